Source: an optimization exercise on an open RTL-to-GDS flow (aim: small area and a short achievable clock period). Production flows keep margins and buffers that such runs may drop. At most, simulation tests tie the RTL to the original design; equivalence was not proved. Order is by start time. A run may have started before the one above it ended, and the first run may already hold edits. Not every run is shown, and edits may drop behaviour that the tests do not exercise. For runs 2 and 3, only the layout was checked, not whether the RTL still works. Power figures rest on the tool's default switching activity, not on a simulated workload.

<file path="design/flow/design.v">
module adder #(parameter N = 64)
					(input logic [N-1:0] a, b,
					output logic [N-1:0] y);
	assign y = a + b;
endmodule
module mux2 #(parameter N = 64)
				(input logic [N-1:0] d0, d1,
				input logic s,
				output logic [N-1:0] y);
	assign y = s ? d1 : d0;
endmodule
module flopr
				#(parameter N = 64)  
				(input logic clk,
				 input logic reset,
				 input logic [N-1:0] d,
				 output logic [N-1:0] q);
always_ff @(posedge clk, posedge reset)
if (reset) q <= 4'b0;
else q <= d;
endmodule
module sl2 #(parameter N = 64)
				(input logic [N-1:0] a,					
				output logic [N-1:0] y);
	assign y[0] = 1'b0;
	assign y[1] = 1'b0;
	assign y[63:2] = a[61:0];
endmodule
module signext (input logic [31:0] a,
					 output logic [63:0] y);
	always_comb
	casez(a[31:21])
		11'b111_1100_0010: y= { {56{a[20]}}, a[19:12]};
		11'b111_1100_0000: y= {{56{a[20]}}, a[19:12]};		
		11'b101_1010_0???: y= {{46{a[23]}}, a[22:5]};		
		default:y = 64'b0;
	endcase
endmodule
module alu (input logic [63:0] a,
				input logic [63:0] b,
				input logic [3:0] ALUControl,
				output logic [63:0] result,
				output logic zero);
	always_comb
		begin
			casez(ALUControl)
				4'b0000: result = a & b;
				4'b0001: result = a | b;
				4'b0010: result = a + b;
				4'b0110: result = a - b;
				4'b0111: result = b;
				4'b1100: result = ~(a | b);
				default: result = 64'b0;
			endcase
			if (result === 64'b0) zero = 1;
			else zero = 0;
		end
endmodule
module aludec (input  logic [10:0] funct,  
					input  logic [1:0]  aluop,  
					output logic [3:0] alucontrol);  				
	always_comb
		if (aluop == 2'b00) alucontrol = 4'b0010;			 
		else if (aluop == 2'b01) alucontrol = 4'b0111; 	 
		else if((aluop == 2'b10)  & (funct == 11'b10001011000)) alucontrol = 4'b0010;	 
		else if((aluop == 2'b10)  & (funct == 11'b11001011000)) alucontrol = 4'b0110;	 
		else if((aluop == 2'b10)  & (funct == 11'b10001010000)) alucontrol = 4'b0000;	 
		else if((aluop == 2'b10)  & (funct == 11'b10101010000)) alucontrol = 4'b0001;	 
		else alucontrol = 4'b0000;
endmodule
module maindec (input logic [10:0] Op,
					 output logic Reg2Loc, ALUSrc, MemtoReg, RegWrite, MemRead, MemWrite, Branch,
					 output logic [1:0] ALUOp);
		always_comb
		begin
			casez(Op)
			11'b100_0101_1000,11'b110_0101_1000,11'b100_0101_0000,11'b101_0101_0000: begin
				{ Reg2Loc, ALUSrc, MemtoReg, RegWrite, MemRead, MemWrite, Branch, ALUOp } = 9'b000100010;
			end
			11'b111_1100_0010 : { Reg2Loc, ALUSrc, MemtoReg, RegWrite, MemRead, MemWrite, Branch, ALUOp } = 9'b011110000;
			11'b111_1100_0000 : { Reg2Loc, ALUSrc, MemtoReg, RegWrite, MemRead, MemWrite, Branch, ALUOp } = 9'b110001000;
			11'b101_1010_0??? : { Reg2Loc, ALUSrc, MemtoReg, RegWrite, MemRead, MemWrite, Branch, ALUOp } = 9'b100000101;
			default: { Reg2Loc, ALUSrc, MemtoReg, RegWrite, MemRead, MemWrite, Branch, ALUOp } = 9'b0;
			endcase
		end
endmodule
module controller(input logic [10:0] instr,
						output logic [3:0] AluControl,						
						output logic reg2loc, regWrite, AluSrc, Branch,
											memtoReg, memRead, memWrite);
	logic [1:0] AluOp_s;
	maindec 	decPpal 	(.Op(instr), 
							.Reg2Loc(reg2loc), 
							.ALUSrc(AluSrc), 
							.MemtoReg(memtoReg), 
							.RegWrite(regWrite), 
							.MemRead(memRead), 
							.MemWrite(memWrite), 
							.Branch(Branch), 
							.ALUOp(AluOp_s));	
	aludec 	decAlu 	(.funct(instr), 
							.aluop(AluOp_s), 
							.alucontrol(AluControl));
endmodule
module regfile (input logic clk, we3,
					 input logic [4:0] ra1, ra2, wa3,
					 input logic [63:0] wd3,
					 output logic [63:0] rd1, rd2);
	logic [63:0] regs [31];
	assign rd1 = (wa3==ra1 && (we3 && wa3 != 31)) ? wd3 : (ra1 == 5'd31) ? 64'b0 : regs[ra1];
	assign rd2 = (wa3==ra2 && (we3 && wa3 != 31)) ? wd3 : (ra2 == 5'd31) ? 64'b0 : regs[ra2];
	always_ff @(posedge clk)
	begin
		if(we3 && (wa3 != 31)) regs[wa3] <= wd3;
	end
endmodule
module fetch #(parameter N = 64)
					(input logic PCSrc_F, clk, reset,
					input logic [N-1:0] PCBranch_F,
					output logic [N-1:0] imem_addr_F);
	logic [63:0] result_adder;
	logic [63:0] pc_final;
	adder Add (.a(imem_addr_F), .b(64'b100), .y(result_adder));
	mux2 MUX (.d0(result_adder), .d1(PCBranch_F), .s(PCSrc_F), .y(pc_final));
	flopr PC (.clk(clk), .reset(reset), .d(pc_final), .q(imem_addr_F));
endmodule
module decode #(parameter N = 64)
					(input logic regWrite_D, reg2loc_D, clk,
					input logic [N-1:0] writeData3_D,
					input logic [31:0] instr_D,
					output logic [N-1:0] signImm_D, readData1_D, readData2_D, 
					input logic [4:0] wa3_D);  
	logic [4:0] ra2;			
	mux2 	#(5) 	ra2mux	(.d0(instr_D[20:16]), .d1(instr_D[4:0]), .s(reg2loc_D), .y(ra2));
	regfile 		registers(.clk(clk), .we3(regWrite_D), .ra1(instr_D[9:5]), .ra2(ra2), .wa3(wa3_D), 
								 .wd3(writeData3_D), .rd1(readData1_D), .rd2(readData2_D));
	signext 		ext		(.a(instr_D), .y(signImm_D));	
endmodule
module execute #(parameter N = 64)    (
													input logic AluSrc,
                                       input logic [3:0] AluControl,
                                       input logic [63:0] PC_E, signImm_E, readData1_E, readData2_E,
                                       output logic [63:0] PCBranch_E, aluResult_E, writeData_E,
                                       output logic zero_E);
    logic [N-1:0] Sl2ToAdd, MuxToALU;             
    mux2     #(N)        MUX            (.d0(readData2_E), .d1(signImm_E), .s(AluSrc), .y(MuxToALU));
    adder #(N)        Add            (.a(Sl2ToAdd), .b(PC_E), .y(PCBranch_E));
    sl2     #(N)        ShiftLeft2    (.a(signImm_E), .y(Sl2ToAdd));
    alu                 ALU            (.a(readData1_E), .b(MuxToALU), .ALUControl(AluControl), .result(aluResult_E), .zero(zero_E));
    assign writeData_E = readData2_E;
endmodule
module memory 	(input logic Branch_M, zero_M,					
					output logic PCSrc_M);
	assign PCSrc_M = Branch_M & zero_M;
endmodule
module writeback #(parameter N = 64)
					(input logic [N-1:0] aluResult_W, DM_readData_W,
					input logic memtoReg,
					output logic [N-1:0] writeData3_W);					
	mux2 #(64) MtoRmux (.d0(aluResult_W), .d1(DM_readData_W), .s(memtoReg), .y(writeData3_W));
endmodule
module datapath #(parameter N = 64)
					(input logic reset, clk,
					input logic reg2loc,									
					input logic AluSrc,
					input logic [3:0] AluControl,
					input logic	Branch,
					input logic memRead,
					input logic memWrite,
					input logic regWrite,	
					input logic memtoReg,									
					input logic [31:0] IM_readData,
					input logic [N-1:0] DM_readData,
					output logic [N-1:0] IM_addr, DM_addr, DM_writeData,
					output logic DM_writeEnable, DM_readEnable );					
	logic PCSrc;
	logic [N-1:0] PCBranch_E, aluResult_E, writeData_E, writeData3; 
	logic [N-1:0] signImm_D, readData1_D, readData2_D;
	logic zero_E;
	logic [95:0] qIF_ID;
	logic [270:0] qID_EX;
	logic [202:0] qEX_MEM;
	logic [134:0] qMEM_WB;
	fetch 	#(64) 	FETCH 	(.PCSrc_F(PCSrc),
										.clk(clk),
										.reset(reset),
										.PCBranch_F(qEX_MEM[197:134]),
										.imem_addr_F(IM_addr));								
	flopr 	#(96)		IF_ID 	(.clk(clk),
										.reset(reset), 
										.d({IM_addr, IM_readData}),
										.q(qIF_ID));
	decode 	#(64) 	DECODE 	(.regWrite_D(qMEM_WB[134]),
										.reg2loc_D(reg2loc), 
										.clk(clk),
										.writeData3_D(writeData3),
										.instr_D(qIF_ID[31:0]), 
										.signImm_D(signImm_D), 
										.readData1_D(readData1_D),
										.readData2_D(readData2_D),
										.wa3_D(qMEM_WB[4:0]));				
	flopr 	#(271)	ID_EX 	(.clk(clk),
										.reset(reset), 
										.d({AluSrc, AluControl, Branch, memRead, memWrite, regWrite, memtoReg,	
											qIF_ID[95:32], signImm_D, readData1_D, readData2_D, qIF_ID[4:0]}),
										.q(qID_EX));	
	execute 	#(64) 	EXECUTE 	(.AluSrc(qID_EX[270]),
										.AluControl(qID_EX[269:266]),
										.PC_E(qID_EX[260:197]), 
										.signImm_E(qID_EX[196:133]), 
										.readData1_E(qID_EX[132:69]), 
										.readData2_E(qID_EX[68:5]), 
										.PCBranch_E(PCBranch_E), 
										.aluResult_E(aluResult_E), 
										.writeData_E(writeData_E), 
										.zero_E(zero_E));											
	flopr 	#(203)	EX_MEM 	(.clk(clk),
										.reset(reset), 
										.d({qID_EX[265:261], PCBranch_E, zero_E, aluResult_E, writeData_E, qID_EX[4:0]}),
										.q(qEX_MEM));	
	memory				MEMORY	(.Branch_M(qEX_MEM[202]), 
										.zero_M(qEX_MEM[133]), 
										.PCSrc_M(PCSrc));
	assign DM_writeData = qEX_MEM[68:5];
	assign DM_addr = qEX_MEM[132:69];
	assign DM_writeEnable = qEX_MEM[200];
	assign DM_readEnable = qEX_MEM[201];
	flopr 	#(135)	MEM_WB 	(.clk(clk),
										.reset(reset), 
										.d({qEX_MEM[199:198], qEX_MEM[132:69],	DM_readData, qEX_MEM[4:0]}),
										.q(qMEM_WB));
	writeback #(64) 	WRITEBACK (.aluResult_W(qMEM_WB[132:69]), 
										.DM_readData_W(qMEM_WB[68:5]), 
										.memtoReg(qMEM_WB[133]), 
										.writeData3_W(writeData3));		
endmodule
module processor_arm #(parameter N = 64)
							(input logic CLOCK_50, reset,
							output logic [N-1:0] IM_addr,
							input logic [31:0] IM_readData,
							output logic [N-1:0] DM_writeData, DM_addr,
							output logic DM_writeEnable, DM_readEnable,
							input logic [N-1:0] DM_readData);
	logic [31:0] q;
	logic [3:0] AluControl;
	logic reg2loc, regWrite, AluSrc, Branch, memtoReg, memRead, memWrite;
	logic [10:0] instr;
	assign q = IM_readData;
	controller 		c 			(.instr(instr),
									.AluControl(AluControl),
									.reg2loc(reg2loc),
									.regWrite(regWrite),
									.AluSrc(AluSrc),
									.Branch(Branch),
									.memtoReg(memtoReg),
									.memRead(memRead),
									.memWrite(memWrite));
	datapath #(64) dp 		(.reset(reset),
									.clk(CLOCK_50),
									.reg2loc(reg2loc),
									.AluSrc(AluSrc),
									.AluControl(AluControl),
									.Branch(Branch),
									.memRead(memRead),
									.memWrite(memWrite),
									.regWrite(regWrite),
									.memtoReg(memtoReg),
									.IM_readData(q),
									.DM_readData(DM_readData),
									.IM_addr(IM_addr),
									.DM_addr(DM_addr),
									.DM_writeData(DM_writeData),
									.DM_writeEnable(DM_writeEnable),
									.DM_readEnable(DM_readEnable));
	flopr #(11)		IF_ID_TOP(.clk(CLOCK_50),
									.reset(reset),
									.d(q[31:21]),
									.q(instr));
endmodule
</file>
<file path="design/flow/run.sh">
#!/bin/bash
# synth_recipe.tcl (not shown) runs the flow's synth.tcl, then flattens the netlist and writes it again
# the make line also repeats each setting of config.mk as NAME=value (left out here)
make -C /OpenROAD-flow-scripts/flow DESIGN_CONFIG=/design/flow/config.mk WORK_HOME=/design/flow/orfs CLKGATE_MAP_FILE= SYNTH_SCRIPT=/design/flow/synth_recipe.tcl finish
</file>
<file path="design/flow/config.mk">
export PLATFORM = sky130hd
export DESIGN_NAME = processor_arm
export DESIGN_NICKNAME = processor_arm
export VERILOG_FILES = /design/flow/design.v
export SDC_FILE = /design/flow/constraint.sdc
export NUM_CORES = 4
export LEC_CHECK = 0
export CAP_MARGIN = 20
export CORE_MARGIN = 2
export CORE_UTILIZATION = 40
export SLEW_MARGIN = 20
</file>
<file path="design/flow/constraint.sdc">
create_clock -name core_clock -period 7.0 [get_ports {CLOCK_50}]
set_input_delay 1.4000 -clock core_clock [delete_from_list [all_inputs] [get_ports {CLOCK_50}]]
set_output_delay 1.4000 -clock core_clock [all_outputs]
set_load 0.01 [all_outputs]
</file>
==> impl_metrics.toml, run 1 <==
[synthesis]
synthCells = 10400
seq_area_frac_synth = 0.603
ys_warn_count = 11
avgSynthCellArea_um2 = 12.4
synth_cell_types = 95
ys_async_sr_fraction = 0.267
mappedNetlistArea_um2 = 129000
synth-seq-cells = 2705
ys.flop_type = "edfxtp_1"
synth_edf_count = 1984

[worst_setup_path]
r2r_start = "dp.ID_EX.q[270]"
rrSetupSlack_ns = 0.24
crit_fanout = 5
cp_slowest_cell = "or4b_4"
cpPeakStageDelay_ns = 0.56
worstPathArrival_ns = 7.54
crit_path_end_kind = "flop"
crit_type = "reg -> reg"
r2r-end = "dp.EX_MEM.q[133]"
crit_required_ns = 7.79
critPathLaunchType = "flop"
reg2reg_depth = 26

[sta]
maxSlewViolCount = 0
min_period_over_period = 0.965
period_needed_ns = 6.76
setup_tns_ns = 0
timing.hold.ws_ns = 0.333
worst_slew_pin_slew_ns = 1.26
hold_viol = 0
clock_skew_ns = 0.0454
maxSlewHeadroom = 0.136
setup_violations = 0
fmax_mhz = 148

[floorplan]
ioPinCount = 292
dieHeight_um = 571
design.core.area_um2 = 321000
die_width_um = 571
start_util = 0.402
dieArea_um2 = 326000
rows = 208

[final_layout]
drive_gt1_frac = 0.148
fin_nets = 10700
area_growth_pct = 14.4
fillers = 28400

[pwr]
p_leak_uw = 0.0538
ir_drop_uv = 223
power_density_nw_per_um2 = 292

[grt]
overflow = 0
grt_max_degree = 158
antenna_found_initial = 43
grt.total_usage = 0.271
grt_pass1_vias = 90800
grt_pass1_wl_um = 646000

[worst_hold_path]
hold_path.startpoint = "dp.EX_MEM.q[3]"
holdPathStages = 0
hold_path_end = "dp.MEM_WB.q[3]"
hp-class = "reg -> reg"

[route]
num_vias = 92600
final_antenna_net_count = 0
finalWirelength_um = 453000
drtIter0Drc = 12000
viasPerCell = 6.17
wl_per_cell_um = 30.2
dr.pass1.iters = 7
drc_errors = 0

[clock_tree]
cts_tree = "yes"
root_buffer = "clkbuf_16"
clock_latency_ns = 0.88
cts_buffers = 288
h-tree-depth = 5
cts_max_path_buffers = 4
clock_sinks = 2705
path_clk_slew_ns = 0.06

[status]
status = "complete, no violations"

[placed_design]
gp_congestion = 0.919
io_buffer_count = 291
dpl.hpwl_um = 272000

[flow_run]
cap_violations = 0
## critical path: cells and delay by family, from the launching register on
family	cells	cell delay, ns
DFF	1	0.43
and+or+nand+nor	14	3.90
buffers and inverters	3	0.44
adders and majority gates	1	0.38
xor gates and xnor gates	1	0.14
AOI/OAI and AO/OA	7	1.38
## Yosys cell counts (13+ instances only)
master | instances | share of area
ha_1 | 128 | 0.012
inv_1 | 139 | 0.0041
clkbuf_1 | 557 | 0.016
xnor2_1 | 138 | 0.0094
nand4_1 | 55 | 0.0027
or3_1 | 31 | 0.0015
nand2_1 | 2235 | 0.065
mux2_2 | 15 | 0.0013
nor3_1 | 65 | 0.0025
o21ai_0 | 252 | 0.0098
mux4_2 | 576 | 0.10
a22o_1 | 16 | 0.0011
a22oi_1 | 73 | 0.0043
o211ai_1 | 33 | 0.0019
a21o_1 | 122 | 0.0071
buf_4 | 131 | 0.0076
a211oi_1 | 13 | 0.00076
nor2b_1 | 19 | 0.00092
buf_1 | 118 | 0.0034
nor2_1 | 292 | 0.0085
a31oi_1 | 143 | 0.0069
and3_1 | 122 | 0.0059
a311oi_1 | 241 | 0.016
a2111oi_0 | 23 | 0.0016
nand2b_1 | 18 | 0.00087
or2_2 | 14 | 0.00068
o21a_1 | 25 | 0.0015
maj3_1 | 53 | 0.0041
xor2_1 | 89 | 0.0061
o31ai_1 | 16 | 0.00093
mux2i_1 | 216 | 0.017
o22ai_1 | 71 | 0.0034
o221ai_1 | 15 | 0.0010
and2_1 | 19 | 0.00092
a21oi_1 | 280 | 0.011
edfxtp_1 | 1984 | 0.46
nor4_1 | 18 | 0.00087
o21bai_1 | 16 | 0.00093
buf_2 | 62 | 0.0024
nand3_1 | 1045 | 0.041
dfrtp_1 | 721 | 0.14
## where the power goes
part	internal (µW)	total, µW	switching (µW)
Clock	8910	15400	6460
Sequential	19600	20100	489
Combinational	2280	7610	5330
## per-layer routing
layer	global-route usage	wire (µm)
met5	0	147
met3	0.0633	52100
met1	0.376	179000
met2	0.416	204000
met4	0.0999	18000
## cell usage in the layout (no fill, tap or decap), drive strengths merged, types with 33 or more instances in the layout
cell           synthesis  layout
nand2               2235    2235
edfxtp              1984    1984
nand3               1045    1045
dfrtp                721     721
mux4                 576     576
buf                  313     390
clkbuf               558     367
nor2                 292     292
clkdlybuf4s50          0     291
a21oi                281     281
o21ai                263     263
a311oi               241     241
mux2i                216     216
inv                  140     147
a31oi                144     144
xnor2                138     138
ha                   128     128
a21o                 122     122
and3                 122     122
clkinv                 0     104
xor2                  89      89
a22oi                 73      73
o22ai                 72      72
nor3                  67      67
maj3                  56      56
nand4                 55      55
o211ai                33      33
## metrics by stage
step / instances / total power (µW) / worst slack, ns / utilization / area, µm²
2_1_floorplan: 10400 / 24200 / -4.28 / - / 129000
3_5_place_dp: 14500 / 27700 / -0.534 / 0.428 / 137000
3_3_place_gp: 14500 / 27600 / -0.592 / 0.428 / 137000
5_1_grt: 15000 / 44400 / -0.0316 / 0.460 / 147000
4_1_cts: 15000 / 42900 / 0.00757 / 0.458 / 147000
6_report: 15000 / 43000 / 0.243 / 0.460 / 147000
## cell type report
cell class	instances	area (µm²)	area share
Clock buffer	367	7860	0.0533
Clock inverter	141	1430	0.00971
Timing Repair Buffer	681	6750	0.0458
Sequential cell	2705	77600	0.527
Tap cell	4305	5390	0.0366
Antenna cell	9	22.5	0.000153
Inverter	140	529	0.00359
Multi-Input combinational cell	6670	47700	0.324
## registers in the layout (all words and copies together), names as in the netlist
name,flops
dp.MEM_WB.q,135
dp.DECODE.registers.regs,1984
dp.FETCH.PC.q,64
IF_ID_TOP.q,10
dp.EX_MEM.q,202
dp.ID_EX.q,224
dp.IF_ID.q,86
## how the worst max path moves through the flow
stage,from,to,slack (ns)
final,dp.ID_EX.q[270],dp.EX_MEM.q[133],0.24
after global routing,dp.ID_EX.q[270],dp.EX_MEM.q[133],-0.03
after detailed placement,dp.ID_EX.q[270],dp.EX_MEM.q[133],-0.53
after CTS,dp.ID_EX.q[270],dp.EX_MEM.q[133],0.008
after floorplan,reset,IF_ID_TOP.q[0],-4.28
after global placement,dp.ID_EX.q[270],dp.EX_MEM.q[133],-0.59
## cells by family after synthesis
kind of cell             count (synthesis)  synth area share
flip-flops                            2705             0.603
AND/OR/NAND/NOR                       4000             0.136
buffers and inverters                 1011            0.0340
XOR/XNOR                               227            0.0154
adder cells (fa/ha/maj)                186            0.0171
AO/OA/AOI/OAI                         1450            0.0761
multiplexers                           807             0.119
## repair_timing
| action | CTS | global route |
|---|---|---|
| endpoints found under the setup margin | 1 | 2 |
| hold buffers | 0 | 0 |
| resized for setup | 11 | 98 |
| pin swaps | 5 | 34 |
| buffers inserted | 10 | 8 |
==> run 2, diff against run 1 <==
==> design/flow/design.v (replaced) <==
module regfile (input  logic        clk, we3,
                input  logic [4:0]  ra1, ra2, wa3,
                input  logic [63:0] wd3,
                output logic [63:0] rd1, rd2);
	logic [63:0] regs [31];
	logic [30:0] s1, s2;
	always_comb begin
		rd1 = 64'b0;
		rd2 = 64'b0;
		for (int i = 0; i < 31; i++) begin
			s1[i] = (ra1 == i[4:0]);
			s2[i] = (ra2 == i[4:0]);
			rd1 = rd1 | ({64{s1[i]}} & regs[i]);
			rd2 = rd2 | ({64{s2[i]}} & regs[i]);
		end
	end
	always_ff @(posedge clk)
		if (we3) regs[wa3] <= wd3;
endmodule
module processor_arm #(parameter N = 64)
	(input  logic CLOCK_50, reset,
	 output logic [N-1:0] IM_addr,
	 input  logic [31:0] IM_readData,
	 output logic [N-1:0] DM_writeData, DM_addr,
	 output logic DM_writeEnable, DM_readEnable,
	 input  logic [N-1:0] DM_readData);
	logic clk;
	assign clk = CLOCK_50;
	logic [63:2] pc;
	logic [31:0] ins;
	logic [10:0] op;
	assign ins = IM_readData;
	assign op  = ins[31:21];
	assign IM_addr = {pc, 2'b00};
	logic dADD, dSUB, dAND, dORR, dLD, dST, dCBZ;
	assign dADD = (op == 11'b10001011000);
	assign dSUB = (op == 11'b11001011000);
	assign dAND = (op == 11'b10001010000);
	assign dORR = (op == 11'b10101010000);
	assign dLD  = (op == 11'b11111000010);
	assign dST  = (op == 11'b11111000000);
	assign dCBZ = (op[10:3] == 8'b10110100);
	logic [63:2] f_pc;
	logic [4:0]  f_ra1, f_ra2, f_rd;
	logic [18:0] f_off;
	logic        f_sub, f_and, f_orr, f_immD;
	logic        f_ld, f_st, f_cbz, f_rw;
	always_ff @(posedge clk) begin
		f_pc  <= pc;
		f_ra1 <= ins[9:5];
		f_ra2 <= ins[28] ? ins[4:0] : ins[20:16];
		f_rd  <= ins[4:0];
		f_off <= ins[23:5];
		f_sub <= dSUB;
		f_and <= dAND;
		f_orr <= dORR;
		f_immD <= dLD | dST;
	end
	always_ff @(posedge clk, posedge reset)
		if (reset) begin
			f_ld <= 1'b0; f_st <= 1'b0; f_cbz <= 1'b0; f_rw <= 1'b0;
		end else begin
			f_ld  <= dLD;
			f_st  <= dST;
			f_cbz <= dCBZ;
			f_rw  <= (dADD | dSUB | dAND | dORR | dLD) & (ins[4:0] != 5'd31);
		end
	logic [63:0] rd1, rd2;
	logic        m_rw, m_ld;
	logic [4:0]  m_rd;
	logic [63:0] m_res, wd;
	regfile registers (.clk(clk), .we3(m_rw), .ra1(f_ra1), .ra2(f_ra2), .wa3(m_rd),
	                   .wd3(wd), .rd1(rd1), .rd2(rd2));
	logic [63:0] e_A, e_B;
	logic [18:0] e_off;
	logic [4:0]  e_rd;
	logic        e_sub, e_and, e_orr, e_immD, e_immB;
	logic        e_ld, e_st, e_cbz, e_rw;
	always_ff @(posedge clk) begin
		e_A    <= f_cbz ? {f_pc, 2'b00} : rd1;
		e_B    <= rd2 ^ {64{f_sub}};
		e_off  <= f_off;
		e_rd   <= f_rd;
		e_sub  <= f_sub;
		e_and  <= f_and;
		e_orr  <= f_orr;
		e_immD <= f_immD;
		e_immB <= f_cbz;
	end
	always_ff @(posedge clk, posedge reset)
		if (reset) begin
			e_ld <= 1'b0; e_st <= 1'b0; e_cbz <= 1'b0; e_rw <= 1'b0;
		end else begin
			e_ld  <= f_ld;
			e_st  <= f_st;
			e_cbz <= f_cbz;
			e_rw  <= f_rw;
		end
	logic [63:0] b, sum, res;
	logic        zero;
	always_comb begin
		if (e_immD)      b = {{55{e_off[15]}}, e_off[15:7]};
		else if (e_immB) b = {{43{e_off[18]}}, e_off, 2'b00};
		else             b = e_B;
	end
	assign sum  = e_A + b + {63'b0, e_sub};
	assign res  = e_and ? (e_A & b) : e_orr ? (e_A | b) : sum;
	assign zero = (e_B == 64'b0);
	logic [63:0] m_sd;
	logic        m_st, m_taken;
	always_ff @(posedge clk) begin
		m_res <= res;
		m_sd  <= e_B;
		m_rd  <= e_rd;
	end
	always_ff @(posedge clk, posedge reset)
		if (reset) begin
			m_ld <= 1'b0; m_st <= 1'b0; m_taken <= 1'b0; m_rw <= 1'b0;
		end else begin
			m_ld    <= e_ld;
			m_st    <= e_st;
			m_taken <= e_cbz & zero;
			m_rw    <= e_rw;
		end
	assign DM_addr        = m_res;
	assign DM_writeData   = m_sd;
	assign DM_writeEnable = m_st;
	assign DM_readEnable  = m_ld;
	assign wd = m_ld ? DM_readData : m_res;
	always_ff @(posedge clk, posedge reset)
		if (reset) pc <= 62'b0;
		else       pc <= m_taken ? m_res[63:2] : pc + 62'd1;
endmodule
==> run 2 against run 1 <==
Net effect:
- still clean
- wire length grew 10%
- combinational power decreased by 12%
- critical path depth down 11
- worst hold slack worse by 0.0084 ns
- clock power is 16% lower
- sequential cell count shrank 262
- first-iteration DRC count is 75% higher
- non-clock buffer count decreased by 153
- cell count decreased by 26%
- die area decreased by 21%
==> impl_metrics.toml, run 2 <==
[synthesis]
synthTopCellsByArea = "edfxtp_1 (58%), dfxtp_1 (7.6%), a221oi_1 (5.4%), a22o_1 (5.3%), a22oi_1 (4.5%)"
synth_edf_count = 1984
ys_async_sr_fraction = 0.0303
synth-seq-cells = 2443
synth.most_common_cell = "edfxtp_1"
ys_warn_count = 2
synthTopCellsByCount = "edfxtp_1 (1984), a221oi_1 (624), a22o_1 (622)"
seq_area_frac_synth = 0.679
synthCells = 7207
ys.flop_type = "edfxtp_1"
yosys.area.top_type = "edfxtp_1"
synth_top_area_share = 0.585
avgSynthCellArea_um2 = 14.1
mappedNetlistArea_um2 = 102000
synth_cell_types = 92

[clock_tree]
path_clk_slew_ns = 0.06
cts_hold_buf = 0
root_buffer = "clkbuf_16"
h-tree-depth = 4
cts_max_path_buffers = 3
cts_setup_buffers = 0
clock_latency_ns = 0.92
cts_resized = 0
clock_sinks = 2443
cts_buffers = 229
cts_tree = "yes"

[sta]
worst_slew_pin_slew_ns = 1.33
rsz0062_at_grt = "no"
hold_viol = 0
maxSlewViolCount = 0
setup_tns_ns = 0
fmax_mhz = 184
min_period_over_period = 0.775
maxSlewHeadroom = 0.105
clock_skew_ns = 0.0395
setup_violations = 0
period_needed_ns = 5.42

[worst_setup_path]
path_buf_inv = 1
reg2reg_depth = 15
crit_type = "reg -> reg"
crit_required_ns = 7.81
rrSetupSlack_ns = 1.58
startpoint = "e_immB"
r2r_start = "e_immB"
crit_path_end_kind = "flop"
cpPeakStageDelay_ns = 0.96
crit_fanout = 44
r2r-end = "m_res[61]"
critPathLaunchType = "flop"
worstPathArrival_ns = 6.23
path_delay_family = "compound AO/OA/AOI/OAI gates"
cp_cell_sequence = "nand2_1 > o21ai_4 > buf_4 > a21oi_1 > ha_1 > nand4_1 > or2_1 > nor3_1 > o21ai_0 > a211o_1 > a211oi_2 > o22ai_1 > o21bai_1 > mux2_2 > a221oi_1"
cp_slowest_cell = "dfxtp_1"

[grt]
grt_pass1_wl_um = 660000
overflow = 0
antenna_found_initial = 24
grt_max_degree = 88
grt_pass1_vias = 76700
grt.total_usage = 0.372

[final_layout]
area_growth_pct = 15.9
final_common_cell = "edfxtp_1"
design_area_um2 = 118000
finish.utilization = 0.466
final_cell_mix = "edfxtp_1 (1984), a221oi_1 (624), a22o_1 (622)"
largest_reg_flops = 1984
fin_nets = 7698
drive_gt1_frac = 0.116
top_register = "registers.regs"

[floorplan]
start_util = 0.402
dieArea_um2 = 259000
rows = 185
dieHeight_um = 509
die_width_um = 509
ioPinCount = 292
design.core.area_um2 = 254000

[flow_run]
cap_violations = 0

[pwr]
ir_drop_uv = 227
p_int_uw = 27000
power_density_nw_per_um2 = 324
sequentialPowerShare = 0.488
combPwrFrac = 0.175
p_sw_uw = 11300
power.share.clock = 0.337
netSwitchingFraction = 0.294
p_leak_uw = 0.0387

[worst_hold_path]
hold_path.startpoint = "f_and"
holdPathStages = 0
hp-class = "reg -> reg"
hold_path_end = "e_and"

[placed_design]
dpl.hpwl_um = 270000
dpl_cell_area_um2 = 110000
io_buffer_count = 289
gp_congestion = 0.968

[route]
wl_per_cell_um = 45.3
viasPerCell = 7.55
dr.pass1.iters = 11
drtIter0Drc = 20900
drc_errors = 0
final_antenna_net_count = 0
finalWirelength_um = 501000
num_vias = 83400

[status]
status = "complete, no violations"
[run 2: cell types whose count changed after synthesis, moves of 539 or more]
cell / previous run / this run
nand2_1: 2235 / 198
mux4_2: 576 / 0
dfrtp_1: 721 / 74
a22o_1: 16 / 622
nand3_1: 1045 / 252
a22oi_1: 73 / 612
a221oi_1: 9 / 624
[run 2: kinds of logic after synthesis]
logic type | synth area share
xor+xnor | 0.0150
simple gates | 0.0558
flops | 0.679
other cells | 0.0000368
buf+inv | 0.0291
fa+ha+maj | 0.0162
compound gates | 0.190
mux | 0.0156
[run 2: cell type report]
cell class / count / area [µm²]
antenna: 10 / 25.0
clock buffer: 283 / 6090
clock inverter: 149 / 1530
fill: 22100 / 136000
inverter: 221 / 832
multi-input combinational: 4046 / 30700
sequential: 2443 / 69200
tap: 3366 / 4210
timing repair buffer: 528 / 5540
[run 2: how the worst max path moves through the flow]
stage / end / slack [ns] / cells past startpoint
2_1_floorplan: registers.regs[12][0] / 2.84 / 3
3_3_place_gp: m_res[61] / 1.43 / 15
3_5_place_dp: m_res[61] / 1.55 / 15
4_1_cts: m_res[61] / 1.50 / 15
5_1_grt: m_res[61] / 1.32 / 15
6_report: m_res[61] / 1.58 / 15
[run 2: power groups by stage]
stage | Clock [µW] | Sequential [µW] | Combinational (µW)
6_report | 12900 | 18700 | 6690
5_1_grt | 13400 | 18700 | 6890
4_1_cts | 12800 | 18700 | 6240
3_5_place_dp | 0 | 19000 | 6240
3_3_place_gp | 0 | 19000 | 6160
2_1_floorplan | 0 | 18700 | 3250
[run 2: stage by stage]
stage / hold WS [ns] / total power [µW] / instances / worst slack (ns)
after floorplan: 0.310 / 21900 / 7208 / 2.84
after global placement: 0.313 / 25100 / 10600 / 1.43
after detailed placement: 0.312 / 25200 / 10600 / 1.55
after CTS: 0.325 / 37800 / 11000 / 1.50
after global routing: 0.333 / 39000 / 11000 / 1.32
final: 0.325 / 38300 / 11000 / 1.58
[run 2: layer usage]
layer	wire length [µm]	vias to the layer above	global-route usage
met3	97800	2668	0.193
li1	-	30200	-
met1	165000	40300	0.458
met5	586	-	0.00537
met4	38100	38	0.209
met2	199000	10100	0.521
[run 2: worst register-to-register path: stages, from the launching register on]
cell	delay, ns
dfxtp_1	0.96
nand2_1	0.22
o21ai_4	0.19
buf_4	0.48
a21oi_1	0.14
ha_1	0.45
nand4_1	0.16
or2_1	0.30
nor3_1	0.16
o21ai_0	0.23
a211o_1	0.45
a211oi_2	0.38
o22ai_1	0.25
o21bai_1	0.33
mux2_2	0.38
a221oi_1	0.25
==> run 3, diff against run 2 <==
--- a/design/flow/design.v
+++ b/design/flow/design.v
@@ -1,3 +1,6 @@
 module regfile (input  logic        clk, we3,
-                input  logic [4:0]  ra1, ra2, wa3,
+                input  logic [31:0] sel1,
+                input  logic [30:0] sel2,
+                input  logic [63:0] ext1,
+                input  logic [4:0]  wa3,
                 input  logic [63:0] wd3,
@@ -5,11 +8,8 @@
 	logic [63:0] regs [31];
-	logic [30:0] s1, s2;
 	always_comb begin
-		rd1 = 64'b0;
+		rd1 = {64{sel1[31]}} & ext1;
 		rd2 = 64'b0;
 		for (int i = 0; i < 31; i++) begin
-			s1[i] = (ra1 == i[4:0]);
-			s2[i] = (ra2 == i[4:0]);
-			rd1 = rd1 | ({64{s1[i]}} & regs[i]);
-			rd2 = rd2 | ({64{s2[i]}} & regs[i]);
+			rd1 = rd1 | ({64{sel1[i]}} & regs[i]);
+			rd2 = rd2 | ({64{sel2[i]}} & regs[i]);
 		end
@@ -34,2 +34,5 @@
 	assign IM_addr = {pc, 2'b00};
+	logic [4:0] ra1, ra2;
+	assign ra1 = ins[9:5];
+	assign ra2 = ins[28] ? ins[4:0] : ins[20:16];
 	logic dADD, dSUB, dAND, dORR, dLD, dST, dCBZ;
@@ -43,3 +46,5 @@
 	logic [63:2] f_pc;
-	logic [4:0]  f_ra1, f_ra2, f_rd;
+	logic [31:0] f_s1;
+	logic [30:0] f_s2;
+	logic [4:0]  f_rd;
 	logic [18:0] f_off;
@@ -49,4 +54,7 @@
 		f_pc  <= pc;
-		f_ra1 <= ins[9:5];
-		f_ra2 <= ins[28] ? ins[4:0] : ins[20:16];
+		for (int i = 0; i < 31; i++) begin
+			f_s1[i] <= ~dCBZ & (ra1 == i[4:0]);
+			f_s2[i] <= (ra2 == i[4:0]);
+		end
+		f_s1[31] <= dCBZ;
 		f_rd  <= ins[4:0];
@@ -71,4 +79,4 @@
 	logic [63:0] m_res, wd;
-	regfile registers (.clk(clk), .we3(m_rw), .ra1(f_ra1), .ra2(f_ra2), .wa3(m_rd),
-	                   .wd3(wd), .rd1(rd1), .rd2(rd2));
+	regfile registers (.clk(clk), .we3(m_rw), .sel1(f_s1), .sel2(f_s2),
+	                   .ext1({f_pc, 2'b00}), .wa3(m_rd), .wd3(wd), .rd1(rd1), .rd2(rd2));
 	logic [63:0] e_A, e_B;
@@ -79,3 +87,3 @@
 	always_ff @(posedge clk) begin
-		e_A    <= f_cbz ? {f_pc, 2'b00} : rd1;
+		e_A    <= rd1;
 		e_B    <= rd2 ^ {64{f_sub}};
--- a/design/flow/config.mk
+++ b/design/flow/config.mk
@@ -7,2 +7,3 @@
 export LEC_CHECK = 0
+export ABC_CLOCK_PERIOD_IN_PS = 2500
 export CAP_MARGIN = 20
@@ -10,2 +11,3 @@
 export CORE_UTILIZATION = 40
+export SETUP_SLACK_MARGIN = 4.2
 export SLEW_MARGIN = 20
==> run 3 against run 2 <==
Net effect:
- still clean
- register-to-register slack improved by 1.5 ns
- die area increased by 0.71%
- global-route usage increased by 2.3 points
- core utilization increased by 1.7 points
- power increased by 4.9%
- maximum frequency increased by 38%
- synthesized cell count increased by 0.85%
- combinational power increased by 6.6%
- synthesized area increased by 0.71%
- setup slack improved by 1.5 ns
- first-iteration DRC count increased by 9.1%
- worst hold slack improved by 0.0011 ns
- critical endpoint is now m_res[60]
- highest routed layer unchanged
==> impl_metrics.toml, run 3 <==
[placed_design]
io_buffer_count = 289
dpl.hpwl_um = 285000
pre_cts_ws_ns = 2.07
gp_congestion = 0.975
dpl_cell_area_um2 = 110000

[synthesis]
avgSynthCellArea_um2 = 14.1
synthTopCellsByCount = "edfxtp_1 (1984), a22oi_1 (1080), dfxtp_1 (443)"
synth_top_family_by_area = "compound AO/OA/AOI/OAI gates"
synthSimpleGateAreaFrac = 0.0614
synthAdderAreaFrac = 0.0161
synth_edf_count = 1984
seq_area_frac_synth = 0.685
muxShareOfSynthArea = 0.0106
mappedNetlistArea_um2 = 103000
synth_cell_types = 104
synth_xor_area_frac = 0.0143
synth.most_common_cell = "edfxtp_1"
ys_async_sr_fraction = 0.0296
synth_top_area_share = 0.581
synthCells = 7268
ys.flop_type = "edfxtp_1"
synthTopCellsByArea = "edfxtp_1 (58%), dfxtp_1 (8.6%), a22oi_1 (7.9%), a221oi_1 (3.6%), a22o_1 (3.6%)"
yosys.area.top_type = "edfxtp_1"
synth_compound_area_frac = 0.186
ys_warn_count = 2
synth-seq-cells = 2501

[worst_setup_path]
rrSetupSlack_ns = 3.07
worstPathArrival_ns = 4.76
critPathLaunchType = "flop"
crit_path_end_kind = "flop"
crit_required_ns = 7.83
crit_type = "reg -> reg"
crit_fanout = 5

[sta]
setup_tns_ns = 0
timing.hold.ws_ns = 0.326
worst_slew_pin_slew_ns = 1.28
maxSlewHeadroom = 0.147
setup_violations = 0
setup_ws_ns = 3.07
rsz0062_at_grt = "yes"
clock_skew_ns = 0.0800
min_period_over_period = 0.561
period_needed_ns = 3.93
fmax_mhz = 255
hold_viol = 0
maxSlewViolCount = 0

[clock_tree]
clock_sinks = 2501
path_clk_slew_ns = 0.06
cts_tree = "yes"
root_buffer = "clkbuf_16"
cts_max_path_buffers = 3
cts_hold_buf = 0
h-tree-depth = 4
clock_latency_ns = 0.96
cts_buffers = 235

[pwr]
p_leak_uw = 0.0410
power_density_nw_per_um2 = 327
finalPower_uw = 40200
ir_drop_uv = 277

[route]
drc_errors = 0
dr.pass1.iters = 14
final_antenna_net_count = 0
finalWirelength_um = 535000
drtIter0Drc = 22800
wl_per_cell_um = 47.2
num_vias = 86700
viasPerCell = 7.66

[worst_hold_path]
hp-class = "reg -> reg"

[grt]
grt_pass1_vias = 79600
antenna_found_initial = 47
grt.total_usage = 0.395
grt_pass1_wl_um = 699000
grt_max_degree = 81
overflow = 0

[final_layout]
fin_nets = 7936
design_area_um2 = 123000
drive_gt1_frac = 0.207
final_cell_mix = "edfxtp_1 (1984), a22oi_1 (1078), a22o_1 (419), a221oi_1 (419), buf_4 (336)"
top_register = "registers.regs"
area_growth_pct = 19.7
largest_reg_flops = 1984
final_common_cell = "edfxtp_1"

[floorplan]
dieArea_um2 = 261000
dieHeight_um = 511
rows = 185
die_width_um = 511
design.core.area_um2 = 255000
ioPinCount = 292
start_util = 0.403

[status]
status = "complete, no violations"

[flow_run]
cap_violations = 0
[run 3: cell types whose count changed in the layout (fill, tap and decap cells not counted), moves of 110 or more]
cell,change
a22oi_1,+466
buf_6,+210
a221oi_1,-205
a22o_1,-203
clkdlybuf4s50_1,-193
a21oi_1,-170
buf_4,+164
dfxtp_4,+128
dfxtp_1,-110
[run 3: report_power, final]
part	switching [µW]	internal, µW
clock network	6030	7650
logic	4830	2300
registers	959	18400
[run 3: layer usage]
layer | up-vias | GRT usage | wire length, µm
met5 | - | 0.0163 | 850
met4 | 49 | 0.263 | 47200
met3 | 3073 | 0.217 | 104000
met2 | 10500 | 0.537 | 208000
met1 | 42300 | 0.476 | 175000
li1 | 30800 | - | -
[run 3: final cells by class]
| cell class | count | area [µm²] |
|---|---|---|
| sequential | 2501 | 70900 |
| multi-input combinational | 4062 | 31400 |
| antenna | 39 | 97.6 |
| fill | 21600 | 132000 |
| clock inverter | 132 | 1670 |
| inverter | 163 | 617 |
| timing repair buffer | 744 | 7370 |
| clock buffer | 314 | 6480 |
| tap | 3366 | 4210 |
[run 3: stage by stage]
step / utilization / std cells
after detailed placement: 0.433 / 10500
after floorplan: - / 7269
final: 0.482 / 11300
after global routing: 0.482 / 11300
after CTS: 0.478 / 11200
after global placement: 0.433 / 10500
[run 3: repair_timing]
item,in CTS,in global routing
endpoints found under the setup margin,963,1606
setup buffers,241,49
gates resized for setup,1404,167
pin swaps,117,83
[run 3: kinds of logic (layout without fill, tap and decap cells)]
kind of cell,Yosys count,in the layout
flip-flops,2501,2501
other,1,41
AND/OR/NAND/NOR,1208,1208
AO/OA/AOI/OAI,2456,2456
XOR/XNOR,167,167
multiplexers,98,98
adder cells (fa/ha/maj),131,131
buffers and inverters,706,1353
[run 3: worst paths after layout]
| kind | startpoint | endpoint | cells past startpoint |
|---|---|---|---|
| worst min-delay path | f_orr | e_orr | 0 |
| worst max register to register | e_immB | m_res[60] | 18 |
| min in group asynchronous | reset | f_rw | 2 |
| worst max-delay path | e_immB | m_res[60] | 18 |
| worst min register to register | f_orr | e_orr | 0 |
| max in group asynchronous | reset | pc[49] | 3 |
[run 3: worst max-delay path, stage by stage, from the launching register on]
cell and delay (ns):
dfxtp_4 0.36, buf_12 0.14, nor2_4 0.12, buf_6 0.12, a22oi_2 0.07, fa_2 0.39
inv_2 0.07, fa_2 0.20, a211o_1 0.15, a21o_4 0.16, o21ai_4 0.09, a2111oi_4 0.46
o311ai_4 0.12, buf_6 0.15, a21oi_4 0.23, a31oi_4 0.17, o41ai_2 0.24, mux2_2 0.38
a311oi_2 0.18
==> run 4, diff against run 3 <==
--- a/design/flow/design.v
+++ b/design/flow/design.v
@@ -1 +1,57 @@
+module adder (input  logic [63:0] g0, p0,
+              output logic [63:0] s);
+	logic [63:0] ng1, np1, g2, p2, ng3, np3, g4, p4, ng5, np5, g6, p6;
+	pfx_inv  #(1)  l1 (.g(g0),  .p(p0),  .ng(ng1), .np(np1));
+	pfx_true #(2)  l2 (.ng(ng1), .np(np1), .g(g2),  .p(p2));
+	pfx_inv  #(4)  l3 (.g(g2),  .p(p2),  .ng(ng3), .np(np3));
+	pfx_true #(8)  l4 (.ng(ng3), .np(np3), .g(g4),  .p(p4));
+	pfx_inv  #(16) l5 (.g(g4),  .p(p4),  .ng(ng5), .np(np5));
+	pfx_true #(32) l6 (.ng(ng5), .np(np5), .g(g6),  .p(p6));
+	assign s = p0 ^ {g6[62:0], 1'b0};
+endmodule
+module pfx_inv #(parameter D = 1)
+	(input  logic [63:0] g, p,
+	 output logic [63:0] ng, np);
+	genvar i;
+	generate
+		for (i = 0; i < 64; i++) begin : b
+			if (i >= D) begin : c
+				assign ng[i] = ~(g[i] | (p[i] & g[i-D]));
+				assign np[i] = ~(p[i] & p[i-D]);
+			end else begin : t
+				assign ng[i] = ~g[i];
+				assign np[i] = ~p[i];
+			end
+		end
+	endgenerate
+endmodule
+module pfx_true #(parameter D = 2)
+	(input  logic [63:0] ng, np,
+	 output logic [63:0] g, p);
+	genvar i;
+	generate
+		for (i = 0; i < 64; i++) begin : b
+			if (i >= D) begin : c
+				assign g[i] = ~(ng[i] & (np[i] | ng[i-D]));
+				assign p[i] = ~(np[i] | np[i-D]);
+			end else begin : t
+				assign g[i] = ~ng[i];
+				assign p[i] = ~np[i];
+			end
+		end
+	endgenerate
+endmodule
+module incr (input  logic [63:2] a,
+             output logic [63:2] y);
+	logic [63:0] z, p0, ng1, np1, g2, p2, ng3, np3, g4, p4, ng5, np5, g6, p6;
+	assign z  = 64'b0;
+	assign p0 = {2'b0, a};
+	pfx_inv  #(1)  l1 (.g(z),   .p(p0),  .ng(ng1), .np(np1));
+	pfx_true #(2)  l2 (.ng(ng1), .np(np1), .g(g2),  .p(p2));
+	pfx_inv  #(4)  l3 (.g(g2),  .p(p2),  .ng(ng3), .np(np3));
+	pfx_true #(8)  l4 (.ng(ng3), .np(np3), .g(g4),  .p(p4));
+	pfx_inv  #(16) l5 (.g(g4),  .p(p4),  .ng(ng5), .np(np5));
+	pfx_true #(32) l6 (.ng(ng5), .np(np5), .g(g6),  .p(p6));
+	assign y = a ^ {p6[60:0], 1'b1};
+endmodule
 module regfile (input  logic        clk, we3,
@@ -81,17 +137,22 @@
 	                   .ext1({f_pc, 2'b00}), .wa3(m_rd), .wd3(wd), .rd1(rd1), .rd2(rd2));
-	logic [63:0] e_A, e_B;
-	logic [18:0] e_off;
+	logic [63:0] bop;
+	always_comb begin
+		if (f_immD)     bop = {{55{f_off[15]}}, f_off[15:7]};
+		else if (f_cbz) bop = {{43{f_off[18]}}, f_off, 2'b00};
+		else            bop = rd2 ^ {64{f_sub}};
+	end
+	logic [63:0] ga, pa;
+	assign ga = rd1 & bop;
+	assign pa = rd1 ^ bop;
+	logic [63:0] e_g, e_p, e_sd;
 	logic [4:0]  e_rd;
-	logic        e_sub, e_and, e_orr, e_immD, e_immB;
+	logic        e_and, e_orr;
 	logic        e_ld, e_st, e_cbz, e_rw;
 	always_ff @(posedge clk) begin
-		e_A    <= rd1;
-		e_B    <= rd2 ^ {64{f_sub}};
-		e_off  <= f_off;
+		e_g    <= {ga[63:1], ga[0] | (pa[0] & f_sub)};
+		e_p    <= {pa[63:1], pa[0] ^ f_sub};
+		e_sd   <= rd2;
 		e_rd   <= f_rd;
-		e_sub  <= f_sub;
 		e_and  <= f_and;
 		e_orr  <= f_orr;
-		e_immD <= f_immD;
-		e_immB <= f_cbz;
 	end
@@ -106,17 +167,13 @@
 		end
-	logic [63:0] b, sum, res;
+	logic [63:0] sum, res;
 	logic        zero;
-	always_comb begin
-		if (e_immD)      b = {{55{e_off[15]}}, e_off[15:7]};
-		else if (e_immB) b = {{43{e_off[18]}}, e_off, 2'b00};
-		else             b = e_B;
-	end
-	assign sum  = e_A + b + {63'b0, e_sub};
-	assign res  = e_and ? (e_A & b) : e_orr ? (e_A | b) : sum;
-	assign zero = (e_B == 64'b0);
+	adder alu_add (.g0(e_g), .p0(e_p), .s(sum));
+	assign res  = e_and ? e_g : e_orr ? (e_g | e_p) : sum;
+	assign zero = (e_sd == 64'b0);
 	logic [63:0] m_sd;
-	logic        m_st, m_taken;
+	logic        m_st, m_taken, m_ldsel;
 	always_ff @(posedge clk) begin
 		m_res <= res;
-		m_sd  <= e_B;
+		m_ldsel <= e_ld;     
+		m_sd  <= e_sd;
 		m_rd  <= e_rd;
@@ -136,6 +193,8 @@
 	assign DM_readEnable  = m_ld;
-	assign wd = m_ld ? DM_readData : m_res;
+	assign wd = m_ldsel ? DM_readData : m_res;
+	logic [63:2] pc_inc;
+	incr pc_add (.a(pc), .y(pc_inc));
 	always_ff @(posedge clk, posedge reset)
 		if (reset) pc <= 62'b0;
-		else       pc <= m_taken ? m_res[63:2] : pc + 62'd1;
-endmodule
+		else       pc <= m_taken ? m_res[63:2] : pc_inc;
+endmodule
==> design/flow/flow/run.sh (new file) <==
#!/bin/bash
# Layout flow: the standard ORFS flow (standard synthesis unchanged), with
# the I/O port buffers made with buf_4 instead of the default pick and with
# cell sizing not restricted to the same footprint. Each tool's output goes
# to its own log file in this folder (ORFS keeps per-step logs in orfs/logs).
set -euo pipefail
export BUFFER_PORTS_ARGS="-buffer_cell sky130_fd_sc_hd__buf_4"
bash standard.sh synth > synth.log 2>&1
bash standard.sh MATCH_CELL_FOOTPRINT=0 finish > layout.log 2>&1
==> design/flow/standard.sh (new file) <==
#!/bin/bash
# synth_recipe.tcl (not shown) runs the flow's synth.tcl, then flattens the netlist and writes it again
# the make line also repeats each setting of config.mk as NAME=value (left out here)
make -C /OpenROAD-flow-scripts/flow DESIGN_CONFIG=/design/flow/config.mk WORK_HOME=/design/flow/orfs CLKGATE_MAP_FILE= SYNTH_SCRIPT=/design/flow/synth_recipe.tcl "${@:-finish}"
--- a/design/flow/config.mk
+++ b/design/flow/config.mk
@@ -7,3 +7,2 @@
 export LEC_CHECK = 0
-export ABC_CLOCK_PERIOD_IN_PS = 2500
 export CAP_MARGIN = 20
@@ -11,3 +10,6 @@
 export CORE_UTILIZATION = 40
-export SETUP_SLACK_MARGIN = 4.2
+export CTS_CLUSTER_DIAMETER = 150
+export CTS_CLUSTER_SIZE = 25
+export SETUP_SLACK_MARGIN = 4.05
 export SLEW_MARGIN = 20
+export SYNTH_HIERARCHICAL = 1
removed: design/flow/run.sh
==> run 4 against run 3 <==
Net effect:
- count of clock-buffer cells in the layout shrank 112
- wire length grew 2.8%
- still clean on timing, DRC and antenna
- die area grew 0.93%
- worst hold slack gained 0.014 ns
- global-route usage grew 0.40 points
- final area shrank 5.7%
- cell count is essentially flat
- combinational power shrank 18%
- clock power shrank 41%
- critical path type unchanged
- synthesized cell count grew 3.9%
- critical endpoint is now registers.regs[4][1]
==> impl_metrics.toml, run 4 <==
[final_layout]
fin_nets = 7944
top_register = "registers.regs"
final_cell_mix = "edfxtp_1 (1984), a22oi_1 (1788), buf_4 (463)"
area_growth_pct = 11.8
finish.utilization = 0.450
drive_gt1_frac = 0.147
largest_reg_flops = 1984
final_common_cell = "edfxtp_1"

[floorplan]
dieHeight_um = 513
ioPinCount = 292
die_width_um = 513
start_util = 0.403
rows = 186
dieArea_um2 = 263000
design.core.area_um2 = 257000

[placed_design]
dpl.hpwl_um = 323000
gp_congestion = 1.11
io_buffer_count = 289

[sta]
clock_skew_ns = 0.101
fmax_mhz = 322
rsz0062_at_grt = "yes"
timing.hold.ws_ns = 0.340
maxSlewViolCount = 0
worst_slew_pin_slew_ns = 1.29
setup_tns_ns = 0
period_needed_ns = 3.11
min_period_over_period = 0.444
hold_viol = 0
setup_violations = 0
maxSlewHeadroom = 0.140

[flow_run]
cap_violations = 0

[worst_setup_path]
r2r_start = "m_rw"
crit_fanout = 27
crit_path_end_kind = "flop"
worstPathArrival_ns = 3.58
startpoint = "m_rw"
crit_type = "reg -> reg"
critPathLaunchType = "flop"
crit_required_ns = 7.47

[route]
drtIter0Drc = 21500
finalWirelength_um = 550000
viasPerCell = 7.50
dr.pass1.iters = 13
wl_per_cell_um = 48.6
final_antenna_net_count = 0
drc_errors = 0
num_vias = 84800

[clock_tree]
cts_max_path_buffers = 3
cts_buffers = 112
h-tree-depth = 3
path_clk_slew_ns = 0.11
cts_tree = "yes"
root_buffer = "clkbuf_16"
clock_sinks = 2544
clock_latency_ns = 0.91
cts_hold_buf = 0

[pwr]
ir_drop_uv = 261
p_leak_uw = 0.0377
power_density_nw_per_um2 = 294

[synthesis]
ys_warn_count = 8
avgSynthCellArea_um2 = 13.7
synthCells = 7554
mappedNetlistArea_um2 = 104000

[grt]
gr-usage-met1 = 0.481
grt.total_usage = 0.399
grtUsageMet3 = 0.183
grt_pass1_vias = 78900
grt_max_degree = 59
top_usage_layer = "met2"
overflow = 0
antenna_found_initial = 48
use_met2 = 0.554
grt_pass1_wl_um = 706000

[worst_hold_path]
hold_path.startpoint = "f_rd[1]"
hp-class = "reg -> reg"

[status]
status = "complete, no violations"
run 4: changes by cell type in the layout (fill, tap and decap cells not counted), moves of 125 or more:
cell | before | now
a22oi_1 | 1078 | 1788
a221oi_1 | 419 | 3
a22o_1 | 419 | 62
nor2_1 | 139 | 335
a21oi_1 | 109 | 292
nand3_1 | 271 | 135
nand4_1 | 253 | 386
nand2_1 | 203 | 334
buf_4 | 336 | 463
buf_6 | 211 | 86
run 4: final cells by class:
class,count,area (µm²)
sequential,2544,71600
multi-input combinational,4304,29900
tap,3384,4230
timing repair buffer,618,5840
fill,22800,141000
clock buffer,202,3140
antenna,49,123
clock inverter,11,163
inverter,202,762
run 4: through the flow:
stage	worst slack (ns)	std cells	power [µW]	instance area [µm²]
after floorplan	3.05	7557	22100	104000
after global placement	3.55	10900	25500	110000
after detailed placement	3.62	10900	25500	110000
after CTS	3.79	11200	33500	115000
after global routing	3.97	11300	34500	116000
final	3.89	11300	34100	116000
run 4: path summary, 6_finish.rpt:
| path | endpoint | slack [ns] | depth (start not counted) |
|---|---|---|---|
| worst max-delay path | registers.regs[4][1] | 3.89 | 3 |
| worst min-delay path | e_rd[1] | 0.34 | 0 |
| worst max register to register | registers.regs[4][1] | 3.89 | 3 |
| worst min register to register | e_rd[1] | 0.34 | 0 |
| max in group asynchronous | pc[30] | 4.66 | 4 |
| min in group asynchronous | m_ld | 0.55 | 2 |
run 4: layer usage:
layer | part of all wire | vias to the layer above
li1 | - | 31000
met1 | 0.33 | 41500
met2 | 0.40 | 9774
met3 | 0.17 | 2558
met4 | 0.093 | 38
met5 | 0.0013 | -
run 4: where the power goes:
group,internal (µW),switching [µW],leakage (µW),total (µW)
Clock,3100,5000,0.00155,8100
Combinational,1580,4240,0.0132,5820
Sequential,18700,1460,0.0229,20200
Total,23400,10700,0.0377,34100
run 4: timing repair:
| item | in CTS | in global routing |
|---|---|---|
| gates cloned | 2 | 1 |
| endpoints found under the hold margin | 0 | 0 |
| gates resized for setup | 253 | 59 |
| setup buffers | 117 | 46 |
| pin swaps | 6 | 12 |
| setup endpoints to repair | 457 | 122 |
run 4: worst max-delay path, cell delays in order (launching register included):
cell	delay, ns
dfrtp_1	0.41
or3b_2	0.69
nor2_4	0.66
buf_4	0.85
==> run 5, diff against run 4 <==
--- a/design/flow/design.v
+++ b/design/flow/design.v
@@ -56,2 +56,10 @@
 endmodule
+module flopr #(parameter N = 64)
+	(input  logic clk, reset,
+	 input  logic [N-1:0] d,
+	 output logic [N-1:0] q);
+	always_ff @(posedge clk, posedge reset)
+		if (reset) q <= '0;
+		else       q <= d;
+endmodule
 module regfile (input  logic        clk, we3,
@@ -64,12 +72,40 @@
 	logic [63:0] regs [31];
-	always_comb begin
-		rd1 = {64{sel1[31]}} & ext1;
-		rd2 = 64'b0;
-		for (int i = 0; i < 31; i++) begin
-			rd1 = rd1 | ({64{sel1[i]}} & regs[i]);
-			rd2 = rd2 | ({64{sel2[i]}} & regs[i]);
-		end
-	end
+	logic [10:0][63:0] x1, x2;
+	genvar k;
+	generate
+		for (k = 0; k < 10; k++) begin : grp
+			aoi222 p1 (.s0(sel1[3*k]), .s1(sel1[3*k+1]), .s2(sel1[3*k+2]),
+			           .d0(regs[3*k]), .d1(regs[3*k+1]), .d2(regs[3*k+2]), .y(x1[k]));
+			aoi222 p2 (.s0(sel2[3*k]), .s1(sel2[3*k+1]), .s2(sel2[3*k+2]),
+			           .d0(regs[3*k]), .d1(regs[3*k+1]), .d2(regs[3*k+2]), .y(x2[k]));
+		end
+	endgenerate
+	aoi22 p1_last (.s0(sel1[30]), .s1(sel1[31]), .d0(regs[30]), .d1(ext1), .y(x1[10]));
+	nand_sel p2_last (.s0(sel2[30]), .d0(regs[30]), .y(x2[10]));
+	nand11 o1 (.x(x1), .y(rd1));
+	nand11 o2 (.x(x2), .y(rd2));
 	always_ff @(posedge clk)
 		if (we3) regs[wa3] <= wd3;
+endmodule
+module aoi222 (input  logic s0, s1, s2,
+               input  logic [63:0] d0, d1, d2,
+               output logic [63:0] y);
+	assign y = ~(({64{s0}} & d0) | ({64{s1}} & d1) | ({64{s2}} & d2));
+endmodule
+module aoi22 (input  logic s0, s1,
+              input  logic [63:0] d0, d1,
+              output logic [63:0] y);
+	assign y = ~(({64{s0}} & d0) | ({64{s1}} & d1));
+endmodule
+module nand_sel (input  logic s0,
+                 input  logic [63:0] d0,
+                 output logic [63:0] y);
+	assign y = ~({64{s0}} & d0);
+endmodule
+module nand11 (input  logic [10:0][63:0] x,
+               output logic [63:0] y);
+	always_comb begin
+		y = 64'b0;
+		for (int i = 0; i < 11; i++) y = y | ~x[i];
+	end
 endmodule
@@ -89,3 +125,4 @@
 	assign op  = ins[31:21];
-	assign IM_addr = {pc, 2'b00};
+	logic [63:2] pc_o, pc_next;
+	assign IM_addr = {pc_o, 2'b00};
 	logic [4:0] ra1, ra2;
@@ -196,5 +233,7 @@
 	incr pc_add (.a(pc), .y(pc_inc));
+	assign pc_next = m_taken ? m_res[63:2] : pc_inc;
 	always_ff @(posedge clk, posedge reset)
 		if (reset) pc <= 62'b0;
-		else       pc <= m_taken ? m_res[63:2] : pc_inc;
-endmodule
+		else       pc <= pc_next;
+	flopr #(62) pc_out (.clk(clk), .reset(reset), .d(pc_next), .q(pc_o));
+endmodule
==> run 5 against run 4 <==
Net effect:
- clock power rose by 0.7%
- die area rose by 0.89%
- non-clock buffer count fell by 63
- synthesized cell count fell by 8.4%
- sequential power barely moved
- maximum frequency fell by 5.0%
- sequential share of layout area rose by 2.2 points
- cell count fell by 6.2%
- critical endpoint is now registers.regs[6][57]
- largest power group unchanged
==> impl_metrics.toml, run 5 <==
[placed_design]
dpl.hpwl_um = 306000
gp_congestion = 1.06
io_buffer_count = 289
dpl_cell_area_um2 = 109000
dpl.cell_count = 10300

[final_layout]
area_growth_pct = 9.05
final_common_cell = "edfxtp_1"
final_cell_mix = "edfxtp_1 (1984), a222oi_1 (1280), buf_4 (444)"
top_register = "registers.regs"
finish.utilization = 0.439
largest_reg_flops = 1984
fin_cells = 10600
fin_nets = 7254
design_area_um2 = 114000
drive_gt1_frac = 0.131

[floorplan]
rows = 187
dieHeight_um = 515
design.core.area_um2 = 260000
dieArea_um2 = 265000
ioPinCount = 292
start_util = 0.402
die_width_um = 515

[worst_setup_path]
worstPathArrival_ns = 3.77
cpPeakStageDelay_ns = 0.98
cp_cell_sequence = "nand4b_1 > nor2_4 > buf_4"
rrSetupSlack_ns = 3.73
crit_required_ns = 7.50
reg2reg_depth = 3
crit_type = "reg -> reg"
path_buf_inv = 1
crit_fanout = 44
r2r_start = "m_rw"
critPathLaunchType = "flop"
cp_slowest_cell = "nor2_4"
r2r-end = "registers.regs[6][57]"
path_delay_family = "simple AND/OR/NAND/NOR gates"
crit_path_end_kind = "flop"
crit_cells = 3

[grt]
grt.total_usage = 0.336
grt_max_degree = 65
antenna_found_initial = 80
grt_pass1_vias = 70700
grt_pass1_wl_um = 612000
overflow = 0

[sta]
clock_skew_ns = 0.0626
hold_viol = 0
setup_violations = 0
maxSlewHeadroom = 0.0994
worst_slew_pin_slew_ns = 1.34
rsz0062_at_grt = "yes"
min_period_over_period = 0.467
timing.hold.ws_ns = 0.319
period_needed_ns = 3.27
fmax_mhz = 306
setup_tns_ns = 0
maxSlewViolCount = 0

[clock_tree]
clock_sinks = 2606
cts_hold_buf = 0
h-tree-depth = 3
clock_latency_ns = 0.91
cts_buffers = 115
cts_max_path_buffers = 3
path_clk_slew_ns = 0.10
cts_tree = "yes"
root_buffer = "clkbuf_16"

[synthesis]
mappedNetlistArea_um2 = 105000
synthCells = 6921
avgSynthCellArea_um2 = 15.1
ys_warn_count = 10

[route]
num_vias = 77300
drtIter0Drc = 23300
dr.pass1.iters = 14
finalWirelength_um = 472000
final_antenna_net_count = 0
drc_errors = 0
wl_per_cell_um = 44.4
viasPerCell = 7.28

[pwr]
power_density_nw_per_um2 = 307
p_leak_uw = 0.0380
ir_drop_uv = 343

[worst_hold_path]
hold_path.startpoint = "f_orr"
holdPathStages = 0
hold_path_end = "e_orr"
hp-class = "reg -> reg"

[flow_run]
cap_violations = 0

[status]
status = "complete, no violations"
[run 5: repair_timing]
action	in CTS	in global routing
gates resized for setup	148	117
endpoints found under the setup margin	1180	451
cloned	5	7
pin swaps	30	83
setup buffers	22	60
[run 5: power breakdown]
part           switching (µW)  leakage, µW  internal, µW
registers                1360       0.0238         19100
clock network            4950      0.00161          3210
logic                    4830       0.0125          1630
total                   11100       0.0380         23900
[run 5: worst max-delay path by stage]
stage                               start               endpoint  slack (ns)
after global routing                 m_rw  registers.regs[6][49]        3.70
after global placement    IM_readData[28]               f_s2[15]        3.59
after floorplan                   m_rd[3]   registers.regs[1][0]        3.05
after detailed placement  IM_readData[28]               f_s2[15]        3.62
after CTS                            m_rw  registers.regs[3][15]        3.73
final                                m_rw  registers.regs[6][57]        3.73
[run 5: layout make-up]
type	instances	area, µm²
Tap cell	3402	4260
Sequential cell	2606	73000
Clock inverter	10	161
Multi-Input combinational cell	3612	27300
Timing Repair Buffer	555	5180
Fill cell	23300	146000
Clock buffer	209	3250
Inverter	202	764
Antenna cell	19	47.5
[run 5: stage by stage]
step / worst slack [ns] / total power, µW
floorplan: 3.05 / 22600
global placement: 3.59 / 26400
detailed placement: 3.62 / 26500
CTS: 3.73 / 34500
global route: 3.70 / 35600
finish: 3.73 / 35000
[run 5: metal layers]
metal | GRT usage | share of wire
met1 | 0.436 | 0.35
met2 | 0.482 | 0.41
met3 | 0.141 | 0.18
met4 | 0.165 | 0.067
met5 | 0.00365 | 0.0010
==> run 6, diff against run 5 <==
--- a/design/flow/design.v
+++ b/design/flow/design.v
@@ -183,2 +183,5 @@
 	assign pa = rd1 ^ bop;
+	logic g0, p0;
+	assign p0 = f_sub ? (rd1[0] ^ rd2[0]) : pa[0];
+	assign g0 = f_sub ? (rd1[0] | ~rd2[0]) : ga[0];
 	logic [63:0] e_g, e_p, e_sd;
@@ -188,4 +191,4 @@
 	always_ff @(posedge clk) begin
-		e_g    <= {ga[63:1], ga[0] | (pa[0] & f_sub)};
-		e_p    <= {pa[63:1], pa[0] ^ f_sub};
+		e_g    <= {ga[63:1], g0};
+		e_p    <= {pa[63:1], p0};
 		e_sd   <= rd2;
--- a/design/flow/config.mk
+++ b/design/flow/config.mk
@@ -9,6 +9,6 @@
 export CORE_MARGIN = 2
-export CORE_UTILIZATION = 40
+export CORE_UTILIZATION = 50
 export CTS_CLUSTER_DIAMETER = 150
 export CTS_CLUSTER_SIZE = 25
-export SETUP_SLACK_MARGIN = 4.05
+export SETUP_SLACK_MARGIN = 4.2
 export SLEW_MARGIN = 20
==> run 6 against run 5 <==
Net effect:
- still clean on timing, DRC and antenna
- core utilization rose by 11 points
- count of clock-buffer cells in the layout rose by 3
- critical path depth rose by 4
- synthesized cell count barely moved
- cell count fell by 5.4%
- clock power fell by 0.6%
- sequential cell count did not move
- via count rose by 2.0%
- sequential share of layout area fell by 0.056 points
- critical path type unchanged
- largest cell class unchanged
- highest routed layer unchanged
==> impl_metrics.toml, run 6 <==
[worst_hold_path]
hp-class = "reg -> reg"
hold_path.startpoint = "f_orr"
hold_path_end = "e_orr"
holdPathStages = 0

[clock_tree]
clock_sinks = 2606
root_buffer = "clkbuf_16"
cts_tree = "yes"
cts_buffers = 114
cts_hold_buf = 0
cts_max_path_buffers = 3
h-tree-depth = 3
path_clk_slew_ns = 0.11
clock_latency_ns = 0.87

[worst_setup_path]
cp_cell_sequence = "buf_4 > a222oi_1 > nand4_1 > or3_1 > xnor2_1 > a21oi_1 > ha_1"
cp_slowest_cell = "a222oi_1"
cpPeakStageDelay_ns = 0.58
worstPathArrival_ns = 3.81
reg2reg_depth = 7
crit_cells = 7
path_delay_family = "simple AND/OR/NAND/NOR gates"
crit_type = "reg -> reg"
path_buf_inv = 1
rrSetupSlack_ns = 3.93
r2r-end = "e_p[51]"
crit_fanout = 6
r2r_start = "f_s2[15]"
crit_path_end_kind = "flop"
critPathLaunchType = "flop"
crit_required_ns = 7.74

[grt]
grt.total_usage = 0.418
grt_max_degree = 65
grt_pass1_vias = 71900
overflow = 0
grt_pass1_wl_um = 606000
antenna_found_initial = 61

[sta]
fmax_mhz = 326
setup_violations = 0
maxSlewHeadroom = 0.209
setup_tns_ns = 0
worst_slew_pin_slew_ns = 1.19
maxSlewViolCount = 0
clock_skew_ns = 0.0528
min_period_over_period = 0.438
rsz0062_at_grt = "yes"
period_needed_ns = 3.07
hold_viol = 0

[floorplan]
rows = 167
dieHeight_um = 461
die_width_um = 461
ioPinCount = 292
design.core.area_um2 = 207000
dieArea_um2 = 213000
start_util = 0.504

[placed_design]
dpl.hpwl_um = 296000
io_buffer_count = 289
gp_congestion = 1.08
dpl.cell_count = 9627

[final_layout]
final_cell_mix = "edfxtp_1 (1984), a222oi_1 (1280), nand2_1 (395)"
area_growth_pct = 9.34
final_common_cell = "edfxtp_1"
finish.utilization = 0.551
largest_reg_flops = 1984
top_register = "registers.regs"
fin_nets = 7279
fin_cells = 10000
drive_gt1_frac = 0.150
fillers = 16800

[synthesis]
avgSynthCellArea_um2 = 15.1
ys_warn_count = 10
mappedNetlistArea_um2 = 105000
synthCells = 6924

[pwr]
power_density_nw_per_um2 = 303
p_leak_uw = 0.0383
ir_drop_uv = 347

[route]
num_vias = 78900
wl_per_cell_um = 47.3
viasPerCell = 7.85
final_antenna_net_count = 0
drtIter0Drc = 23500
finalWirelength_um = 475000
drc_errors = 0
dr.pass1.iters = 17

[flow_run]
cap_violations = 0

[status]
status = "complete, no violations"
[run 6: changes by cell type in the layout (fill, tap and decap cells not counted), sizes merged, moves of 2 or more]
| cell | change |
|---|---|
| buf | +15 |
| clkbuf | +12 |
| clkinv | -5 |
| diode | +16 |
| ha | +2 |
| inv | -3 |
| mux2i | +2 |
[run 6: stage by stage]
stage          hold slack [ns]  worst slack [ns]  total power (µW)  cell area (µm²)
3_5_place_dp             0.312              3.60             25900           107000
3_3_place_gp             0.312              3.63             25800           107000
2_1_floorplan            0.310              3.17             22600           105000
6_report                 0.331              3.93             34700           114000
4_1_cts                  0.331              3.78             34100           113000
5_1_grt                  0.344              4.09             35300           114000
[run 6: worst max-delay path by stage]
stage | startpoint | end | slack, ns
2_1_floorplan | m_rw | registers.regs[9][0] | 3.17
3_3_place_gp | f_s2[0] | e_p[18] | 3.63
3_5_place_dp | f_s2[0] | e_p[19] | 3.60
4_1_cts | m_rw | registers.regs[5][18] | 3.78
5_1_grt | f_s2[15] | e_p[47] | 4.09
6_report | f_s2[15] | e_p[51] | 3.93
[run 6: metal layers]
metal / share of wire / track usage
met2: 0.41 / 0.601
met3: 0.17 / 0.149
met1: 0.35 / 0.562
met5: 0.00091 / 0.0147
met4: 0.066 / 0.204
[run 6: what timing repair did]
item | 4_1_cts | 5_1_grt
endpoints found under the setup margin | 753 | 471
pin swaps | 34 | 92
gates cloned | 7 | 18
buffers inserted | 77 | 59
resized for setup | 363 | 93
[run 6: final cells by class]
class,instances,area (µm²),share of cell area
clock inverters,4,40.0,0.000350
flip-flops and latches,2606,73200,0.640
repair buffers,579,6190,0.0542
clock buffers,212,3280,0.0287
diodes,35,87.6,0.000766
multi-input cells,3614,27300,0.239
well taps,2788,3490,0.0305
inverters,201,762,0.00667
[run 6: power by group]
group	internal [µW]	leakage, µW	switching [µW]
clock	3200	0.00157	4910
combinational	1740	0.0129	4490
sequential	19100	0.0238	1200
total	24100	0.0383	10600
[run 6: worst reg2reg max path, delay by kind of cell (launching register included)]
| kind | cells | cell delay (ns) |
|---|---|---|
| and+or+nand+nor | 2 | 1.10 |
| AOI/OAI and AO/OA | 2 | 0.77 |
| DFF | 1 | 0.46 |
| adders and majority gates | 1 | 0.24 |
| buffers and inverters | 1 | 0.23 |
| xor gates and xnor gates | 1 | 0.15 |
==> run 7, diff against run 6 <==
--- a/design/flow/config.mk
+++ b/design/flow/config.mk
@@ -10,4 +10,4 @@
 export CORE_UTILIZATION = 50
-export CTS_CLUSTER_DIAMETER = 150
-export CTS_CLUSTER_SIZE = 25
+export CTS_CLUSTER_DIAMETER = 100
+export CTS_CLUSTER_SIZE = 20
 export SETUP_SLACK_MARGIN = 4.2
==> run 7 against run 6 <==
Net effect:
- still clean
- wire length barely moved
- count of clock-buffer cells in the layout rose by 53
- cell count rose by 0.65%
- final area rose by 1.2%
- first-iteration DRC count fell by 0.21%
- largest power group unchanged
- highest routed layer unchanged
==> impl_metrics.toml, run 7 <==
[final_layout]
area_growth_pct = 10.6
multiInputGateArea_um2 = 27300
seq_area_um2 = 73200
final_cell_mix = "edfxtp_1 (1984), a222oi_1 (1280), nand2_1 (395)"
final_common_cell = "edfxtp_1"
finish.utilization = 0.557
fin_nets = 7326
drive_gt1_frac = 0.158
largest_reg_flops = 1984
fin_cells = 10100
top_register = "registers.regs"
fillers = 16800

[synthesis]
avgSynthCellArea_um2 = 15.1
ys_warn_count = 10
mappedNetlistArea_um2 = 105000
synthCells = 6924

[grt]
overflow = 0
grt_pass1_vias = 72700
antenna_found_initial = 55
grt.total_usage = 0.425
grt_max_degree = 65
grt_pass1_wl_um = 613000

[status]
status = "complete, no violations"

[pwr]
p_leak_uw = 0.0389
ir_drop_uv = 303
power_density_nw_per_um2 = 311

[sta]
maxSlewHeadroom = 0.147
setup_violations = 0
period_needed_ns = 3.04
hold_viol = 0
rsz0062_at_grt = "yes"
setup_ws_ns = 3.96
maxSlewViolCount = 0
fmax_mhz = 329
setup_tns_ns = 0
worst_slew_pin_slew_ns = 1.28
clock_skew_ns = 0.0457
min_period_over_period = 0.434

[clock_tree]
cts_max_path_buffers = 3
cts_hold_buf = 0
cts_buffers = 150
clock_latency_ns = 0.89
clock_sinks = 2606
cts_tree = "yes"
h-tree-depth = 4
path_clk_slew_ns = 0.09
root_buffer = "clkbuf_16"

[worst_setup_path]
critPathLaunchType = "flop"
crit_type = "reg -> reg"
crit_path_end_kind = "flop"
crit_required_ns = 7.76
worstPathArrival_ns = 3.79
crit_fanout = 22

[worst_hold_path]
hp-class = "reg -> reg"

[flow_run]
cap_violations = 0

[floorplan]
dieArea_um2 = 213000
design.core.area_um2 = 207000
start_util = 0.504
ioPinCount = 292
rows = 167
dieHeight_um = 461
die_width_um = 461

[placed_design]
io_buffer_count = 289
dpl.hpwl_um = 296000
pre_cts_ws_ns = 3.60
dpl.cell_count = 9627
gp_congestion = 1.08

[route]
finalWirelength_um = 476000
final_antenna_net_count = 0
num_vias = 79000
viasPerCell = 7.82
drtIter0Drc = 23500
dr.pass1.iters = 15
wl_per_cell_um = 47.1
drc_errors = 0
## run 7: final cells by class
class                   count  share of cell area
repair buffers            590              0.0553
diodes                     27            0.000584
clock inverters            13             0.00162
multi-input cells        3614               0.236
well taps                2788              0.0302
clock buffers             265              0.0369
inverters                 201             0.00659
flip-flops and latches   2606               0.633
## run 7: worst paths after layout
check	from	endpoint	slack [ns]	depth (start not counted)
min in group asynchronous	reset	pc_out.q[61]	0.48	2
hold reg to reg	f_rd[1]	e_rd[1]	0.33	0
setup / recovery	f_s2[3]	e_p[19]	3.96	9
setup reg to reg	f_s2[3]	e_p[19]	3.96	9
max in group asynchronous	reset	pc[41]	4.96	4
hold / removal	f_rd[1]	e_rd[1]	0.33	0
## run 7: stage by stage
stage,cell area (µm²),hold WS (ns),power (µW)
final,116000,0.330,36000
after global routing,116000,0.337,36700
after CTS,114000,0.327,35500
after detailed placement,107000,0.312,25900
after global placement,107000,0.312,25800
after floorplan,105000,0.310,22600
## run 7: power by group
part,switching [µW],internal (µW)
clock network,5200,4210
registers,1190,19100
logic,4510,1780
total,10900,25100
## run 7: repair_timing
action                     in CTS  in global routing
gates cloned                   14                 13
pin swaps                      38                 92
gates resized for setup       402                 91
setup endpoints to repair     819                415
buffers inserted               90                 55
## run 7: worst max-delay path: stages (launching register included)
cell	delay, ns
dfxtp_4	0.40
buf_16	0.17
a222oi_1	0.43
nand4_1	0.42
or3_4	0.52
xnor2_1	0.14
nor2_1	0.11
a21oi_1	0.06
o21ai_1	0.28
ha_1	0.28
## run 7: per-layer routing
metal	track usage	up-vias	share of wire
li1	-	29800	-
met1	0.563	39500	0.35
met2	0.602	8335	0.41
met3	0.168	1346	0.17
met4	0.214	32	0.065
met5	0.00666	-	0.0013
==> run 8, diff against run 7 <==
--- a/design/flow/design.v
+++ b/design/flow/design.v
@@ -64,3 +64,4 @@
 endmodule
-module regfile (input  logic        clk, we3,
+module regfile (input  logic        clk,
+                input  logic [30:0] we,
                 input  logic [31:0] sel1,
@@ -68,3 +69,2 @@
                 input  logic [63:0] ext1,
-                input  logic [4:0]  wa3,
                 input  logic [63:0] wd3,
@@ -87,3 +87,4 @@
 	always_ff @(posedge clk)
-		if (we3) regs[wa3] <= wd3;
+		for (int i = 0; i < 31; i++)
+			if (we[i]) regs[i] <= wd3;
 endmodule
@@ -169,7 +170,7 @@
 	logic [63:0] rd1, rd2;
-	logic        m_rw, m_ld;
-	logic [4:0]  m_rd;
+	logic        m_ld;
+	logic [30:0] m_we;
 	logic [63:0] m_res, wd;
-	regfile registers (.clk(clk), .we3(m_rw), .sel1(f_s1), .sel2(f_s2),
-	                   .ext1({f_pc, 2'b00}), .wa3(m_rd), .wd3(wd), .rd1(rd1), .rd2(rd2));
+	regfile registers (.clk(clk), .we(m_we), .sel1(f_s1), .sel2(f_s2),
+	                   .ext1({f_pc, 2'b00}), .wd3(wd), .rd1(rd1), .rd2(rd2));
 	logic [63:0] bop;
@@ -218,3 +219,2 @@
 		m_sd  <= e_sd;
-		m_rd  <= e_rd;
 	end
@@ -222,3 +222,3 @@
 		if (reset) begin
-			m_ld <= 1'b0; m_st <= 1'b0; m_taken <= 1'b0; m_rw <= 1'b0;
+			m_ld <= 1'b0; m_st <= 1'b0; m_taken <= 1'b0; m_we <= 31'b0;
 		end else begin
@@ -227,3 +227,3 @@
 			m_taken <= e_cbz & zero;
-			m_rw    <= e_rw;
+			for (int i = 0; i < 31; i++) m_we[i] <= e_rw & (e_rd == i[4:0]);
 		end
==> run 8 against run 7 <==
Net effect:
- largest power group unchanged
- sequential share of layout area up 0.76 points
- highest routed layer unchanged
- worst hold slack better by 0.0015 ns
- still clean on timing, DRC and antenna
- clock power up 2%
- synthesized area up 0.62%
==> impl_metrics.toml, run 8 <==
[sta]
min_period_over_period = 0.421
setup_violations = 0
setup_tns_ns = 0
fmax_mhz = 339
maxSlewHeadroom = 0.140
hold_viol = 0
maxSlewViolCount = 0
worst_slew_pin_slew_ns = 1.28
clock_skew_ns = 0.0292
rsz0062_at_grt = "yes"
period_needed_ns = 2.95

[clock_tree]
cts_tree = "yes"
root_buffer = "clkbuf_16"
clock_latency_ns = 0.88
cts_max_path_buffers = 3
h-tree-depth = 4
clock_sinks = 2631
path_clk_slew_ns = 0.09
cts_buffers = 152

[flow_run]
cap_violations = 0

[worst_setup_path]
path_buf_inv = 1
crit_fanout = 1
cp_slowest_cell = "dfrtp_2"
critPathLaunchType = "flop"
crit_path_end_kind = "output pin"
crit_required_ns = 5.60
cpPeakStageDelay_ns = 0.52
path_delay_family = "flip-flops"
cp_cell_sequence = "buf_6"
crit_type = "reg -> out"
worstPathArrival_ns = 1.55

[placed_design]
gp_congestion = 1.08
dpl.hpwl_um = 299000
io_buffer_count = 289

[pwr]
p_leak_uw = 0.0389
finalPower_uw = 36500
ir_drop_uv = 348
power_density_nw_per_um2 = 316

[route]
finalWirelength_um = 488000
final_antenna_net_count = 0
num_vias = 79600
met3_length_um = 86700
dr.max_layer_used = "met5"
wl_met1_um = 169000
wl_per_cell_um = 48.3
wl_met2_um = 202000
dr.pass1.iters = 14
viasPerCell = 7.87
drc_errors = 0
drtIter0Drc = 24000

[floorplan]
die_width_um = 463
rows = 168
design.core.area_um2 = 209000
ioPinCount = 292
dieHeight_um = 463
start_util = 0.502
dieArea_um2 = 214000

[worst_hold_path]
hp-class = "reg -> reg"

[final_layout]
largest_reg_flops = 1984
final_common_cell = "edfxtp_1"
area_growth_pct = 9.76
top_register = "registers.regs"
fin_nets = 7309
drive_gt1_frac = 0.151
final_cell_mix = "edfxtp_1 (1984), a222oi_1 (1280), nand2_1 (407)"
finish.utilization = 0.551

[grt]
grt_pass1_wl_um = 632000
grt_pass1_vias = 74200
overflow = 0
grt_max_degree = 105
grt.total_usage = 0.433
antenna_found_initial = 60

[synthesis]
avgSynthCellArea_um2 = 15.1
synthCells = 6955
mappedNetlistArea_um2 = 105000
ys_warn_count = 12

[status]
status = "complete, no violations"
## run 8: final timing paths
kind                         startpoint      endpoint  slack, ns  depth (start not counted)
setup / recovery           pc_out.q[55]   IM_addr[57]       4.05                          1
hold / removal                  f_rd[1]       e_rd[1]       0.33                          0
setup reg to reg               f_s2[30]        e_p[5]       4.08                          9
hold reg to reg                 f_rd[1]       e_rd[1]       0.33                          0
max in group asynchronous         reset  pc_out.q[14]       4.91                          3
min in group asynchronous         reset        pc[54]       0.71                          3
## run 8: stage by stage
stage	cell area, µm²	hold WS [ns]	cells	setup slack [ns]
2_1_floorplan	105000	0.310	6958	4.35
3_3_place_gp	108000	0.312	9656	3.44
3_5_place_dp	108000	0.312	9657	3.42
5_1_grt	115000	0.336	10100	4.01
4_1_cts	114000	0.331	10000	4.02
6_report	115000	0.332	10100	4.05
## run 8: power by group
part	switching (µW)	total (µW)	leakage [µW]	internal, µW
registers	1160	20400	0.0241	19300
clock network	5260	9570	0.00216	4310
logic	4740	6490	0.0126	1760
## run 8: layer usage
layer / vias up / GRT usage
li1: 29800 / -
met1: 40000 / 0.561
met2: 8238 / 0.612
met3: 1454 / 0.194
met4: 52 / 0.214
met5: - / 0.0156
## run 8: area by class of cell
| cell class | count | area (µm²) |
|---|---|---|
| clock buffers | 269 | 4370 |
| flip-flops and latches | 2631 | 73900 |
| multi-input cells | 3612 | 26900 |
| clock inverters | 14 | 178 |
| repair buffers | 546 | 5680 |
| diodes | 36 | 90.1 |
| inverters | 203 | 769 |
| fillers | 17100 | 93900 |
| well taps | 2805 | 3510 |
## run 8: what timing repair did
item	4_1_cts	5_1_grt
gates resized for setup	323	96
hold buffers	0	0
pin swaps	17	55
gates cloned	2	10
setup buffers	97	31
endpoints found under the setup margin	239	137
==> run 9, diff against run 8 <==
--- a/design/flow/design.v
+++ b/design/flow/design.v
@@ -64,4 +64,3 @@
 endmodule
-module regfile (input  logic        clk,
-                input  logic [30:0] we,
+module regfile (input  logic        clk, we3,
                 input  logic [31:0] sel1,
@@ -69,2 +68,3 @@
                 input  logic [63:0] ext1,
+                input  logic [4:0]  wa3,
                 input  logic [63:0] wd3,
@@ -87,4 +87,3 @@
 	always_ff @(posedge clk)
-		for (int i = 0; i < 31; i++)
-			if (we[i]) regs[i] <= wd3;
+		if (we3) regs[wa3] <= wd3;
 endmodule
@@ -170,7 +169,7 @@
 	logic [63:0] rd1, rd2;
-	logic        m_ld;
-	logic [30:0] m_we;
+	logic        m_rw, m_ld;
+	logic [4:0]  m_rd;
 	logic [63:0] m_res, wd;
-	regfile registers (.clk(clk), .we(m_we), .sel1(f_s1), .sel2(f_s2),
-	                   .ext1({f_pc, 2'b00}), .wd3(wd), .rd1(rd1), .rd2(rd2));
+	regfile registers (.clk(clk), .we3(m_rw), .sel1(f_s1), .sel2(f_s2),
+	                   .ext1({f_pc, 2'b00}), .wa3(m_rd), .wd3(wd), .rd1(rd1), .rd2(rd2));
 	logic [63:0] bop;
@@ -219,2 +218,3 @@
 		m_sd  <= e_sd;
+		m_rd  <= e_rd;
 	end
@@ -222,3 +222,3 @@
 		if (reset) begin
-			m_ld <= 1'b0; m_st <= 1'b0; m_taken <= 1'b0; m_we <= 31'b0;
+			m_ld <= 1'b0; m_st <= 1'b0; m_taken <= 1'b0; m_rw <= 1'b0;
 		end else begin
@@ -227,3 +227,3 @@
 			m_taken <= e_cbz & zero;
-			for (int i = 0; i < 31; i++) m_we[i] <= e_rw & (e_rd == i[4:0]);
+			m_rw    <= e_rw;
 		end
--- a/design/flow/config.mk
+++ b/design/flow/config.mk
@@ -10,5 +10,5 @@
 export CORE_UTILIZATION = 50
-export CTS_CLUSTER_DIAMETER = 100
-export CTS_CLUSTER_SIZE = 20
-export SETUP_SLACK_MARGIN = 4.2
+export CTS_CLUSTER_DIAMETER = 150
+export CTS_CLUSTER_SIZE = 25
+export SETUP_SLACK_MARGIN = 4.4
 export SLEW_MARGIN = 20
==> run 9 against run 8 <==
Net effect:
- still clean
- maximum frequency is 1.1% higher
- highest routed layer unchanged
- count of clock-buffer cells in the layout is 57 lower
- worst hold slack improved by 0.010 ns
- clock power down 14%
- cell count rose by 0.52%
- first-iteration DRC count down 4.2%
- sequential cell count shrank 25
- largest power group unchanged
==> impl_metrics.toml, run 9 <==
[pwr]
finalPower_uw = 35400
power_density_nw_per_um2 = 301
ir_drop_uv = 342
sequentialPowerShare = 0.576
combPwrFrac = 0.193
netSwitchingFraction = 0.312
p_int_uw = 24400
power.share.clock = 0.231
p_leak_uw = 0.0393
p_sw_uw = 11000

[sta]
hold_viol = 0
maxSlewHeadroom = 0.0881
clock_skew_ns = 0.0670
min_period_over_period = 0.417
setup_violations = 0
maxSlewViolCount = 0
fmax_mhz = 343
rsz0062_at_grt = "yes"
worst_slew_pin_slew_ns = 1.37
setup_tns_ns = 0
period_needed_ns = 2.92

[grt]
grt.total_usage = 0.432
grt_pass1_wl_um = 623000
antenna_found_initial = 48
grt_max_degree = 64
grt_pass1_vias = 73000
overflow = 0

[clock_tree]
cts_buffers = 115
clock_sinks = 2606
path_clk_slew_ns = 0.11
cts_tree = "yes"
cts_max_path_buffers = 3
root_buffer = "clkbuf_16"
h-tree-depth = 3
cts_hold_buf = 0
clock_latency_ns = 0.88

[worst_setup_path]
crit_fanout = 8
crit_required_ns = 7.72
crit_path_end_kind = "flop"
crit_type = "reg -> reg"
critPathLaunchType = "flop"
worstPathArrival_ns = 3.64

[final_layout]
largest_reg_flops = 1984
fillers = 16500
seq_area_um2 = 73300
drive_gt1_frac = 0.204
multiInputGateArea_um2 = 28300
area_growth_pct = 12.5
final_common_cell = "edfxtp_1"
final_cell_mix = "edfxtp_1 (1984), a222oi_1 (1280), nand2_1 (395)"
top_register = "registers.regs"
fin_nets = 7411

[floorplan]
dieHeight_um = 461
rows = 167
ioPinCount = 292
start_util = 0.504
design.core.area_um2 = 207000
dieArea_um2 = 213000
die_width_um = 461

[route]
drc_errors = 0
num_vias = 79800
viasPerCell = 7.85
dr.pass1.iters = 17
finalWirelength_um = 484000
drtIter0Drc = 23000
final_antenna_net_count = 0
wl_per_cell_um = 47.6

[placed_design]
dpl.hpwl_um = 291000
gp_congestion = 1.13
io_buffer_count = 289

[synthesis]
avgSynthCellArea_um2 = 15.1
ys_warn_count = 10
mappedNetlistArea_um2 = 105000
synthCells = 6924

[status]
status = "complete, no violations"

[worst_hold_path]
hp-class = "reg -> reg"

[flow_run]
cap_violations = 0
run 9: final cells by class:
| cell class | instances | area share |
|---|---|---|
| diodes | 30 | 0.000638 |
| clock buffers | 212 | 0.0277 |
| clock inverters | 8 | 0.00130 |
| inverters | 201 | 0.00648 |
| multi-input cells | 3621 | 0.241 |
| flip-flops and latches | 2606 | 0.623 |
| well taps | 2788 | 0.0297 |
| repair buffers | 703 | 0.0704 |
run 9: routing by layer:
| metal | up-vias | wire (µm) | GRT usage |
|---|---|---|---|
| met2 | 8379 | 198000 | 0.617 |
| met5 | - | 291 | 0 |
| met4 | 38 | 31500 | 0.207 |
| met1 | 39900 | 165000 | 0.573 |
| met3 | 1502 | 88700 | 0.174 |
| li1 | 30000 | - | - |
run 9: through the flow:
step | setup WS (ns) | utilization | std cells | hold slack (ns) | instance area, µm²
after floorplan | 3.94 | - | 6927 | 0.310 | 105000
after global placement | 3.54 | 0.517 | 9627 | 0.315 | 107000
after detailed placement | 3.59 | 0.517 | 9627 | 0.318 | 107000
after CTS | 3.93 | 0.555 | 10000 | 0.332 | 115000
after global routing | 4.10 | 0.567 | 10100 | 0.351 | 118000
final | 4.08 | 0.567 | 10200 | 0.342 | 118000
run 9: worst max-delay path: stages, from the launching register on:
cell      delay, ns
dfxtp_4        0.44
buf_16         0.20
a222oi_1       0.52
nand4_1        0.47
or3_4          0.51
xnor2_2        0.15
a21oi_2        0.16
ha_2           0.28
run 9: power groups by stage:
stage | sequential [µW] | clock (µW) | combinational [µW]
after detailed placement | 20500 | 0 | 5490
after global placement | 20500 | 0 | 5390
after global routing | 20400 | 8640 | 6970
after CTS | 20300 | 8130 | 6280
final | 20400 | 8190 | 6840
after floorplan | 19800 | 0 | 2740
run 9: worst paths after layout:
path,end,from,slack (ns),cells past startpoint
max in group asynchronous,pc[41],reset,4.80,4
worst max register to register,e_p[42],f_s2[12],4.08,7
worst min-delay path,e_and,f_and,0.34,0
min in group asynchronous,pc_out.q[5],reset,0.66,2
worst min register to register,e_and,f_and,0.34,0
worst max-delay path,e_p[42],f_s2[12],4.08,7
run 9: repair_timing:
| action | in CTS | in global routing |
|---|---|---|
| hold endpoints to repair | 0 | 0 |
| setup buffers | 161 | 86 |
| resized for setup | 668 | 301 |
| endpoints found under the setup margin | 1522 | 623 |
| gates cloned | 31 | 13 |
| pin swaps | 173 | 248 |
==> run 10, diff against run 9 <==
--- a/design/flow/design.v
+++ b/design/flow/design.v
@@ -64,3 +64,4 @@
 endmodule
-module regfile (input  logic        clk, we3,
+module regfile (input  logic        clk,
+                input  logic [30:0] we,
                 input  logic [31:0] sel1,
@@ -68,3 +69,2 @@
                 input  logic [63:0] ext1,
-                input  logic [4:0]  wa3,
                 input  logic [63:0] wd3,
@@ -87,3 +87,4 @@
 	always_ff @(posedge clk)
-		if (we3) regs[wa3] <= wd3;
+		for (int i = 0; i < 31; i++)
+			if (we[i]) regs[i] <= wd3;
 endmodule
@@ -169,7 +170,7 @@
 	logic [63:0] rd1, rd2;
-	logic        m_rw, m_ld;
-	logic [4:0]  m_rd;
+	logic        m_ld;
+	logic [30:0] m_we;
 	logic [63:0] m_res, wd;
-	regfile registers (.clk(clk), .we3(m_rw), .sel1(f_s1), .sel2(f_s2),
-	                   .ext1({f_pc, 2'b00}), .wa3(m_rd), .wd3(wd), .rd1(rd1), .rd2(rd2));
+	regfile registers (.clk(clk), .we(m_we), .sel1(f_s1), .sel2(f_s2),
+	                   .ext1({f_pc, 2'b00}), .wd3(wd), .rd1(rd1), .rd2(rd2));
 	logic [63:0] bop;
@@ -218,3 +219,2 @@
 		m_sd  <= e_sd;
-		m_rd  <= e_rd;
 	end
@@ -222,3 +222,3 @@
 		if (reset) begin
-			m_ld <= 1'b0; m_st <= 1'b0; m_taken <= 1'b0; m_rw <= 1'b0;
+			m_ld <= 1'b0; m_st <= 1'b0; m_taken <= 1'b0; m_we <= 31'b0;
 		end else begin
@@ -227,3 +227,3 @@
 			m_taken <= e_cbz & zero;
-			m_rw    <= e_rw;
+			for (int i = 0; i < 31; i++) m_we[i] <= e_rw & (e_rd == i[4:0]);
 		end
--- a/design/flow/config.mk
+++ b/design/flow/config.mk
@@ -12,3 +12,3 @@
 export CTS_CLUSTER_SIZE = 25
-export SETUP_SLACK_MARGIN = 4.4
+export SETUP_SLACK_MARGIN = 4.3
 export SLEW_MARGIN = 20
==> run 10 against run 9 <==
Net effect:
- synthesized cell count increased by 0.45%
- setup slack got worse by 0.087 ns
- critical path depth increased by 2
- count of clock-buffer cells in the layout unchanged
- maximum frequency decreased by 2.9%
- critical path type unchanged
- largest power group unchanged
- highest routed layer unchanged
==> impl_metrics.toml, run 10 <==
[status]
status = "complete, no violations"

[pwr]
power_density_nw_per_um2 = 305
p_leak_uw = 0.0391
ir_drop_uv = 363

[final_layout]
top_register = "registers.regs"
area_growth_pct = 10.6
design_area_um2 = 116000
final_cell_mix = "edfxtp_1 (1984), a222oi_1 (1280), nand2_1 (407)"
largest_reg_flops = 1984
fin_nets = 7350
fin_cells = 10100
drive_gt1_frac = 0.175
final_common_cell = "edfxtp_1"

[clock_tree]
path_clk_slew_ns = 0.10
cts_buffers = 115
clock_sinks = 2631
cts_tree = "yes"
cts_max_path_buffers = 3
cts_hold_buf = 0
clock_latency_ns = 0.88
root_buffer = "clkbuf_16"
h-tree-depth = 3

[sta]
maxSlewHeadroom = 0.188
timing.hold.ws_ns = 0.335
clock_skew_ns = 0.0501
setup_tns_ns = 0
period_needed_ns = 3.00
min_period_over_period = 0.429
hold_viol = 0
maxSlewViolCount = 0
worst_slew_pin_slew_ns = 1.22
setup_violations = 0
rsz0062_at_grt = "yes"
fmax_mhz = 333

[floorplan]
die_width_um = 463
ioPinCount = 292
start_util = 0.502
rows = 168
dieHeight_um = 463
design.core.area_um2 = 209000
dieArea_um2 = 214000

[worst_setup_path]
path_buf_inv = 1
crit_path_end_kind = "flop"
crit_required_ns = 7.76
cp_cell_sequence = "buf_12 > a222oi_1 > nand4_1 > or3_4 > xnor2_2 > nor2_1 > a21oi_2 > o21ai_2 > ha_1"
cp_slowest_cell = "a222oi_1"
worstPathArrival_ns = 3.76
cpPeakStageDelay_ns = 0.47
r2r_start = "f_s2[2]"
crit_fanout = 33
crit_end = "e_p[5]"
crit_cells = 9
rrSetupSlack_ns = 4.00
reg2reg_depth = 9
critPathLaunchType = "flop"
startpoint = "f_s2[2]"
path_delay_family = "simple AND/OR/NAND/NOR gates"
r2r-end = "e_p[5]"
crit_type = "reg -> reg"

[grt]
grt_pass1_wl_um = 638000
overflow = 0
grt_pass1_vias = 74000
grt.total_usage = 0.437
grt_max_degree = 105
antenna_found_initial = 63

[route]
final_antenna_net_count = 0
finalWirelength_um = 499000
num_vias = 80000
drc_errors = 0
drtIter0Drc = 24400
viasPerCell = 7.91
dr.pass1.iters = 15
wl_per_cell_um = 49.3

[placed_design]
gp_congestion = 1.08
io_buffer_count = 289
dpl_cell_area_um2 = 108000
dpl.hpwl_um = 299000
dpl.cell_count = 9657

[synthesis]
mappedNetlistArea_um2 = 105000
avgSynthCellArea_um2 = 15.1
synthCells = 6955
ys_warn_count = 12

[worst_hold_path]
hp-class = "reg -> reg"
hold_path.startpoint = "f_rd[1]"
holdPathStages = 0

[flow_run]
cap_violations = 0
-- run 10: per-stage QoR --
stage / power, µW / worst slack, ns / util
detailed placement: 26100 / 3.42 / 0.515
global placement: 26100 / 3.44 / 0.514
finish: 35400 / 4.00 / 0.556
CTS: 34700 / 4.01 / 0.546
global route: 36000 / 4.01 / 0.555
floorplan: 22700 / 4.35 / -
-- run 10: worst register-to-register path, cell delays in order, from the launching register on --
cell	delay [ns]
dfxtp_4	0.40
buf_12	0.18
a222oi_1	0.58
nand4_1	0.32
or3_4	0.45
xnor2_2	0.14
nor2_1	0.20
a21oi_2	0.06
o21ai_2	0.30
ha_1	0.28
-- run 10: metal layers --
layer / global-route usage / up-vias / routed length, µm
met5: 0.00512 / - / 650
met4: 0.218 / 36 / 32900
met3: 0.193 / 1545 / 89800
met2: 0.621 / 8404 / 206000
met1: 0.567 / 40200 / 170000
li1: - / 29800 / -
-- run 10: repair_timing --
action                                  4_1_cts  5_1_grt
pin swaps                                    37      197
endpoints found under the setup margin      352      309
gates cloned                                  4       19
gates resized for setup                     535      207
setup buffers                               131       64
-- run 10: how the worst min path moves through the flow --
stage          endpoint  slack [ns]
2_1_floorplan     e_and        0.31
3_3_place_gp      e_and        0.31
3_5_place_dp    e_rd[1]        0.31
4_1_cts         e_rd[1]        0.33
5_1_grt           e_orr        0.34
6_report        e_rd[1]        0.34
-- run 10: area by class of cell --
type	count	area, µm²
well taps	2805	3510
inverters	203	769
diodes	27	67.6
fillers	17000	93100
clock inverters	7	87.6
repair buffers	624	7220
clock buffers	212	3260
multi-input cells	3612	27400
flip-flops and latches	2631	74000
-- run 10: where the power goes --
part	switching, µW	leakage (µW)	internal [µW]
sequential	1180	0.0241	19300
clock	5010	0.00158	3190
combinational	4830	0.0134	1960
total	11000	0.0391	24400
==> run 11, diff against run 10 <==
--- a/design/flow/config.mk
+++ b/design/flow/config.mk
@@ -10,5 +10,5 @@
 export CORE_UTILIZATION = 50
-export CTS_CLUSTER_DIAMETER = 150
-export CTS_CLUSTER_SIZE = 25
-export SETUP_SLACK_MARGIN = 4.3
+export CTS_CLUSTER_DIAMETER = 100
+export CTS_CLUSTER_SIZE = 20
+export SETUP_SLACK_MARGIN = 4.45
 export SLEW_MARGIN = 20
==> run 11 against run 10 <==
Net effect:
- still clean on timing, DRC and antenna
- die area unchanged
- critical path depth decreased by 8
- via count increased by 3.1%
==> impl_metrics.toml, run 11 <==
[final_layout]
final_common_cell = "edfxtp_1"
largest_reg_flops = 1984
finish.utilization = 0.574
fin_nets = 7500
drive_gt1_frac = 0.214
final_cell_mix = "edfxtp_1 (1984), a222oi_1 (1280), nand2_1 (404)"
design_area_um2 = 120000
top_register = "registers.regs"
area_growth_pct = 14.2

[route]
num_vias = 82500
wl_per_cell_um = 50.2
viasPerCell = 7.99
final_antenna_net_count = 0
drtIter0Drc = 25400
finalWirelength_um = 519000
drc_errors = 0
dr.pass1.iters = 11

[sta]
timing.hold.ws_ns = 0.332
fmax_mhz = 337
maxSlewViolCount = 0
clock_skew_ns = 0.0355
maxSlewHeadroom = 0.227
period_needed_ns = 2.97
setup_violations = 0
hold_viol = 0
setup_tns_ns = 0
rsz0062_at_grt = "yes"
worst_slew_pin_slew_ns = 1.16
min_period_over_period = 0.424
setup_ws_ns = 4.03

[worst_setup_path]
critPathLaunchType = "flop"
crit_fanout = 1
cp_slowest_cell = "dfrtp_2"
crit_required_ns = 5.60
worstPathArrival_ns = 1.57
path_buf_inv = 1
path_delay_family = "flip-flops"
crit_type = "reg -> out"
crit_path_end_kind = "output pin"
cp_cell_sequence = "buf_6"
cpPeakStageDelay_ns = 0.53

[floorplan]
rows = 168
design.core.area_um2 = 209000
start_util = 0.502
dieHeight_um = 463
ioPinCount = 292
dieArea_um2 = 214000
die_width_um = 463

[synthesis]
synthCells = 6955
mappedNetlistArea_um2 = 105000
ys_warn_count = 12
avgSynthCellArea_um2 = 15.1

[clock_tree]
path_clk_slew_ns = 0.09
clock_latency_ns = 0.88
cts_tree = "yes"
root_buffer = "clkbuf_16"
h-tree-depth = 4
cts_max_path_buffers = 3
cts_buffers = 152
cts_hold_buf = 0
clock_sinks = 2631

[pwr]
p_leak_uw = 0.0406
netSwitchingFraction = 0.309
combPwrFrac = 0.191
power.share.clock = 0.259
p_int_uw = 25700
sequentialPowerShare = 0.550
ir_drop_uv = 361
power_density_nw_per_um2 = 309
p_sw_uw = 11500

[status]
status = "complete, no violations"

[placed_design]
dpl.hpwl_um = 299000
io_buffer_count = 289
gp_congestion = 1.08
dpl_cell_area_um2 = 108000
pre_cts_ws_ns = 3.42

[grt]
grt_pass1_vias = 75500
antenna_found_initial = 66
grt.total_usage = 0.463
grt_max_degree = 105
overflow = 0
grt_pass1_wl_um = 668000

[flow_run]
cap_violations = 0

[worst_hold_path]
hp-class = "reg -> reg"
## run 11: path summary, 6_finish.rpt
path	startpoint	to	slack (ns)	cells after the start
worst max-delay path	pc_out.q[55]	IM_addr[57]	4.03	1
worst min-delay path	f_rd[1]	e_rd[1]	0.33	0
worst max register to register	f_s2[13]	e_p[5]	4.06	9
worst min register to register	f_rd[1]	e_rd[1]	0.33	0
max in group asynchronous	reset	pc_out.q[56]	4.92	3
min in group asynchronous	reset	pc[54]	0.69	3
## run 11: cell type report
| class | instances | area [µm²] |
|---|---|---|
| Fill cell | 16600 | 89200 |
| Sequential cell | 2631 | 74000 |
| Multi-Input combinational cell | 3612 | 28100 |
| Timing Repair Buffer | 737 | 9030 |
| Clock buffer | 269 | 4370 |
| Tap cell | 2805 | 3510 |
| Inverter | 203 | 769 |
| Clock inverter | 14 | 178 |
| Antenna cell | 61 | 153 |
## run 11: what timing repair did
item                                    in CTS  in global routing
endpoints found under the setup margin     627                345
gates cloned                                35                 11
resized for setup                          801                214
pin swaps                                  188                238
buffers inserted                           226                 59
## run 11: stage by stage
step                cells  power, µW
detailed placement   9657      26100
finish              10300      37200
global placement     9656      26100
floorplan            6958      22700
global route        10300      37700
CTS                 10200      36400
## run 11: metal layers
layer | routed length (µm) | up-vias | part of all wire | track usage
li1 | - | 30300 | - | -
met4 | 38000 | 46 | 0.073 | 0.268
met2 | 210000 | 9125 | 0.41 | 0.642
met1 | 174000 | 41300 | 0.34 | 0.581
met3 | 95000 | 1785 | 0.18 | 0.229
met5 | 1620 | - | 0.0031 | 0.0180
## run 11: power groups by stage
stage | clock [µW] | combinational, µW | sequential (µW)
4_1_cts | 9550 | 6510 | 20300
6_report | 9630 | 7090 | 20500
3_5_place_dp | 0 | 5480 | 20700
3_3_place_gp | 0 | 5390 | 20700
5_1_grt | 10100 | 7150 | 20400
2_1_floorplan | 0 | 2740 | 20000
==> run 12, diff against run 11 <==
--- a/design/flow/config.mk
+++ b/design/flow/config.mk
@@ -12,4 +12,4 @@
 export CTS_CLUSTER_SIZE = 20
-export SETUP_SLACK_MARGIN = 4.45
-export SLEW_MARGIN = 20
+export SETUP_SLACK_MARGIN = 4.2
+export SLEW_MARGIN = 40
 export SYNTH_HIERARCHICAL = 1
==> run 12 against run 11 <==
Net effect:
- still clean
- count of clock-buffer cells in the layout decreased by 2
- register-to-register slack worse by 0.12 ns
- sequential power about the same
- highest routed layer unchanged
==> impl_metrics.toml, run 12 <==
[clock_tree]
cts_max_path_buffers = 3
clock_sinks = 2631
h-tree-depth = 4
path_clk_slew_ns = 0.08
root_buffer = "clkbuf_16"
clock_latency_ns = 0.89
cts_buffers = 153
cts_hold_buf = 0
cts_tree = "yes"

[pwr]
p_leak_uw = 0.0391
finalPower_uw = 36600
power_density_nw_per_um2 = 315
ir_drop_uv = 340

[worst_setup_path]
crit_cells = 9
cp_cell_sequence = "buf_12 > a222oi_1 > nand4_1 > or3_4 > xnor2_2 > nor2_2 > a21oi_2 > o21ai_2 > ha_2"
startpoint = "f_s2[1]"
worstPathArrival_ns = 3.82
crit_end = "e_p[5]"
reg2reg_depth = 9
r2r-end = "e_p[5]"
path_delay_family = "simple AND/OR/NAND/NOR gates"
crit_path_end_kind = "flop"
cp_slowest_cell = "or3_4"
crit_type = "reg -> reg"
path_buf_inv = 1
cpPeakStageDelay_ns = 0.48
critPathLaunchType = "flop"
crit_fanout = 32
r2r_start = "f_s2[1]"
crit_required_ns = 7.76
rrSetupSlack_ns = 3.94

[synthesis]
mappedNetlistArea_um2 = 105000
avgSynthCellArea_um2 = 15.1
ys_warn_count = 12
synthCells = 6955

[grt]
grt.total_usage = 0.433
grt_max_degree = 105
overflow = 0
grt_pass1_wl_um = 633000
antenna_found_initial = 57
grt_pass1_vias = 74200

[sta]
min_period_over_period = 0.438
worst_slew_pin_slew_ns = 0.971
setup_tns_ns = 0
maxSlewHeadroom = 0.353
period_needed_ns = 3.06
fmax_mhz = 326
maxSlewViolCount = 0
clock_skew_ns = 0.0434
hold_viol = 0
rsz0062_at_grt = "yes"
timing.hold.ws_ns = 0.330
setup_violations = 0

[worst_hold_path]
holdPathStages = 0
hold_path.startpoint = "f_rd[1]"
hp-class = "reg -> reg"

[status]
status = "complete, no violations"

[floorplan]
die_width_um = 463
dieArea_um2 = 214000
ioPinCount = 292
start_util = 0.502
dieHeight_um = 463
design.core.area_um2 = 209000
rows = 168

[final_layout]
fin_nets = 7331
top_register = "registers.regs"
final_cell_mix = "edfxtp_1 (1984), a222oi_1 (1280), nand2_1 (407)"
area_growth_pct = 10.3
drive_gt1_frac = 0.156
final_common_cell = "edfxtp_1"
largest_reg_flops = 1984

[placed_design]
gp_congestion = 1.08
io_buffer_count = 289
dpl.hpwl_um = 299000

[route]
viasPerCell = 7.88
dr.pass1.iters = 13
finalWirelength_um = 487000
wl_per_cell_um = 48.0
drc_errors = 0
drtIter0Drc = 24300
final_antenna_net_count = 0
num_vias = 79900

[flow_run]
cap_violations = 0
run 12: cell types whose count changed in the layout (fill, tap and decap cells not counted), moves of 37 or more:
| cell | before | now |
|---|---|---|
| or3_4 | 65 | 23 |
| dfxtp_2 | 84 | 18 |
| or3_1 | 63 | 105 |
| xnor2_2 | 52 | 4 |
| xnor2_1 | 10 | 56 |
| a21oi_1 | 239 | 284 |
| buf_12 | 99 | 62 |
| buf_6 | 250 | 140 |
| a21oi_2 | 52 | 11 |
| dfxtp_1 | 285 | 350 |
run 12: layout make-up:
type	instances	area, µm²
fill	16900	93300
sequential	2631	73900
multi-input combinational	3612	27000
timing repair buffer	567	6170
clock buffer	267	4300
tap	2805	3510
inverter	203	769
clock inverter	20	299
antenna	32	80.1
run 12: timing repair:
| item | 4_1_cts | 5_1_grt |
|---|---|---|
| endpoints found under the setup margin | 247 | 153 |
| buffers inserted | 95 | 40 |
| pin swaps | 16 | 69 |
| endpoints found under the hold margin | 0 | 0 |
| cloned | 4 | 5 |
| gates resized for setup | 352 | 109 |
run 12: report_power, final:
part	leakage (µW)	internal [µW]	total, µW	switching, µW
clock network	0.00218	4280	9610	5340
logic	0.0128	1810	6560	4750
registers	0.0241	19300	20400	1160
total	0.0391	25300	36600	11200
run 12: how the worst min path moves through the flow:
stage | endpoint | slack [ns]
floorplan | e_and | 0.31
global placement | e_and | 0.31
detailed placement | e_rd[1] | 0.31
CTS | e_rd[1] | 0.33
global route | e_orr | 0.34
finish | e_rd[1] | 0.33
run 12: stage by stage:
stage / cell area [µm²] / worst slack [ns] / util / cells
2_1_floorplan: 105000 / 4.35 / - / 6958
3_3_place_gp: 108000 / 3.44 / 0.514 / 9656
3_5_place_dp: 108000 / 3.43 / 0.515 / 9664
4_1_cts: 115000 / 4.01 / 0.548 / 10100
5_1_grt: 116000 / 4.01 / 0.554 / 10100
6_report: 116000 / 3.94 / 0.554 / 10100
run 12: routing by layer:
metal | wire [µm] | up-vias | global-route usage
met2 | 202000 | 8479 | 0.614
met1 | 166000 | 40000 | 0.557
met3 | 87300 | 1479 | 0.195
li1 | - | 29900 | -
met4 | 29800 | 40 | 0.220
met5 | 1110 | - | 0.00824

## port drivers added, routing unchanged
How much do the figures lean on ideal ports? The routed layouts below were timed once more, with nothing changed but the port constraints.
Step 1, drivers: a clkbuf_16 drives CLOCK_50 and a buf_2 each remaining input, both assumed.
Step 2 times the ports against the registers' clock, not the clock port: input delays grow and output delays shrink by t, the midpoint of the rising clock arrivals with the driver on.
Three values: no drivers, after step 1, after step 2; two values: the first two.
run | t (ns) | setup slack, ns | worst slew at a driven data input, ns | cell pins on the clock port's net
run 1 | 0.965 | 0.243 / 0.243 / 0.243 | 0.15 | 1
run 2 | 1.004 | 1.575 / 1.575 / 1.575 | 0.13 | 1
run 3 | 1.019 | 3.074 / 3.074 / 3.074 | 0.16 | 1
run 4 | 0.968 | 3.894 / 3.855 / 3.773 | 0.21 | 1
run 5 | 0.964 | 3.730 / 3.730 / 3.515 | 0.10 | 1
run 6 | 0.943 | 3.931 / 3.931 / 3.931 | 0.08 | 1
run 7 | 0.959 | 3.964 / 3.964 / 3.964 | 0.08 | 1
run 8 | 0.946 | 4.051 / 3.964 / 4.032 | 0.07 | 1
run 9 | 0.935 | 4.083 / 4.003 / 3.922 | 0.05 | 1
run 10 | 0.941 | 3.995 / 3.925 / 3.995 | 0.07 | 1
run 11 | 0.948 | 4.030 / 3.944 / 4.034 | 0.08 | 1
run 12 | 0.951 | 3.937 / 3.931 / 3.937 | 0.08 | 1
After both steps every run listed still meets setup and hold. The setup slack of run 5, which loses most, moves by 0.000 ns with the drivers and by -0.215 ns with both steps. Setup slack includes reset recovery checks.
